This design comes from an exercise in tuning for small area on the open sky130 flow, not from production work. RTL that was checked went through simulation tests only; none was proved equivalent to the original. The runs stand in the order in which they began. Some may have run side by side, so a run need not build on the results above it, and the first need not be the original design. Some runs may be left out. An edit can pass the tests and still lose a function that they never use. The RTL of runs 2, 4 and 5 was laid out without a check of its function. Power and IR drop assume default switching activity.

## design/flow/design.v

```verilog
module pctrl(
   input             clk,
   input             nRst,
   input       [7:0] address,
   input             rx,
   output reg  [2:0] opcode
);
   parameter      OUT_DATA1      = 3'h0,
                  OUT_DATA2      = 3'h1,
                  OUT_RES        = 3'h2,
                  OUT_RES_ADD    = 3'h3,
                  LOAD_RES       = 3'h4,
                  MUL            = 3'h5,
                  MUL_ADD        = 3'h6,
                  NO_OP          = 3'h7;
   parameter      IDLE           = 3'h0,
                  FETCH          = 3'h1,
                  DECODE         = 3'h2,
                  EXECUTE        = 3'h3,
                  WAIT           = 3'h4;
   reg      [3:0]    state;
   reg      [7:0]    shifter;
   reg      [6:0]    count;
   always @(posedge clk or negedge nRst) begin
      if (!nRst) begin
         opcode   <= NO_OP; 
         state    <= IDLE;
         shifter  <= 0;
         count    <= 0;
       end else begin
         count <= count - 1'b1;
         case(state) 
            IDLE:       if(!rx) begin
                           count       <= 8;
                           state       <= FETCH;
                        end
            FETCH:      begin
                           shifter     <= {rx,shifter[7:1]}; 
                           if(count == 0)
                              if(shifter == address) begin
                                 count <= 7'd6;
                                 state <= DECODE;
                              end else begin 
                                 count <= 7'd50;
                                 state <= WAIT;
                              end
                        end
            DECODE:     begin
                           shifter     <= {rx,shifter[7:1]}; 
                           if(count == 0) begin
                              opcode   <= shifter[3:1];      
                              state    <= EXECUTE;
                              case(shifter[3:1])
                                 OUT_RES,
                                 OUT_RES_ADD:   count    <= 7'd127;
                                 default:       count    <= 7'd31;
                              endcase
                           end
                        end
            EXECUTE:    begin
                           if(opcode == MUL)       opcode <= NO_OP;
                           if(opcode == MUL_ADD)   opcode <= NO_OP;
                           if(count == 0) begin 
                              state <= IDLE;
                              opcode <= NO_OP;
                           end
                        end
            WAIT:       begin
                           count <= count - 1'b1;
                           if(count == 1) begin
                              state <= IDLE;
                              shifter <= 0;
                           end 
                        end
            default:    state <= IDLE;
          endcase
       end
   end
endmodule
module pdata(
   input             clk,
   input             nRst,
   input             rx,
   input    [2:0]    opcode,
   output            tx
);
   parameter      SIZE        = 32;
   parameter      OUT_DATA1   = 3'h0,
                  OUT_DATA2   = 3'h1,
                  OUT_RES     = 3'h2,
                  OUT_RES_ADD = 3'h3,
                  LOAD_RES    = 3'h4,
                  MUL         = 3'h5,
                  MUL_ADD     = 3'h6,
                  NO_OP       = 3'h7;
   reg   [SIZE-1:0]        data_1;
   reg   [SIZE-1:0]        data_2;
   reg   [(4*SIZE)-1:0]    acc;
   assign   tx = 
      (opcode == OUT_DATA1  )    ? data_1[0]:
      (opcode == OUT_DATA2  )    ? data_2[0]:
      (opcode == OUT_RES    )    ? acc[0]:
      (opcode == OUT_RES_ADD)    ? acc[0]:
                                 1'b0; 
   always @(posedge clk or negedge nRst) begin
      if (!nRst) begin
         data_1         <= 0;
         data_2         <= 0;  
         acc            <= 0;
      end else begin
         case(opcode)
            OUT_DATA1:  data_1      <= {rx,data_1[SIZE-1:1]};
            OUT_DATA2:  data_2      <= {rx,data_2[SIZE-1:1]};
            OUT_RES,
            OUT_RES_ADD:    acc     <= {1'b0,acc[(4*SIZE)-1:1]};  
            MUL:        acc         <= data_1*data_2;
            MUL_ADD:    acc         <= acc + (data_1*data_2);
         endcase
      end
   end
endmodule
module percept(
   input             clk,
   input             nRst,
   input [7:0]       address,
   input             rx,
   output            tx
);
   wire  [2:0] opcode;
   pctrl pctrl(
      .clk           (clk        ),
      .nRst          (nRst       ),
      .address       (address    ),
      .rx            (rx         ),
      .opcode        (opcode     )
   );
   pdata pdata(
      .clk           (clk        ),
      .nRst          (nRst       ),
      .rx            (rx         ),
      .opcode        (opcode     ),
      .tx            (tx         )
   );
endmodule
module bank(
   input             clk,
   input             nRst,
   input             rx,
   output            tx
);
   wire   [7:0] address [3:0];
   wire   [3:0] tx_i;
   genvar i;
   generate
      for (i=0; i <= 3; i=i+1)  begin: bank
         percept percept_inst (  
            .clk           (clk        ),
            .nRst          (nRst       ),
            .address       (address[i] ),
            .rx            (rx         ),
            .tx            (tx_i[i]    )
         );  
      end  
   endgenerate
   assign tx = |tx_i;
   assign address[0] = 0;
   assign address[1] = 1;
   assign address[2] = 2;
   assign address[3] = 4;
endmodule
```

## design/flow/constraint.sdc

```tcl
create_clock -name core_clock -period 14.0 [get_ports {clk}]
set_input_delay 2.8000 -clock core_clock [delete_from_list [all_inputs] [get_ports {clk}]]
set_output_delay 2.8000 -clock core_clock [all_outputs]
set_load 0.01 [all_outputs]
```

## design/flow/run.sh

```bash
#!/bin/bash
# synth_recipe.tcl (not shown) runs the flow's synth.tcl, then flattens the netlist and writes it again
# the make line also repeats each setting of config.mk as NAME=value (left out here)
make -C /OpenROAD-flow-scripts/flow DESIGN_CONFIG=/design/flow/config.mk WORK_HOME=/design/flow/orfs CLKGATE_MAP_FILE= SYNTH_SCRIPT=/design/flow/synth_recipe.tcl finish
```

## design/flow/config.mk

```make
export PLATFORM = sky130hd
export DESIGN_NAME = bank
export DESIGN_NICKNAME = bank
export VERILOG_FILES = /design/flow/design.v
export SDC_FILE = /design/flow/constraint.sdc
export NUM_CORES = 4
export LEC_CHECK = 0
export CAP_MARGIN = 20
export CORE_MARGIN = 2
export CORE_UTILIZATION = 40
export PLACE_DENSITY = 0.6
export SLEW_MARGIN = 20
```

==> results of run 1 <==
==> Yosys cell counts (67+ instances only) <==
library cell,n
sky130_fd_sc_hd__fa_1,3588
sky130_fd_sc_hd__inv_1,3534
sky130_fd_sc_hd__nand2_1,2864
sky130_fd_sc_hd__and2_1,2329
sky130_fd_sc_hd__clkbuf_1,1368
sky130_fd_sc_hd__ha_1,1356
sky130_fd_sc_hd__a21oi_1,908
sky130_fd_sc_hd__dfrtp_1,840
sky130_fd_sc_hd__nor2_1,730
sky130_fd_sc_hd__o21ai_0,609
sky130_fd_sc_hd__a21o_1,354
sky130_fd_sc_hd__nand3_1,319
sky130_fd_sc_hd__xnor2_1,303
sky130_fd_sc_hd__mux2_2,268
sky130_fd_sc_hd__nand4_1,243
sky130_fd_sc_hd__nor3_1,241
sky130_fd_sc_hd__o22ai_1,218
sky130_fd_sc_hd__xor2_1,218
sky130_fd_sc_hd__and3_1,159
sky130_fd_sc_hd__o211ai_1,146
sky130_fd_sc_hd__a211oi_1,138
sky130_fd_sc_hd__a31oi_1,118
sky130_fd_sc_hd__mux2i_1,103
sky130_fd_sc_hd__o21bai_1,101
sky130_fd_sc_hd__nor4_1,90
sky130_fd_sc_hd__nand2b_1,77
sky130_fd_sc_hd__o21a_1,75
sky130_fd_sc_hd__a221oi_1,74
sky130_fd_sc_hd__o221ai_1,72
sky130_fd_sc_hd__or3_1,72
sky130_fd_sc_hd__a22oi_1,70
sky130_fd_sc_hd__o31ai_1,67
==> through the flow <==
step | instance area (um2) | setup slack (ns) | cells | utilization, %
floorplan | 196000 | 3.96 | 22400 | -
global placement | 202000 | 0.936 | 27800 | 41.3
detailed placement | 202000 | 1.11 | 27800 | 41.3
CTS | 207000 | 1.04 | 28100 | 42.2
global route | 207000 | 0.522 | 28100 | 42.2
finish | 207000 | 1.26 | 28100 | 42.2
==> logic make-up after synthesis <==
group | after synthesis | synth area share (%)
simple gates | 7357 | 18.6
buf+inv | 4949 | 9.48
fa+ha+maj | 4949 | 45.3
compound gates | 3414 | 11.3
flops | 852 | 10.9
xor+xnor | 521 | 2.33
mux | 371 | 2.06
==> final cells by class <==
cell class                 count  area share (%)
clock buffer                 182            1.90
timing repair buffer         348            1.30
multi-input combinational  16600            75.7
antenna                        3         0.00363
sequential                   852            10.4
tap                         6475            3.92
clock inverter                63           0.351
inverter                    3542            6.43
==> critical path, delay by kind of cell (launching register included) <==
family                   cells  cell delay [ns]
AO/OA/AOI/OAI                9             2.68
XOR/XNOR                     1             0.18
adder cells (fa/ha/maj)     10             4.92
buffers and inverters        5             0.79
flip-flops                   1             0.70
AND/OR/NAND/NOR             11             3.28
==> per-layer routing <==
layer	vias to the layer above	GRT usage, %
li1	69600	-
met1	80000	32.2
met2	4563	38.5
met3	764	2.24
met4	2	5.26
met5	-	0
==> power by group through the flow <==
| stage | clock network (mW) | logic, mW | registers [mW] |
|---|---|---|---|
| after floorplan | 0 | 2.79 | 3.10 |
| after global placement | 0 | 3.97 | 3.59 |
| after detailed placement | 0 | 4.01 | 3.60 |
| after CTS | 3.82 | 4.04 | 3.56 |
| after global routing | 3.90 | 4.41 | 3.64 |
| final | 3.72 | 4.06 | 3.58 |
==> sequential cells by signal (all words and copies together), names as in the netlist <==
| name | count |
|---|---|
| bank.percept_inst.pdata.data_1 | 128 |
| bank.percept_inst.pctrl.state | 12 |
| bank.percept_inst.pdata.acc | 512 |
| bank.percept_inst.pdata.data_2 | 128 |
| bank.percept_inst.pctrl.count | 28 |
| bank.percept_inst.pctrl.opcode | 12 |
| bank.percept_inst.pctrl.shifter | 32 |
==> path summary, 6_finish.rpt <==
check                                                             end  cells past startpoint                                  start  slack (ns)
worst max register to register     bank[1].percept_inst.pdata.acc[95]                     36  bank[1].percept_inst.pdata.data_2[24]        1.26
worst min-delay path            bank[2].percept_inst.pctrl.shifter[0]                      2  bank[2].percept_inst.pctrl.shifter[0]        0.49
max in group asynchronous       bank[1].percept_inst.pdata.data_2[20]                      4                                   nRst        9.15
worst max-delay path               bank[1].percept_inst.pdata.acc[95]                     36  bank[1].percept_inst.pdata.data_2[24]        1.26
worst min register to register  bank[2].percept_inst.pctrl.shifter[0]                      2  bank[2].percept_inst.pctrl.shifter[0]        0.49
min in group asynchronous           bank[3].percept_inst.pdata.acc[5]                      1                                   nRst        1.97
==> summary.txt, run 1 <==
Run status
The run finished with no timing, DRC or antenna violations.

STA
The final hold violation count is 0. For the final routed database, the setup TNS stands at 0 ns. The max-slew violation total from the final report is 0. The slew at the pin with the worst max-slew slack is approximately 1.2 ns. Setup violations remaining at the end of the flow were counted as 0. Setup repair after global routing left no endpoint under its margin. The achievable frequency is 0.0785 GHz.

The worst path in the final design needs a cycle of 12.74 ns, including I/O delays and setup. Final hold analysis gives a worst-case slack of 0.489 ns. The period utilization is 91.0%. The worst pin sits at a relative slew slack of between 20% and 30%.

The clock skew is approximately 0.066 ns.

Cells and area
Summing all multi-input logic gate instances after layout gives 156000 um2. In the final layout, flip-flops and latches occupy ~21000 um2. Compared with the post-synthesis result, the final layout area differs by 5.28%. In the layout the commonest cells are sky130_fd_sc_hd__fa_1, sky130_fd_sc_hd__inv_1, sky130_fd_sc_hd__nand2_1. The share of final-layout standard cells stronger than drive strength 1 is between 4 and 5%.

The number of nets at the end of the flow is approximately 26000. The library cell used most frequently in the layout, excluding fill and tap cells, is sky130_fd_sc_hd__fa_1. The filler cell count in the final layout is 48700.

Setup path
The kind of launch point of the worst setup path is a flip-flop. The worst setup path is captured at a flip-flop. The required arrival time at the worst endpoint is 14.74 ns. The critical path arrival is 13.48 ns. The highest cell delay on the worst timing path is 0.74 ns. The critical path is of the reg -> reg type. The critical path's most frequent cell is sky130_fd_sc_hd__fa_1.

Along the worst path, the maximum fanout reaches 22. Among all stages on the critical path, the largest delay is contributed by sky130_fd_sc_hd__nor3_1.

Synthesis
Among all flip-flop cells after synthesis, the most frequent one is sky130_fd_sc_hd__dfrtp_1. Of all cell types, the one taking the most synthesized area is sky130_fd_sc_hd__fa_1. For this run, asynchronously set or reset flops after synthesis account for 100%. Counting every instance in the synthesized netlist gives around 22000. Of the synthesized area, sequential elements account for 10.9%. Yosys mapped a number of flops with a built-in enable equal to 0. The register bit total from synthesis is 852.

For this run, the number of Yosys warnings is 3. The cell area after synthesis is 196000 um2. In the post-synthesis netlist, the biggest area contributors are sky130_fd_sc_hd__fa_1, sky130_fd_sc_hd__dfrtp_1, sky130_fd_sc_hd__ha_1. The average instance in the mapped netlist occupies about 8.8 um2. In this run the biggest area consumer among cell types represents 36.6% of the synthesized area. The net count after synthesis is 27400. Counting distinct cell types in the post-synthesis netlist gives approximately 100.

Floorplanning
The core region is 489000 um2. The cell row count is 257. The number of top-level design ports is 4. The full die area is slightly below 500000 um2. The initial utilization of the core area, before any placement, comes to approximately two fifths. In this run the horizontal extent of the chip is 704 um. The die height is 704 um.

Placed design
The final estimated routing congestion in global placement is approximately 0.91. The placed wire-length estimate after detailed placement is 430000 um. In this run the tool buffered the top-level ports with 3 buffer cells.

Power and ir drop
Combinational logic burns between 30% and 40% of the power. The power spent charging and discharging nets is 5.09 mW. The design internal power is around 6.3 mW. Total power for the finished layout comes to around 11 mW. Summed over all cells, the static leakage comes to 102 nW. The sequential fraction of design power is between 30% and 40%. VDD sags by at most 97.7 uV. Dividing total power by cell area gives a power density of 54.9 nW/um2. The fraction of power spent switching nets is 44.8%.

Per report_power, the clock group accounts for 32.7% of the total.

GRT
Across every metal layer, demand over resource in global routing totals 23.0%. The number of global-route vias before repair is between 150k and 200k. For this run the aggregate overflow at the end of global routing stands at 0. The first global-routing pass estimated a little over 900000 um of wire. The number of antenna violations at the first check in global routing is 4.

The largest net degree at the start of global routing is 139.

Routing
The vias per cell is 5.52. The routed design uses 31600 um of met3 wire. The routed wire length per instance is 20.2 um. Across all layers, the routed design uses about 150k vias.

The routed wire length is 567000 um. The post-detailed-route DRC marker count is 0. The highest metal layer carrying signal wires in the routed design is met5.

The total length of routed met2 wires is 271000 um. The detailed router put a total of 251000 um of wire on met1. The detailed router's first-iteration violation count is 10800. The first detailed-routing pass ran for 7 iterations. In this run the remaining antenna-violating nets after routing total 0.

CTS
In this run the post-CTS setup repair buffer count came out at 0. The clock sink count is 852. After clock tree synthesis, the clock-pin slew on the worst setup and hold paths is 0.06 ns. Buffers inserted to repair hold after CTS numbered 0. The post-cts repair resize count is 0. In this run, CTS created clock tree buffers numbering 137. At the later pin of the worst-skew pair, clock insertion delay measures 0.89 ns.

CTS placed an instance of sky130_fd_sc_hd__clkbuf_16 at the clock tree root. The buffer depth of the longest clock path is 4. The TritonCTS clock tree is yes. In this run the number of H-tree levels came out at 4.

Worst hold path
The tightest min-delay check is of the reg -> reg type.

Job
The number of max-cap violations is 0.
==> run 2: changes to the inputs <==
==> design/flow/design.v (replaced) <==
module pctrl #(
   parameter [7:0]   ADDR = 8'd0
)(
   input             clk,
   input             nRst,
   input             rx,
   output reg        busy,
   output reg  [7:0] cnt,
   output reg        mine,
   output reg  [2:0] op
);
   wire last = mine ? (op[2:1] == 2'b01 ? (cnt == 8'd144) : (cnt == 8'd48))
                    : (cnt == 8'd59);
   always @(posedge clk or negedge nRst) begin
      if (!nRst)
         busy <= 1'b0;
      else if (!busy)
         busy <= !rx;
      else if (last)
         busy <= 1'b0;
   end
   always @(posedge clk) begin
      if (!busy) begin
         cnt   <= 8'd1;
         mine  <= 1'b1;
      end else begin
         cnt   <= cnt + 1'b1;
         if (cnt[7:4] == 4'd0 && cnt[3:0] != 4'd0 && cnt[3:0] <= 4'd8)
            if (rx != ADDR[cnt[2:0] - 3'd1]) mine <= 1'b0;
         if (cnt == 8'd9)  op[0] <= rx;
         if (cnt == 8'd10) op[1] <= rx;
         if (cnt == 8'd11) op[2] <= rx;
      end
   end
endmodule
module pdata(
   input             clk,
   input             nRst,
   input             rx,
   input             busy,
   input      [7:0]  cnt,
   input             mine,
   input      [2:0]  op,
   output            tx
);
   reg   [31:0]   d1;
   reg   [31:0]   d2;
   reg   [31:0]   l;
   reg   [31:0]   m;
   reg   [63:0]   up;
   reg            c;
   reg            z1, z2, za;
   reg            mul;
   reg   [5:0]    phi;
   wire  exec     = busy & mine & (cnt >= 8'd17);
   wire  out_d1   = exec & (op == 3'd0);
   wire  out_d2   = exec & (op == 3'd1);
   wire  out_res  = exec & (op[2:1] == 2'b01);
   wire  res_lo   = out_res & (cnt <= 8'd80);
   wire  start    = busy & mine & (cnt == 8'd12) & (op == 3'd5 || op == 3'd6);
   wire  clr      = start & (~op[1] | za);
   wire  s1       = mul | res_lo;
   wire  s2       = phi[5] & ~mul & ~out_res;
   wire  h        = ~s1 & ~s2 & ~clr;
   wire        b     = mul & d2[0] & ~z1 & ~z2;
   wire [32:0] ax    = {m[0], l};
   wire [32:0] ay    = {c, d1 & {32{b}}};
   wire [33:0] cy;
   wire [32:0] res;
   assign cy[0] = 1'b0;
   genvar i;
   generate
      for (i = 0; i < 33; i = i + 1) begin : fa
         assign res[i]  = ax[i] ^ ay[i] ^ cy[i];
         assign cy[i+1] = (ax[i] & ay[i]) | (cy[i] & (ax[i] ^ ay[i]));
      end
   endgenerate
   wire [33:0] sum   = {cy[33], res};
   wire [63:0] ring  = {m, l};
   wire [63:0] ring2 = {ring[1:0], ring[63:2]};
   wire        u_sh  = (out_res & ~res_lo & (cnt[1:0] == 2'd0)) | s2;
   wire        u_h   = ~u_sh & ~clr;
   wire [4:0]  uinc  = {1'b0, up[3:0]} + {4'd0, c};
   wire [3:0]  utop  = s2 ? uinc[3:0] : 4'd0;
   wire [1:0]  usel  = cnt[1:0] - 2'd1;
   wire        tap   = res_lo ? l[0] : up[usel];
   assign tx = (out_d1 & ~z1 & d1[0]) | (out_d2 & ~z2 & d2[0]) |
               (out_res & ~za & tap);
   always @(posedge clk) begin
      if (out_d1)       d1 <= {rx, d1[31:1]};
      if (out_d2)       d2 <= {rx, d2[31:1]};
      else if (mul)     d2 <= {d2[0], d2[31:1]};
      l  <= ({32{h}}  & l)
          | ({32{s1}} & res[32:1])
          | ({32{s2}} & ring2[31:0]);
      m  <= ({32{h}}  & m)
          | ({32{s1}} & {mul & res[0], m[31:1]})
          | ({32{s2}} & ring2[63:32]);
      up <= ({64{u_h}}  & up)
          | ({64{u_sh}} & {utop, up[63:4]});
      c  <= mul ? sum[33] : (s2 & uinc[4]);
   end
   always @(posedge clk or negedge nRst) begin
      if (!nRst) begin
         z1    <= 1'b1;
         z2    <= 1'b1;
         za    <= 1'b1;
         mul   <= 1'b0;
         phi   <= 6'd0;
      end else begin
         if (out_d1 && cnt == 8'd48) z1 <= 1'b0;
         if (out_d2 && cnt == 8'd48) z2 <= 1'b0;
         if (start)                  za <= 1'b0;
         if (start)
            mul <= 1'b1;
         else if (phi == 6'd31)
            mul <= 1'b0;
         if (s1)      phi <= phi + 6'd1;
         else if (s2) phi <= phi + 6'd2;
      end
   end
endmodule
module percept #(
   parameter [7:0]   ADDR = 8'd0
)(
   input             clk,
   input             nRst,
   input             rx,
   output            tx
);
   wire        busy;
   wire [7:0]  cnt;
   wire        mine;
   wire [2:0]  op;
   pctrl #(.ADDR(ADDR)) pctrl (
      .clk     (clk),
      .nRst    (nRst),
      .rx      (rx),
      .busy    (busy),
      .cnt     (cnt),
      .mine    (mine),
      .op      (op)
   );
   pdata pdata (
      .clk     (clk),
      .nRst    (nRst),
      .rx      (rx),
      .busy    (busy),
      .cnt     (cnt),
      .mine    (mine),
      .op      (op),
      .tx      (tx)
   );
endmodule
module bank(
   input             clk,
   input             nRst,
   input             rx,
   output            tx
);
   wire   [3:0] tx_i;
   percept #(.ADDR(8'd0)) p0 (.clk(clk), .nRst(nRst), .rx(rx), .tx(tx_i[0]));
   percept #(.ADDR(8'd1)) p1 (.clk(clk), .nRst(nRst), .rx(rx), .tx(tx_i[1]));
   percept #(.ADDR(8'd2)) p2 (.clk(clk), .nRst(nRst), .rx(rx), .tx(tx_i[2]));
   percept #(.ADDR(8'd4)) p3 (.clk(clk), .nRst(nRst), .rx(rx), .tx(tx_i[3]));
   assign tx = |tx_i;
endmodule
==> summary.txt, run 2 <==
Floorplanning
The horizontal extent of the die is 299 um (-58%). The full die area is 89600 um2 (-82%). The die height is 299 um (-58%). The core footprint was 86600 um2 (-82%).

The number of top-level design ports is 4 (unchanged). The cell row count is 108 (-58%). The starting utilization of the core area came to 40.3% (+0.16 points).

Synthesis
The count of unique library cells instantiated by Yosys is 69 (-34%). The share of the synthesized area in the top cell type is 31.7% (-4.9 points). The share of async-settable or async-resettable flops after synthesis is 5.09% (-95 points).

For this run, the leading register cell type out of synthesis is sky130_fd_sc_hd__dfxtp_1. The average size of a mapped cell is 10.8 um2 (+23%). The instance count of the mapped netlist came to 3228 (-86%). The cell area after synthesis is 34900 um2 (-82%). The register bit total from synthesis is 864 (+1.4%). The number of flops mapped to enable cells by yosys is 268 (+268). The net count after synthesis was 3400 (-88%).

Of all cell types, the one taking the most synthesized area is sky130_fd_sc_hd__dfxtp_1. The number of warnings printed during yosys synthesis is 5 (+2). After synthesis, the cell types taking the most area are sky130_fd_sc_hd__dfxtp_1, sky130_fd_sc_hd__edfxtp_1, sky130_fd_sc_hd__fa_1. The portion of the post-synthesis area used by sequential elements was 58.0% (+47 points). The most repeated cell in the gate-level netlist after synthesis is sky130_fd_sc_hd__nand2_1. The commonest cells after synthesis are sky130_fd_sc_hd__nand2_1, sky130_fd_sc_hd__dfxtp_1, sky130_fd_sc_hd__inv_1, sky130_fd_sc_hd__edfxtp_1, sky130_fd_sc_hd__o21ai_0.

Routing
The remaining antenna violation count came to 0 (unchanged). The vias per cell was 5.06 (-8.3%). The routed wire length is 59400 um (-90%). The routed wire length per instance is 13.5 um (-33%). The detailed router's first-iteration violation count was 2322 (-78%). The iteration count of the initial detailed-routing pass is 14 (+7). The post-detailed-route DRC marker count is 0 (unchanged). The via total after detailed routing is 22300 (-86%).

Cells and area
The filler cell count in the final layout is 7982 (-84%). The most common library cell in the layout ignoring fill and taps is sky130_fd_sc_hd__nand2_1. The register cell area after layout is 20200 um2 (-5.5%). The share of final-layout standard cells stronger than drive strength 1 is 10.3% (+5.6 points). The number of antenna repair diodes came to 0 (-3). The total non-filler cell area in the finished layout is 39400 um2 (-81%). The number of nets at the end of the flow is 3336 (-87%). In the layout the commonest cells are sky130_fd_sc_hd__nand2_1, sky130_fd_sc_hd__dfxtp_1, sky130_fd_sc_hd__inv_1. Compared with the post-synthesis result, the final layout area differs by 12.8%. The final cell count without fillers is 4396 (-84%). The area taken by multi-input logic gates is 13200 um2 (-92%).

Setup path
For this design, the slowest cell found on the critical path is sky130_fd_sc_hd__fa_1. The peak fanout along the critical path is 2 (-91%). The launch point of the worst reg-to-reg path is p2.pdata.z1.

The kind of launch point of the worst setup path is a flip-flop. The worst reg-to-reg setup slack is 0.62 ns (-0.64 ns). The end of the worst register-to-register path is p2.pdata.l[31]. The critical path is of the reg -> reg type.

STA classifies the critical path endpoint as a flip-flop. The required arrival time at the worst endpoint is 14.51 ns (-0.23 ns). The timing endpoint of the critical path is p2.pdata.l[31]. The highest cell delay on the worst timing path was 0.43 ns (-0.31 ns).

The critical path arrival is 13.90 ns (+0.42 ns). The most critical setup path has its startpoint at p2.pdata.z1. Among the stages of the critical path, the cell type that occurs most often is sky130_fd_sc_hd__fa_2. The cell depth of the worst flop-to-flop path came to 41 (+14%).

GRT
The overall track demand over capacity in global routing is 13.3% (-9.6 points). The remaining global-route overflow was 0 (unchanged). The largest net degree at the start of global routing was 122 (-12%). The number of global-route vias before repair is 21000 (-87%). The number of antenna violations at the first check in global routing is 0 (-4). The wire length of the first global-routing pass is 103000 um (-89%).

CTS
The CTS buffer count came to 91 (-34%). The number of buffers inserted by post-CTS setup repair is 0 (unchanged). The clock sink count is 864 (+1.4%). The number of hold-repair buffers added at the cts stage came to 0 (unchanged). In this run the clock root is driven by a sky130_fd_sc_hd__clkbuf_16. The clock-pin slew reported for the worst setup and hold paths after clock tree synthesis is 0.06 ns (about the same). The H-tree depth is 3 (-1).

The clock latency at the later pin of the worst-skew pair is 0.64 ns (-0.25 ns). The buffer depth of the longest clock path is 3 (-1). TritonCTS built the clock tree.

Placed design
The number of port buffers is 3 (unchanged). The standard cell area after detailed placement is 36100 um2 (-82%). The total placed cells including tap cells is 4224 (-85%).

The placed wire-length estimate after detailed placement is 34200 um (-92%). The final estimated routing congestion in global placement came to 0.755 (-17%).

Run status
The flow ran to the end and the layout has no timing, DRC or antenna violations.

Power and ir drop
The overall power is 5.19 mW (-54%). The sequential fraction of design power is 51.2% (+20 points). The fraction of power spent switching nets is 22.1% (-23 points). The relative contribution of combinational cells to total power is 3.1% (-33 points). The power density normalized to cell area is 132 nW/um2 (+140%). The fraction of power consumed by the clock network is 45.7% (+13 points).

The largest vdd supply drop was 92.1 uV (-5.7%). The leakage component of the power is 14.2 nW (-86%). The design internal power is 4.05 mW (-35%). The power spent charging and discharging nets came to 1.15 mW (-77%).

STA
The slew at the pin with the worst max-slew slack is 0.948 ns (-0.218 ns). The final setup violation count is 0 (unchanged). The max-slew violation total from the final report came to 0 (unchanged). The final hold violation count was 0 (unchanged). The period utilization is 95.6% (+4.6 points). The shortest period the worst path allows is 13.38 ns (+0.639 ns). The worst-case hold slack was 0.395 ns (-0.0940 ns).

The headroom to the max-slew limit is 36.8% (+15 points). The clock skew is 0.0540 ns (-0.0118 ns). The achievable frequency is 0.0747 GHz (-4.8%). Setup repair after global routing left no endpoint under its margin.

Worst hold path
The worst min-delay path category is reg -> reg.

Job
The number of max-cap violations came to 0 (unchanged).
[run 2: changes by cell type after synthesis, sizes merged, moves of 1203 or more]
cell / before / now
fa: 3588 / 128
inv: 3534 / 290
and2: 2331 / 64
nand2: 2864 / 656
ha: 1356 / 41
clkbuf: 1369 / 166
[run 2: area by class of cell]
| class | instances | area share [%] |
|---|---|---|
| Inverter | 290 | 2.77 |
| Tap cell | 1155 | 3.67 |
| Multi-Input combinational cell | 1864 | 33.4 |
| Sequential cell | 864 | 51.4 |
| Clock inverter | 47 | 1.05 |
| Timing Repair Buffer | 53 | 1.10 |
| Clock buffer | 123 | 6.61 |
[run 2: metrics by stage]
step | setup WS, ns | util (%) | setup TNS, ns
4_1_cts | 0.0272 | 45.3 | 0
6_report | 0.618 | 45.4 | 0
5_1_grt | 0.00305 | 45.4 | 0
3_3_place_gp | -0.263 | 41.7 | -0.604
3_5_place_dp | -0.493 | 41.7 | -1.27
2_1_floorplan | -0.0327 | - | -0.0327
[run 2: repair_timing]
item,4_1_cts,5_1_grt
setup endpoints to repair,5,7
gates cloned,0,0
resized for setup,32,35
pin swaps,0,6
[run 2: cells by family (layout without fill, tap and decap cells)]
family | after synthesis | in the layout | synth area share, %
simple gates | 1007 | 1007 | 12.6
compound gates | 637 | 637 | 13.7
mux | 11 | 11 | 0.477
flops | 864 | 864 | 58.0
xor+xnor | 40 | 40 | 1.00
fa+ha+maj | 169 | 169 | 8.82
buf+inv | 500 | 513 | 5.50
[run 2: per-layer routing]
metal,up-vias,global-route usage [%],wire [um]
met5,-,0,0
met4,0,4.17,1490
met2,322,19.5,25200
li1,11100,-,-
met1,10700,20.1,30500
met3,94,2.32,2210
[run 2: worst min path at each step]
stage / startpoint / end / cells after the start
finish: p0.pdata.d2[27] / p0.pdata.d2[26] / 0
detailed placement: p1.pdata.d2[28] / p1.pdata.d2[27] / 0
global route: p0.pdata.d2[27] / p0.pdata.d2[26] / 0
CTS: p0.pdata.d2[27] / p0.pdata.d2[26] / 0
floorplan: p0.pdata.d2[1] / p0.pdata.d2[0] / 0
global placement: p3.pdata.d2[8] / p3.pdata.d2[7] / 0
[run 2: critical path, delay by kind of cell, from the launching register on]
family | cells | cell delay, ns
AOI/OAI and AO/OA | 1 | 0.28
DFF | 1 | 0.38
and+or+nand+nor | 2 | 0.45
adders and majority gates | 33 | 11.80
buffers and inverters | 5 | 0.34
[run 2: power groups by stage]
| stage | Sequential (mW) | Combinational [mW] | Clock [mW] |
|---|---|---|---|
| global route | 2.66 | 0.183 | 2.56 |
| detailed placement | 2.71 | 0.160 | 0 |
| floorplan | 2.69 | 0.133 | 0 |
| CTS | 2.66 | 0.161 | 2.46 |
| global placement | 2.71 | 0.158 | 0 |
| finish | 2.66 | 0.159 | 2.38 |
==> run 3: changes to the inputs <==
==> design/flow/design.v (replaced) <==
module pctrl #(
   parameter [7:0]   ADDR = 8'd0
)(
   input             clk,
   input             nRst,
   input             rx,
   output reg        busy,
   output reg  [7:0] cnt,
   output reg        mine,
   output reg  [2:0] op
);
   wire last = mine ? (op[2:1] == 2'b01 ? (cnt == 8'd159) : (cnt == 8'd63))
                    : (cnt == 8'd74);
   always @(posedge clk or negedge nRst) begin
      if (!nRst)
         busy <= 1'b0;
      else if (!busy)
         busy <= !rx;
      else if (last)
         busy <= 1'b0;
   end
   always @(posedge clk) begin
      if (!busy) begin
         cnt   <= 8'd16;
         mine  <= 1'b1;
      end else begin
         cnt   <= cnt + 1'b1;
         if (cnt[7:3] == 5'b00010 && rx != ADDR[cnt[2:0]]) mine <= 1'b0;
         if (cnt == 8'd24) op[0] <= rx;
         if (cnt == 8'd25) op[1] <= rx;
         if (cnt == 8'd26) op[2] <= rx;
      end
   end
endmodule
module pdata(
   input             clk,
   input             nRst,
   input             rx,
   input             busy,
   input      [7:0]  cnt,
   input             mine,
   input      [2:0]  op,
   output            tx
);
   reg   [31:0]   d1;
   reg   [31:0]   d2;
   reg   [31:0]   l;
   reg   [31:0]   m;
   reg   [63:0]   up;
   reg            c;
   reg            pc;
   reg            z1, z2, za;
   wire  act      = busy & mine;
   wire  exec     = act & (cnt[7:5] != 3'd0);
   wire  mulop    = op[2] & (op[1] ^ op[0]);
   wire  out_d1   = exec & (op == 3'd0);
   wire  out_d2   = exec & (op == 3'd1);
   wire  out_res  = exec & (op[2:1] == 2'b01);
   wire  res_lo   = out_res & (cnt[7:5] == 3'd1 || cnt[7:5] == 3'd2);
   wire  res_hi   = out_res & ~res_lo;
   wire  step     = act & mulop & (cnt[7:5] == 3'd1);
   wire  start    = act & mulop & (cnt == 8'd31);
   wire  clr      = start & (~op[1] | za);
   wire  swap     = ~busy & mine & mulop & (cnt == 8'd64);
   wire  s1       = step | res_lo;
   wire  h        = ~s1 & ~swap & ~clr;
   reg         b;
   always @(posedge clk)
      b <= act & mulop & (cnt >= 8'd31) & (cnt <= 8'd62) & ~z1 & ~z2 &
           ((cnt == 8'd31) ? d2[0] : d2[1]);
   wire [32:0] ax    = {m[0], l};
   wire [32:0] ay    = {c, d1 & {32{b}}};
   wire [33:0] cy;
   wire [32:0] res;
   assign cy[0] = 1'b0;
   genvar i;
   generate
      for (i = 0; i < 33; i = i + 1) begin : fa
         assign res[i]  = ax[i] ^ ay[i] ^ cy[i];
         assign cy[i+1] = (ax[i] & ay[i]) | (cy[i] & (ax[i] ^ ay[i]));
      end
   endgenerate
   wire        zap   = za | ~op[1];
   wire [1:0]  uin   = up[1:0] & {2{~zap}};
   wire        u0    = uin[0] ^ pc;
   wire        uc0   = uin[0] & pc;
   wire        u1    = uin[1] ^ uc0;
   wire        uc1   = uin[1] & uc0;
   wire        u_sh  = step | (res_hi & cnt[0]);
   wire        tapu  = up[cnt[0]];
   wire        tap   = res_lo ? l[0] : (tapu ^ pc);
   assign tx = (out_d1 & ~z1 & d1[0]) | (out_d2 & ~z2 & d2[0]) |
               (out_res & ~za & tap);
   always @(posedge clk) begin
      if (out_d1)       d1 <= {rx, d1[31:1]};
      if (out_d2)       d2 <= {rx, d2[31:1]};
      else if (step)    d2 <= {d2[0], d2[31:1]};
      l  <= ({32{h}}    & l)
          | ({32{s1}}   & res[32:1])
          | ({32{swap}} & m);
      m  <= ({32{h}}    & m)
          | ({32{s1}}   & {step & res[0], m[31:1]})
          | ({32{swap}} & l);
      if (u_sh)
         up <= {(step ? {u1, u0} : 2'b00), up[63:2]};
      c  <= step & cy[33];
      if (clr || (res_hi && cnt == 8'd159))
         pc <= 1'b0;
      else if (step)
         pc <= (cnt == 8'd63) ? cy[33] : uc1;
      else if (res_hi)
         pc <= pc & tapu;
   end
   always @(posedge clk or negedge nRst) begin
      if (!nRst) begin
         z1    <= 1'b1;
         z2    <= 1'b1;
         za    <= 1'b1;
      end else begin
         if (out_d1 && cnt == 8'd63) z1 <= 1'b0;
         if (out_d2 && cnt == 8'd63) z2 <= 1'b0;
         if (step   && cnt == 8'd63) za <= 1'b0;
      end
   end
endmodule
module percept #(
   parameter [7:0]   ADDR = 8'd0
)(
   input             clk,
   input             nRst,
   input             rx,
   output            tx
);
   wire        busy;
   wire [7:0]  cnt;
   wire        mine;
   wire [2:0]  op;
   pctrl #(.ADDR(ADDR)) pctrl (
      .clk     (clk),
      .nRst    (nRst),
      .rx      (rx),
      .busy    (busy),
      .cnt     (cnt),
      .mine    (mine),
      .op      (op)
   );
   pdata pdata (
      .clk     (clk),
      .nRst    (nRst),
      .rx      (rx),
      .busy    (busy),
      .cnt     (cnt),
      .mine    (mine),
      .op      (op),
      .tx      (tx)
   );
endmodule
module bank(
   input             clk,
   input             nRst,
   input             rx,
   output            tx
);
   wire   [3:0] tx_i;
   percept #(.ADDR(8'd0)) p0 (.clk(clk), .nRst(nRst), .rx(rx), .tx(tx_i[0]));
   percept #(.ADDR(8'd1)) p1 (.clk(clk), .nRst(nRst), .rx(rx), .tx(tx_i[1]));
   percept #(.ADDR(8'd2)) p2 (.clk(clk), .nRst(nRst), .rx(rx), .tx(tx_i[2]));
   percept #(.ADDR(8'd4)) p3 (.clk(clk), .nRst(nRst), .rx(rx), .tx(tx_i[3]));
   assign tx = |tx_i;
endmodule
--- a/design/flow/config.mk
+++ b/design/flow/config.mk
@@ -7,6 +7,10 @@
 export LEC_CHECK = 0
 export CAP_MARGIN = 20
 export CORE_MARGIN = 2
-export CORE_UTILIZATION = 40
-export PLACE_DENSITY = 0.6
+export CORE_UTILIZATION = 65
+export CTS_BUF_LIST = sky130_fd_sc_hd__clkbuf_8 sky130_fd_sc_hd__clkbuf_16
+export CTS_CLUSTER_DIAMETER = 80
+export CTS_CLUSTER_SIZE = 30
+export PLACE_DENSITY = 0.75
+export SETUP_SLACK_MARGIN = 0.1
 export SLEW_MARGIN = 20
==> summary.txt, run 3 <==
STA
Setup repair after global routing could not meet its margin everywhere. The headroom to the max-slew limit is 38.3% (+1.5 points). The least setup slack across all paths after layout is 0.613 ns (-0.00474 ns).

The final hold violation count came to 0 (unchanged). The shortest period the worst path allows is 13.39 ns (+0.00474 ns). The max-slew violation total from the final report came to 0 (unchanged).

The period utilization is 95.6% (about the same). The slew at the pin with the worst max-slew slack came to 0.923 ns (-0.0257 ns). The clock skew is 0.0182 ns (-0.0358 ns).

The final setup violation count came to 0 (unchanged). The worst-case hold slack is 0.416 ns (+0.0215 ns). The achievable frequency is 0.0747 GHz (about the same).

Setup path
The worst reg-to-reg setup slack is 0.61 ns (about the same). The endpoint identified for the worst register-to-register timing path is p2.pdata.l[31]. The required arrival time at the worst endpoint was 14.51 ns (about the same). The kind of end point of the critical path is a flip-flop. In this design, the critical path's most frequently occurring cell is sky130_fd_sc_hd__fa_1. The path type of the worst setup path is reg -> reg. The timing endpoint of the critical path is p2.pdata.l[31]. The launch point of the worst reg-to-reg path is p2.pdata.d1[0].

The cell depth of the worst flop-to-flop path was 39 (-4.9%). The peak fanout along the critical path is 2 (unchanged). The largest individual stage delay along the critical path comes from the cell sky130_fd_sc_hd__fa_1. The worst setup path is launched from a flip-flop. The highest cell delay on the worst timing path is 0.53 ns (+0.10 ns). The critical path arrival is 13.90 ns (about the same). The launch point of the worst path is p2.pdata.d1[0].

Run status
The flow ran to the end and the layout has no timing, DRC or antenna violations.

CTS
The H-tree depth is 2 (-1). The clock latency at the later pin of the worst-skew pair is 0.61 ns (-0.03 ns). The root buffer cell chosen for the clock tree is sky130_fd_sc_hd__clkbuf_16. The clock-pin slew reported for the worst setup and hold paths after clock tree synthesis is 0.10 ns (+0.04 ns). The buffer depth of the longest clock path is 3 (unchanged).

The clock sink count is 844 (-2.3%). The number of hold-repair buffers added at the cts stage is 0 (unchanged). The TritonCTS clock tree is yes.

The CTS buffer count is 37 (-59%).

Synthesis
The xor/xnor cell area share of the yosys netlist came to 0.656% (-0.35 points). The fraction of the mapped netlist area in simple logic gates was 11.3% (-1.2 points). The number of warnings printed during yosys synthesis is 5 (unchanged). The share of async-settable or async-resettable flops after synthesis is 1.90% (-3.2 points). The most repeated cell in the gate-level netlist after synthesis is sky130_fd_sc_hd__edfxtp_1. The average size of a mapped cell is 13.6 um2 (+26%). The post-synthesis share of cell area spent on full adders, half adders and majority gates came to 9.17% (+0.35 points). The net count after synthesis is 2633 (-23%). The cell area after synthesis is 33400 um2 (-4.2%).

The count of unique library cells instantiated by Yosys is 69 (unchanged). The portion of the post-synthesis area used by sequential elements was 66.6% (+8.6 points). The instance count of the mapped netlist is 2462 (-24%). Sorting the synthesized cells by area gives the leading types as sky130_fd_sc_hd__edfxtp_1, sky130_fd_sc_hd__dfxtp_1, sky130_fd_sc_hd__fa_1.

By count the netlist is led by sky130_fd_sc_hd__edfxtp_1, sky130_fd_sc_hd__dfxtp_1, sky130_fd_sc_hd__nand2_1, sky130_fd_sc_hd__inv_1, sky130_fd_sc_hd__fa_1. The number of flops mapped to enable cells by yosys is 524 (+96%). The register bit total from synthesis came to 844 (-2.3%). The complex-gate fraction of the synthesized area was 8.64% (-5.0 points). The share of the synthesized area in the top cell type came to 47.1% (+15 points). The main combinational cell family by area after synthesis is simple AND/OR/NAND/NOR gates. The fraction of synthesized area in multiplexers was 0.259% (-0.22 points).

The largest total area in the synthesized netlist belongs to sky130_fd_sc_hd__edfxtp_1. The leading register cell type out of synthesis is sky130_fd_sc_hd__edfxtp_1.

Floorplanning
The die height came to 231 um (-23%). The cell row count is 83 (-23%). The horizontal extent of the die was 231 um (-23%). The full die area was 53200 um2 (-41%).

The starting utilization of the core area is 65.4% (+25 points). The core footprint is 51100 um2 (-41%). The number of top-level design ports was 4 (unchanged).

Cells and area
Leaving out fill and tap cells, the most frequent cell in the layout is sky130_fd_sc_hd__edfxtp_1. The register cell area after layout is 22200 um2 (+10%). The share of final-layout standard cells stronger than drive strength 1 is 8.36% (-1.9 points). The filler cell count in the final layout is 3434 (-57%). The number of nets at the end of the flow is 2593 (-22%). The number of antenna repair diodes is 0 (unchanged). The share of the core filled with cells in the final layout is 69.6% (+24 points). The area taken by multi-input logic gates is 10300 um2 (-22%).

The layout overhead on the synthesized area is 6.49%. In the layout the commonest cells are sky130_fd_sc_hd__edfxtp_1, sky130_fd_sc_hd__dfxtp_1, sky130_fd_sc_hd__nand2_1. The total non-filler cell area in the finished layout came to 35600 um2 (-9.6%).

Worst hold path
The min-delay analysis places its worst path in the category reg -> reg.

Routing
The detailed router's first-iteration violation count is 1769 (-24%). The vias per cell was 5.89 (+16%). The remaining antenna violation count is 0 (unchanged).

The routed wire length per instance came to 17.3 um (+28%). The iteration count of the initial detailed-routing pass is 5 (-9). The routed wire length is 54100 um (-9.0%). The post-detailed-route DRC marker count is 0 (unchanged). The via total after detailed routing was 18500 (-17%).

Placed design
The number of port buffers is 3 (unchanged). The placed wire-length estimate after detailed placement was 32500 um (-5.0%). The placement-stage worst setup slack was -0.342 ns (+0.151 ns). The final estimated routing congestion in global placement is 0.853 (+13%). The standard cell area after detailed placement is 34200 um2 (-5.3%).

GRT
The wire length of the first global-routing pass is 90300 um (-13%). The number of global-route vias before repair is 17900 (-15%). The largest net degree at the start of global routing is 96 (-21%).

The remaining global-route overflow is 0 (unchanged). The number of antenna violations at the first check in global routing was 0 (unchanged). The overall track demand over capacity in global routing is 20.6% (+7.3 points).

Power and ir drop
The largest vdd supply drop is 115 uV (+25%). The leakage component of the power is 12.0 nW (-16%). The power density normalized to cell area is 130 nW/um2 (-1.6%).

Job
The number of max-cap violations was 0 (unchanged).
## run 3: layout make-up
type                       count  share of cell area (%)
tap                          680                    2.39
clock buffer                  39                    2.71
sequential                   844                    62.5
timing repair buffer          50                    1.12
clock inverter                29                   0.598
multi-input combinational   1328                    28.9
inverter                     161                    1.70
## run 3: layer usage
| layer | vias up | wire [um] | track usage [%] |
|---|---|---|---|
| li1 | 8749 | - | - |
| met1 | 9250 | 25900 | 31.7 |
| met2 | 391 | 25200 | 31.8 |
| met3 | 60 | 1990 | 2.16 |
| met4 | 0 | 966 | 5.83 |
| met5 | - | 0 | 0 |
## run 3: what timing repair did
action,CTS,global route
resized for setup,27,36
setup endpoints to repair,12,13
buffers inserted,1,2
endpoints found under the hold margin,0,0
gates cloned,1,0
pin swaps,1,2
## run 3: worst min-delay path by stage
stage	cells past startpoint	to	slack (ns)	startpoint
2_1_floorplan	0	p0.pdata.d2[10]	0.40	p0.pdata.d2[11]
3_3_place_gp	0	p2.pdata.up[0]	0.40	p2.pdata.up[2]
3_5_place_dp	0	p1.pdata.up[23]	0.40	p1.pdata.up[25]
4_1_cts	0	p3.pdata.up[3]	0.42	p3.pdata.up[5]
5_1_grt	0	p3.pdata.up[3]	0.41	p3.pdata.up[5]
6_report	0	p3.pdata.up[3]	0.42	p3.pdata.up[5]
## run 3: logic make-up after synthesis
logic type | count (synthesis)
DFF | 844
and+or+nand+nor | 773
xor gates and xnor gates | 25
buffers and inverters | 290
AOI/OAI and AO/OA | 354
muxes | 8
adders and majority gates | 168
## run 3: where the power goes
| part | internal (mW) | total (mW) | switching (mW) |
|---|---|---|---|
| clock | 0.530 | 1.29 | 0.764 |
| combinational | 0.186 | 0.426 | 0.240 |
| sequential | 2.76 | 2.90 | 0.134 |
| total | 3.48 | 4.62 | 1.14 |
## run 3: worst max-delay path: cells and delay by family, from the launching register on
family	cells	cell delay [ns]
fa+ha+maj	33	12.25
flops	1	0.38
buf+inv	3	0.19
simple gates	2	0.19
compound gates	1	0.28
## run 3: per-stage QoR
| stage | TNS, ns | total power, mW | std cells |
|---|---|---|---|
| 3_3_place_gp | -0.153 | 3.34 | 3057 |
| 3_5_place_dp | -1.23 | 3.37 | 3059 |
| 6_report | 0 | 4.62 | 3131 |
| 5_1_grt | 0 | 4.82 | 3131 |
| 2_1_floorplan | 0 | 3.25 | 2462 |
| 4_1_cts | 0 | 4.66 | 3129 |
==> run 4: changes to the inputs <==
--- a/design/flow/design.v
+++ b/design/flow/design.v
@@ -61,9 +61,9 @@
    wire  step     = act & mulop & (cnt[7:5] == 3'd1);
    wire  start    = act & mulop & (cnt == 8'd31);
    wire  clr      = start & (~op[1] | za);
-   wire  swap     = ~busy & mine & mulop & (cnt == 8'd64);
-   wire  s1       = step | res_lo;
-   wire  h        = ~s1 & ~swap & ~clr;
+   wire  last     = step & (cnt == 8'd63);
+   wire  s1       = (step & ~last) | res_lo;
+   wire  h        = ~s1 & ~last & ~clr;
    reg         b;
    always @(posedge clk)
       b <= act & mulop & (cnt >= 8'd31) & (cnt <= 8'd62) & ~z1 & ~z2 &
@@ -97,17 +97,17 @@
       else if (step)    d2 <= {d2[0], d2[31:1]};
       l  <= ({32{h}}    & l)
           | ({32{s1}}   & res[32:1])
-          | ({32{swap}} & m);
+          | ({32{last}} & {res[0], m[31:1]});
       m  <= ({32{h}}    & m)
           | ({32{s1}}   & {step & res[0], m[31:1]})
-          | ({32{swap}} & l);
+          | ({32{last}} & res[32:1]);
       if (u_sh)
          up <= {(step ? {u1, u0} : 2'b00), up[63:2]};
       c  <= step & cy[33];
       if (clr || (res_hi && cnt == 8'd159))
          pc <= 1'b0;
       else if (step)
-         pc <= (cnt == 8'd63) ? cy[33] : uc1;
+         pc <= last ? cy[33] : uc1;
       else if (res_hi)
          pc <= pc & tapu;
    end
@@ -119,7 +119,7 @@
       end else begin
          if (out_d1 && cnt == 8'd63) z1 <= 1'b0;
          if (out_d2 && cnt == 8'd63) z2 <= 1'b0;
-         if (step   && cnt == 8'd63) za <= 1'b0;
+         if (last)                   za <= 1'b0;
       end
    end
 endmodule
==> design/flow/config.mk (replaced) <==
export PLATFORM = sky130hd
export DESIGN_NAME = bank
export DESIGN_NICKNAME = bank
export VERILOG_FILES = /design/flow/design.v
export SDC_FILE = /design/flow/constraint.sdc
export NUM_CORES = 4
export LEC_CHECK = 0
export CAP_MARGIN = 20
export CORE_MARGIN = 2
export CORE_UTILIZATION = 70
export CTS_BUF_LIST = sky130_fd_sc_hd__clkbuf_16
export CTS_CLUSTER_DIAMETER = 50
export CTS_CLUSTER_SIZE = 40
export PLACE_DENSITY = 0.8
export SETUP_SLACK_MARGIN = 0.05
export SLEW_MARGIN = 20
==> summary.txt, run 4 <==
Synthesis
In the post-synthesis netlist, the biggest area contributors are sky130_fd_sc_hd__edfxtp_1, sky130_fd_sc_hd__dfxtp_1, sky130_fd_sc_hd__fa_1. The share of async-settable or async-resettable flops after synthesis is 1.90% (unchanged). The portion of the post-synthesis area used by sequential elements is 67.3% (+0.69 points). Yosys instantiated no cell more often than sky130_fd_sc_hd__edfxtp_1. sky130_fd_sc_hd__edfxtp_1 takes more of the synthesized area than any other cell. The number of flops mapped to enable cells by yosys came to 524 (unchanged). The instance count of the mapped netlist is 2324 (-5.6%). The commonest cells after synthesis are sky130_fd_sc_hd__edfxtp_1, sky130_fd_sc_hd__dfxtp_1, sky130_fd_sc_hd__nor2_1, sky130_fd_sc_hd__a221o_1, sky130_fd_sc_hd__nand2_1. The count of unique library cells instantiated by Yosys was 72 (+4.3%). The net count after synthesis was 2495 (-5.2%). The average size of a mapped cell is 14.2 um2 (+4.9%). The cell area after synthesis came to 33100 um2 (-1.0%).

The share of the synthesized area in the top cell type is 47.6% (+0.49 points). The number of warnings printed during yosys synthesis is 5 (unchanged). The leading register cell type out of synthesis is sky130_fd_sc_hd__edfxtp_1. The register bit total from synthesis was 844 (unchanged).

Placed design
The standard cell area after detailed placement was 33800 um2 (-1.3%). The final estimated routing congestion in global placement came to 0.839 (-1.6%). The total placed cells including tap cells came to 2868 (-6.2%). The placed wire-length estimate after detailed placement came to 32600 um (about the same). The placement-stage worst setup slack came to -0.514 ns (-0.173 ns). The number of port buffers is 3 (unchanged).

Routing
The total length of routed met2 wires came to 26400 um (+4.8%). The vias per cell is 6.13 (+4.0%). The total met3 wirelength after detailed routing is 2770 um (+39%).

The via total after detailed routing is 18200 (-1.3%). The top layer reached by signal wires is met4. The wire length on met1 is 25600 um (-1.1%). The iteration count of the initial detailed-routing pass was 7 (+2). The remaining antenna violation count came to 0 (unchanged).

The routed wire length per instance is 18.8 um (+8.8%). The post-detailed-route DRC marker count was 0 (unchanged). The detailed router's first-iteration violation count is 1611 (-8.9%). The routed wire length is 55900 um (+3.3%).

Floorplanning
The full die area is 49000 um2 (-8.0%). The number of top-level design ports is 4 (unchanged). The starting utilization of the core area is 71.0% (+5.6 points). The horizontal extent of the die was 221 um (-4.1%). The core footprint was 46600 um2 (-8.9%). The cell row count is 79 (-4.8%).

The die height is 221 um (-4.1%).

STA
The clock skew is 0.0486 ns (+0.0303 ns). The period utilization came to 96.5% (+0.88 points). The shortest period the worst path allows was 13.51 ns (+0.123 ns).

The slew at the pin with the worst max-slew slack is 1.11 ns (+0.187 ns). The achievable frequency is 0.0740 GHz (-0.91%). The final hold violation count is 0 (unchanged).

The least setup slack across all paths after layout is 0.491 ns (-0.123 ns). The setup TNS after final layout was 0 ns (unchanged). The max-slew violation total from the final report was 0 (unchanged). The final setup violation count is 0 (unchanged). The headroom to the max-slew limit was 26.0% (-12 points).

Worst hold path
The worst hold path begins at p1.pdata.d2[22]. The worst min-delay path category is reg -> reg.

GRT
The number of antenna violations at the first check in global routing is 0 (unchanged). The overall track demand over capacity in global routing was 22.9% (+2.3 points). The wire length of the first global-routing pass came to 92600 um (+2.6%).

The number of global-route vias before repair was 18300 (+1.8%). The largest net degree at the start of global routing came to 65 (-32%). The remaining global-route overflow is 0 (unchanged).

Cells and area
The total non-filler cell area in the finished layout is 36100 um2 (+1.4%). The share of final-layout standard cells stronger than drive strength 1 came to 12.4% (+4.1 points). Relative to the synthesized area, the layout overhead comes to 9.15%.

The final cell count without fillers came to 2973 (-5.0%). The most common library cell in the layout ignoring fill and taps is sky130_fd_sc_hd__edfxtp_1. The share of the core filled with cells in the final layout came to 77.5% (+7.9 points). The number of antenna repair diodes is 0 (unchanged). Leaving out fill and tap cells, the most frequent cells in the layout are sky130_fd_sc_hd__edfxtp_1, sky130_fd_sc_hd__dfxtp_1, sky130_fd_sc_hd__nor2_1. The number of nets at the end of the flow was 2491 (-3.9%).

CTS
The TritonCTS clock tree is yes. Clock tree synthesis selected as its root buffer the cell sky130_fd_sc_hd__clkbuf_16. The clock sink count was 844 (unchanged). The number of hold-repair buffers added at the cts stage was 0 (unchanged). The clock latency at the later pin of the worst-skew pair is 0.65 ns (+0.04 ns).

The clock-pin slew reported for the worst setup and hold paths after clock tree synthesis is 0.12 ns (+0.02 ns). The buffer depth of the longest clock path is 3 (unchanged). The H-tree depth was 2 (unchanged). The CTS buffer count is 55 (+49%).

Setup path
The kind of launch point of the worst setup path is a flip-flop. The critical path arrival is 14.02 ns (+0.12 ns). The worst setup path is captured at a flip-flop. The highest cell delay on the worst timing path is 0.44 ns (-0.09 ns).

The peak fanout along the critical path is 2 (unchanged). By instance count, the cell type seen most on the critical path is sky130_fd_sc_hd__fa_2. The number of buffer and inverter instances along the worst setup path was 3 (unchanged). The required arrival time at the worst endpoint came to 14.51 ns (about the same).

The slowest stage of the critical path is the sky130_fd_sc_hd__fa_1 cell. The path type of the worst setup path is reg -> reg. Tracing the worst setup path back leads to its startpoint at p0.pdata.d1[0]. The critical path's top delay family is adder cells. The launch point of the worst reg-to-reg path is p0.pdata.d1[0].

Job
The number of max-cap violations is 0 (unchanged).

Power and ir drop
The power density normalized to cell area was 153 nW/um2 (+18%). The sequential fraction of design power was 55.3% (-7.5 points). The largest vdd supply drop was 142 uV (+24%).

The relative contribution of combinational cells to total power was 11.4% (+2.2 points). The fraction of power consumed by the clock network came to 33.3% (+5.3 points). The power spent charging and discharging nets was 1.53 mW (+35%). The design internal power is 4.00 mW (+15%). The leakage component of the power was 11.8 nW (-1.9%).

The fraction of power spent switching nets came to 27.7% (+3.1 points).

Run status
The run finished with no timing, DRC or antenna violations.
run 4: changes by cell type after synthesis, moves of 20 or more:
cell	change
sky130_fd_sc_hd__a22oi_1	-77
sky130_fd_sc_hd__nand2b_1	-37
sky130_fd_sc_hd__a221o_1	+96
sky130_fd_sc_hd__nand2_1	-76
sky130_fd_sc_hd__nor3_1	-34
sky130_fd_sc_hd__buf_2	+20
sky130_fd_sc_hd__nor2_1	+130
sky130_fd_sc_hd__nand3_1	-80
sky130_fd_sc_hd__clkbuf_1	-47
sky130_fd_sc_hd__o211ai_1	-34
run 4: area by class of cell:
cell class	count	area (um2)
Clock inverter	43	633
Sequential cell	844	22200
Fill cell	2591	10500
Multi-Input combinational cell	1199	9910
Inverter	168	631
Clock buffer	60	1500
Timing Repair Buffer	52	400
Tap cell	607	759
run 4: routing by layer:
layer  global-route usage [%]  up-vias
met5                        0        -
met4                     6.73        0
met3                     3.28       82
met2                     36.0      537
met1                     34.1     9197
li1                         -     8403
run 4: cell families after synthesis:
family	after synthesis	synth area share, %
flops	844	67.3
simple gates	647	9.24
compound gates	345	9.42
buf+inv	281	3.69
fa+ha+maj	168	9.27
xor+xnor	26	0.689
mux	13	0.420
run 4: final timing paths:
kind / slack [ns] / end / depth (start not counted)
worst max-delay path: 0.49 / p0.pdata.pc / 40
worst max register to register: 0.49 / p0.pdata.pc / 40
min in group asynchronous: 2.12 / p2.pctrl.busy / 1
worst min register to register: 0.39 / p1.pdata.d2[21] / 0
worst min-delay path: 0.39 / p1.pdata.d2[21] / 0
max in group asynchronous: 11.46 / p0.pdata.z1 / 1
run 4: metrics by stage:
| stage | power (mW) | hold WS [ns] |
|---|---|---|
| 2_1_floorplan | 3.56 | 0.400 |
| 3_3_place_gp | 3.67 | 0.401 |
| 3_5_place_dp | 3.72 | 0.405 |
| 4_1_cts | 5.56 | 0.398 |
| 6_report | 5.54 | 0.392 |
| 5_1_grt | 5.76 | 0.401 |
run 4: repair_timing:
| item | 4_1_cts | 5_1_grt |
|---|---|---|
| endpoints found under the setup margin | 27 | 21 |
| pin swaps | 1 | 2 |
| gates resized for setup | 39 | 27 |
| buffers inserted | 1 | 0 |
run 4: power by group through the flow:
stage | Combinational [mW] | Clock (mW) | Sequential, mW
final | 0.633 | 1.84 | 3.06
after global routing | 0.704 | 1.97 | 3.09
after CTS | 0.628 | 1.88 | 3.06
after detailed placement | 0.613 | 0 | 3.10
after global placement | 0.577 | 0 | 3.09
after floorplan | 0.540 | 0 | 3.02
==> run 5: changes to the inputs <==
--- a/design/flow/config.mk
+++ b/design/flow/config.mk
@@ -9,8 +9,8 @@
 export CORE_MARGIN = 2
 export CORE_UTILIZATION = 70
 export CTS_BUF_LIST = sky130_fd_sc_hd__clkbuf_16
-export CTS_CLUSTER_DIAMETER = 50
-export CTS_CLUSTER_SIZE = 40
+export CTS_CLUSTER_DIAMETER = 80
+export CTS_CLUSTER_SIZE = 30
 export PLACE_DENSITY = 0.8
 export SETUP_SLACK_MARGIN = 0.05
 export SLEW_MARGIN = 20
==> summary.txt, run 5 <==
GRT
The wire length of the first global-routing pass is 88900 um (-4.0%). The largest net degree at the start of global routing was 65 (unchanged). The number of antenna violations at the first check in global routing is 0 (unchanged). The overall track demand over capacity in global routing was 21.9% (-1.0 points). The remaining global-route overflow is 0 (unchanged). The number of global-route vias before repair was 17700 (-3.1%).

Synthesis
The post-synthesis share of cell area spent on full adders, half adders and majority gates was 9.27% (unchanged). The most repeated cell in the gate-level netlist after synthesis is sky130_fd_sc_hd__edfxtp_1. The xor/xnor cell area share of the yosys netlist was 0.689% (unchanged). Ranked by instance count, the synthesized netlist is headed by sky130_fd_sc_hd__edfxtp_1, sky130_fd_sc_hd__dfxtp_1, sky130_fd_sc_hd__nor2_1, sky130_fd_sc_hd__a221o_1, sky130_fd_sc_hd__nand2_1. The average size of a mapped cell is 14.2 um2 (unchanged). The biggest area consumer among synthesized cells is sky130_fd_sc_hd__edfxtp_1. The main combinational cell family by area after synthesis is compound AO/OA/AOI/OAI gates.

The cell area after synthesis is 33100 um2 (unchanged). The portion of the post-synthesis area used by sequential elements is 67.3% (unchanged). The number of flops mapped to enable cells by yosys is 524 (unchanged). The fraction of synthesized area in multiplexers is 0.420% (unchanged). The register bit total from synthesis came to 844 (unchanged). Yosys attributes the largest share of cell area to sky130_fd_sc_hd__edfxtp_1, sky130_fd_sc_hd__dfxtp_1, sky130_fd_sc_hd__fa_1. The most used flip-flop cell after synthesis is sky130_fd_sc_hd__edfxtp_1. The fraction of the mapped netlist area in simple logic gates is 9.24% (unchanged). The count of unique library cells instantiated by Yosys is 72 (unchanged).

The complex-gate fraction of the synthesized area is 9.42% (unchanged). The net count after synthesis is 2495 (unchanged). The number of warnings printed during yosys synthesis is 5 (unchanged). The share of the synthesized area in the top cell type is 47.6% (unchanged). The share of async-settable or async-resettable flops after synthesis is 1.90% (unchanged).

The instance count of the mapped netlist is 2324 (unchanged).

STA
The slew at the pin with the worst max-slew slack is 1.11 ns (-0.00341 ns). The period utilization was 96.5% (about the same). The final setup violation count is 0 (unchanged). The setup TNS after final layout is 0 ns (unchanged).

The shortest period the worst path allows is 13.51 ns (+0.00443 ns). The final hold violation count is 0 (unchanged). The achievable frequency is 0.0740 GHz (about the same). The max-slew violation total from the final report is 0 (unchanged). The clock skew is 0.0250 ns (-0.0236 ns). The worst-case hold slack is 0.414 ns (+0.0223 ns). The headroom to the max-slew limit was 26.3% (+0.23 points).

Setup repair after global routing could not meet its margin everywhere.

Floorplanning
The die height came to 221 um (unchanged). The horizontal extent of the die was 221 um (unchanged). The full die area is 49000 um2 (unchanged). The starting utilization of the core area was 71.0% (unchanged).

The core footprint was 46600 um2 (unchanged). The number of top-level design ports is 4 (unchanged). The cell row count is 79 (unchanged).

Setup path
The kind of launch point of the worst setup path is a flip-flop. In this run the critical register-to-register path is launched from p1.pdata.d1[0]. The highest cell delay on the worst timing path is 0.55 ns (+0.11 ns).

In this run the critical register-to-register path is captured at p1.pdata.l[31]. The path type of the worst setup path is reg -> reg. The required arrival time at the worst endpoint is 14.49 ns (-0.02 ns).

By instance count, the cell type seen most on the critical path is sky130_fd_sc_hd__fa_2. The launch point of the worst path is p1.pdata.d1[0]. The peak fanout along the critical path was 2 (unchanged). The critical path arrival is 14.00 ns (-0.02 ns).

The cell depth of the worst flop-to-flop path is 39 (-2.5%). The critical path's top delay family is adder cells. The slowest stage of the critical path belongs to the cell sky130_fd_sc_hd__fa_1. The worst reg-to-reg setup slack is 0.49 ns (about the same). The count of cell instances traversed by the critical path was 39 (-2.5%). STA classifies the critical path endpoint as a flip-flop.

The number of buffer and inverter instances along the worst setup path is 3 (unchanged).

Cells and area
The layout overhead on the synthesized area is 6.02%. The register cell area after layout came to 22200 um2 (unchanged). Leaving out fill and tap cells, the most frequent cells in the layout are sky130_fd_sc_hd__edfxtp_1, sky130_fd_sc_hd__dfxtp_1, sky130_fd_sc_hd__nor2_1. The number of antenna repair diodes is 0 (unchanged). The area taken by multi-input logic gates is 9910 um2 (about the same). The filler cell count in the final layout is 2733 (+5.5%). The most common library cell in the layout ignoring fill and taps is sky130_fd_sc_hd__edfxtp_1. The number of nets at the end of the flow was 2472 (-0.76%).

The share of final-layout standard cells stronger than drive strength 1 is 10.3% (-2.1 points).

Worst hold path
The hold-critical path endpoint is p3.pdata.d2[9]. The worst min-delay path category is reg -> reg. The hold path depth was 0 (unchanged). The worst hold path begins at p3.pdata.d2[10].

Power and ir drop
The relative contribution of combinational cells to total power is 12.7% (+1.3 points). The overall power came to 4.92 mW (-11%). The power density normalized to cell area came to 140 nW/um2 (-8.6%). The design internal power came to 3.65 mW (-8.8%). The fraction of power consumed by the clock network is 25.1% (-8.2 points). The fraction of power spent switching nets was 25.8% (-1.9 points). The leakage component of the power is 11.3 nW (-3.8%).

The power spent charging and discharging nets is 1.27 mW (-17%). The sequential fraction of design power is 62.2% (+6.9 points). The largest vdd supply drop is 148 uV (+4.5%).

CTS
The clock-pin slew reported for the worst setup and hold paths after clock tree synthesis is 0.11 ns (about the same). TritonCTS built the clock tree. The clock latency at the later pin of the worst-skew pair is 0.61 ns (-0.04 ns).

The CTS buffer count came to 35 (-36%). The H-tree depth was 2 (unchanged). The clock tree root buffer cell is sky130_fd_sc_hd__clkbuf_16. The buffer depth of the longest clock path is 3 (unchanged). The clock sink count is 844 (unchanged).

Routing
The routed wire length is 53700 um (-4.0%). The remaining antenna violation count is 0 (unchanged). The post-detailed-route DRC marker count is 0 (unchanged). The iteration count of the initial detailed-routing pass came to 6 (-1).

The detailed router's first-iteration violation count came to 1646 (+2.2%). The via total after detailed routing was 17900 (-1.5%). The routed wire length per instance was 18.3 um (-2.7%). The vias per cell is 6.12 (-0.21%).

Placed design
The final estimated routing congestion in global placement is 0.839 (unchanged). The placed wire-length estimate after detailed placement is 32600 um (unchanged). The number of port buffers is 3 (unchanged).

Job
The number of max-cap violations is 0 (unchanged).

Run status
The run finished with no timing, DRC or antenna violations.
[run 5: how the worst max path moves through the flow]
stage,endpoint
2_1_floorplan,p1.pdata.l[31]
3_3_place_gp,p0.pdata.pc
3_5_place_dp,p0.pdata.pc
4_1_cts,p0.pdata.pc
5_1_grt,p2.pdata.pc
6_report,p1.pdata.l[31]
[run 5: cell families after synthesis]
family / after synthesis
AND/OR/NAND/NOR: 647
buffers and inverters: 281
flip-flops: 844
XOR/XNOR: 26
multiplexers: 13
adder cells (fa/ha/maj): 168
AO/OA/AOI/OAI: 345
[run 5: routing by layer]
metal  wire [um]  GRT usage [%]
met5           0              0
met4        1030           6.15
met3        2390           2.66
met2       25000           33.9
met1       25300           33.5
[run 5: what timing repair did]
item / CTS / global route
hold buffers: 0 / 0
pin swaps: 1 / 2
setup buffers: 1 / 1
resized for setup: 39 / 26
endpoints found under the hold margin: 0 / 0
endpoints found under the setup margin: 27 / 20
[run 5: area by class of cell]
type	instances	share of cell area, %
Sequential cell	844	63.5
Multi-Input combinational cell	1199	28.3
Clock buffer	37	2.64
Tap cell	607	2.17
Inverter	168	1.80
Timing Repair Buffer	53	1.16
Clock inverter	27	0.493
[run 5: stage by stage]
stage          cells  instance area, um2  util (%)  setup slack, ns
6_report        2935               35000      75.3            0.486
5_1_grt         2935               35000      75.3          0.00922
4_1_cts         2933               35000      75.1           0.0818
3_5_place_dp    2868               33800      72.5           -0.514
3_3_place_gp    2868               33700      72.5           -0.249
2_1_floorplan   2324               33100         -           0.0627
[run 5: worst register-to-register path, delay by kind of cell, from the launching register on]
kind	cells	cell delay (ns)
simple gates	2	0.19
compound gates	1	0.26
fa+ha+maj	33	12.42
buf+inv	3	0.19
flops	1	0.37
[run 5: power groups by stage]
stage / registers, mW / clock network (mW) / logic, mW
final: 3.06 / 1.23 / 0.626
after global routing: 3.09 / 1.34 / 0.698
after CTS: 3.05 / 1.26 / 0.622
after detailed placement: 3.10 / 0 / 0.613
after global placement: 3.09 / 0 / 0.577
after floorplan: 3.02 / 0 / 0.540
==> run 6: changes to the inputs <==
--- a/design/flow/design.v
+++ b/design/flow/design.v
@@ -9,8 +9,10 @@
    output reg        mine,
    output reg  [2:0] op
 );
-   wire last = mine ? (op[2:1] == 2'b01 ? (cnt == 8'd159) : (cnt == 8'd63))
-                    : (cnt == 8'd74);
+   wire end_res = cnt[7] & (cnt[5:0] == 6'd63);
+   wire end_op  = cnt[6] & (cnt[4:0] == 5'd31);
+   wire end_mis = cnt[6] & cnt[5] & (cnt[3:0] == 4'b1010);
+   wire last    = mine ? (op[2:1] == 2'b01 ? end_res : end_op) : end_mis;
    always @(posedge clk or negedge nRst) begin
       if (!nRst)
          busy <= 1'b0;
@@ -21,14 +23,14 @@
    end
    always @(posedge clk) begin
       if (!busy) begin
-         cnt   <= 8'd16;
+         cnt   <= 8'd48;
          mine  <= 1'b1;
       end else begin
          cnt   <= cnt + 1'b1;
-         if (cnt[7:3] == 5'b00010 && rx != ADDR[cnt[2:0]]) mine <= 1'b0;
-         if (cnt == 8'd24) op[0] <= rx;
-         if (cnt == 8'd25) op[1] <= rx;
-         if (cnt == 8'd26) op[2] <= rx;
+         if (cnt[7:3] == 5'b00110 && rx != ADDR[cnt[2:0]]) mine <= 1'b0;
+         if (cnt == 8'd56) op[0] <= rx;
+         if (cnt == 8'd57) op[1] <= rx;
+         if (cnt == 8'd58) op[2] <= rx;
       end
    end
 endmodule
@@ -51,23 +53,22 @@
    reg            pc;
    reg            z1, z2, za;
    wire  act      = busy & mine;
-   wire  exec     = act & (cnt[7:5] != 3'd0);
+   wire  exec     = act & (cnt[7] | cnt[6]);
    wire  mulop    = op[2] & (op[1] ^ op[0]);
    wire  out_d1   = exec & (op == 3'd0);
    wire  out_d2   = exec & (op == 3'd1);
    wire  out_res  = exec & (op[2:1] == 2'b01);
-   wire  res_lo   = out_res & (cnt[7:5] == 3'd1 || cnt[7:5] == 3'd2);
-   wire  res_hi   = out_res & ~res_lo;
-   wire  step     = act & mulop & (cnt[7:5] == 3'd1);
-   wire  start    = act & mulop & (cnt == 8'd31);
+   wire  res_lo   = out_res & ~cnt[7];
+   wire  res_hi   = out_res & cnt[7];
+   wire  step     = act & mulop & ~cnt[7] & cnt[6] & ~cnt[5];
+   wire  start    = act & mulop & ~cnt[7] & ~cnt[6] & (cnt[3:0] == 4'hf);
    wire  clr      = start & (~op[1] | za);
-   wire  last     = step & (cnt == 8'd63);
+   wire  last     = step & (cnt[4:0] == 5'd31);
    wire  s1       = (step & ~last) | res_lo;
    wire  h        = ~s1 & ~last & ~clr;
    reg         b;
    always @(posedge clk)
-      b <= act & mulop & (cnt >= 8'd31) & (cnt <= 8'd62) & ~z1 & ~z2 &
-           ((cnt == 8'd31) ? d2[0] : d2[1]);
+      b <= ~z1 & ~z2 & (start ? d2[0] : (step & ~last & d2[1]));
    wire [32:0] ax    = {m[0], l};
    wire [32:0] ay    = {c, d1 & {32{b}}};
    wire [33:0] cy;
@@ -104,7 +105,7 @@
       if (u_sh)
          up <= {(step ? {u1, u0} : 2'b00), up[63:2]};
       c  <= step & cy[33];
-      if (clr || (res_hi && cnt == 8'd159))
+      if (clr || (res_hi && cnt[5:0] == 6'd63))
          pc <= 1'b0;
       else if (step)
          pc <= last ? cy[33] : uc1;
@@ -117,8 +118,8 @@
          z2    <= 1'b1;
          za    <= 1'b1;
       end else begin
-         if (out_d1 && cnt == 8'd63) z1 <= 1'b0;
-         if (out_d2 && cnt == 8'd63) z2 <= 1'b0;
+         if (out_d1 && cnt[4:0] == 5'd31) z1 <= 1'b0;
+         if (out_d2 && cnt[4:0] == 5'd31) z2 <= 1'b0;
          if (last)                   za <= 1'b0;
       end
    end
==> summary.txt, run 6 <==
Run status
The flow ran to the end and the layout has no timing, DRC or antenna violations.

Placed design
The final estimated routing congestion in global placement is 0.834 (-0.57%). The standard cell area after detailed placement is 33600 um2 (-0.49%). The placed wire-length estimate after detailed placement is 32800 um (+0.78%). The number of port buffers was 3 (unchanged).

Routing
The post-detailed-route DRC marker count is 0 (unchanged). The routed wire length is 54200 um (+1.0%). The remaining antenna violation count is 0 (unchanged). The routed wire length per instance came to 18.6 um (+1.9%). The via total after detailed routing is 17700 (-1.1%). The iteration count of the initial detailed-routing pass is 8 (+2).

The vias per cell is 6.10 (-0.29%). The detailed router's first-iteration violation count is 1409 (-14%).

CTS
The clock-pin slew reported for the worst setup and hold paths after clock tree synthesis was 0.12 ns (about the same). The clock sink count is 844 (unchanged). The H-tree depth is 2 (unchanged).

The buffer depth of the longest clock path was 3 (unchanged). The number of hold-repair buffers added at the cts stage is 0 (unchanged). The clock latency at the later pin of the worst-skew pair is 0.60 ns (about the same). The TritonCTS clock tree is yes. The root buffer cell chosen for the clock tree is sky130_fd_sc_hd__clkbuf_16. The CTS buffer count was 35 (unchanged).

GRT
The wire length of the first global-routing pass is 88900 um (unchanged). The overall track demand over capacity in global routing came to 22.8% (+0.94 points). The remaining global-route overflow is 0 (unchanged). The number of global-route vias before repair was 17600 (-0.61%). The number of antenna violations at the first check in global routing is 0 (unchanged). The largest net degree at the start of global routing is 65 (unchanged).

Synthesis
By area the synthesized netlist is led by sky130_fd_sc_hd__edfxtp_1, sky130_fd_sc_hd__dfxtp_1, sky130_fd_sc_hd__fa_1. By count the netlist is led by sky130_fd_sc_hd__edfxtp_1, sky130_fd_sc_hd__dfxtp_1, sky130_fd_sc_hd__nand2_1, sky130_fd_sc_hd__inv_1, sky130_fd_sc_hd__nor2_1. The share of the synthesized area in the top cell type came to 48.1% (+0.46 points). The fraction of the mapped netlist area in simple logic gates is 9.00% (-0.24 points). The xor/xnor cell area share of the yosys netlist is 0.589% (-0.10 points).

The register bit total from synthesis is 844 (unchanged). The leading register cell type out of synthesis is sky130_fd_sc_hd__edfxtp_1. The fraction of synthesized area in multiplexers is 0.462% (+0.042 points). The complex-gate fraction of the synthesized area is 8.99% (-0.43 points).

The portion of the post-synthesis area used by sequential elements was 67.9% (+0.65 points). The count of unique library cells instantiated by Yosys was 66 (-8.3%). The cell area after synthesis is 32700 um2 (-0.95%). The post-synthesis share of cell area spent on full adders, half adders and majority gates is 9.51% (+0.24 points). The biggest area consumer among synthesized cells is sky130_fd_sc_hd__edfxtp_1.

The instance count of the mapped netlist came to 2297 (-1.2%). The number of flops mapped to enable cells by yosys is 524 (unchanged). The average size of a mapped cell is 14.3 um2 (+0.21%). The share of async-settable or async-resettable flops after synthesis is 1.90% (unchanged).

The net count after synthesis is 2472 (-0.92%). The most repeated cell in the gate-level netlist after synthesis is sky130_fd_sc_hd__edfxtp_1. The number of warnings printed during yosys synthesis was 5 (unchanged). After synthesis, the largest family of logic cells by area is adder cells.

STA
The setup TNS after final layout is 0 ns (unchanged). The period utilization is 96.1% (-0.46 points). The clock skew was 0.0224 ns (-0.00259 ns). The final setup violation count came to 0 (unchanged). The worst-case hold slack was 0.421 ns (+0.00645 ns). The shortest period the worst path allows is 13.45 ns (-0.0637 ns). Setup repair after global routing left no endpoint under its margin. The max-slew violation total from the final report was 0 (unchanged).

The achievable frequency was 0.0743 GHz (+0.47%). The slew at the pin with the worst max-slew slack is 1.16 ns (+0.0570 ns). The final hold violation count came to 0 (unchanged).

The headroom to the max-slew limit is 22.5% (-3.8 points).

Setup path
The worst setup path is of the reg -> reg kind. The peak fanout along the critical path is 2 (unchanged). The slowest stage of the critical path is the sky130_fd_sc_hd__fa_1 cell. The worst reg-to-reg setup slack came to 0.55 ns (+0.06 ns).

The critical path arrival is 13.95 ns (-0.05 ns). In this design, the critical path's most frequently occurring cell is sky130_fd_sc_hd__fa_2. STA classifies the critical path startpoint as a flip-flop. The highest cell delay on the worst timing path is 0.42 ns (-0.13 ns). The required arrival time at the worst endpoint was 14.50 ns (about the same).

STA classifies the critical path endpoint as a flip-flop.

Power and ir drop
The leakage component of the power was 12.5 nW (+10%). The overall power is 4.27 mW (-13%). The power density normalized to cell area is 122 nW/um2 (-13%).

The largest vdd supply drop is 132 uV (-11%).

Floorplanning
The core footprint is 46400 um2 (-0.42%). The horizontal extent of the die is 220 um (-0.47%). The cell row count is 79 (unchanged).

The starting utilization of the core area is 70.6% (-0.38 points). The die height is 220 um (-0.47%). The number of top-level design ports is 4 (unchanged). The full die area is 48500 um2 (-0.94%).

Cells and area
The share of final-layout standard cells stronger than drive strength 1 is 10.6% (+0.29 points). The total non-filler cell area in the finished layout was 34900 um2 (-0.44%). The number of nets at the end of the flow is 2451 (-0.85%). In the layout the commonest cells are sky130_fd_sc_hd__edfxtp_1, sky130_fd_sc_hd__dfxtp_1, sky130_fd_sc_hd__nand2_1. The number of antenna repair diodes came to 0 (unchanged).

The most common library cell in the layout ignoring fill and taps is sky130_fd_sc_hd__edfxtp_1. Compared with the post-synthesis result, the final layout area differs by 6.57%.

Job
The number of max-cap violations came to 0 (unchanged).

Worst hold path
The min-delay analysis places its worst path in the category reg -> reg.
run 6: routing by layer:
metal | global-route usage (%) | share of wire, %
met1 | 32.7 | 45
met2 | 37.8 | 49
met3 | 3.24 | 4.3
met4 | 5.23 | 1.6
met5 | 0 | 0
run 6: path summary, 6_finish.rpt:
path,startpoint,endpoint,depth (start not counted)
worst min register to register,p1.pdata.up[20],p1.pdata.up[18],0
worst max-delay path,p1.pdata.d1[0],p1.pdata.pc,40
min in group asynchronous,nRst,p0.pctrl.busy,1
worst max register to register,p1.pdata.d1[0],p1.pdata.pc,40
worst min-delay path,p1.pdata.up[20],p1.pdata.up[18],0
max in group asynchronous,nRst,p1.pctrl.busy,1
run 6: per-stage QoR:
stage          setup WS [ns]  instances  utilization (%)
6_report               0.550       2910             75.3
4_1_cts               0.0538       2906             75.0
3_3_place_gp          -0.244       2841             72.4
5_1_grt               0.0542       2910             75.3
3_5_place_dp          -0.486       2842             72.4
2_1_floorplan         0.0525       2297                -
run 6: report_power, final:
part	total (mW)	switching, mW	internal (mW)
Sequential	2.75	0.0688	2.69
Clock	1.25	0.731	0.523
Combinational	0.263	0.142	0.120
run 6: worst max-delay path: cells and delay by family (launching register included):
family	cells	cell delay (ns)
mux	1	0.14
simple gates	3	0.44
flops	1	0.36
fa+ha+maj	33	12.19
buf+inv	3	0.21
run 6: timing repair:
action                                  CTS  global route
setup buffers                             0             3
resized for setup                        35            29
pin swaps                                 2             8
endpoints found under the setup margin   22            18
run 6: kinds of logic after synthesis:
| kind of cell | Yosys count |
|---|---|
| DFF | 844 |
| AOI/OAI and AO/OA | 328 |
| buffers and inverters | 289 |
| adders and majority gates | 172 |
| muxes | 14 |
| and+or+nand+nor | 628 |
| xor gates and xnor gates | 22 |
run 6: area by class of cell:
type,count,area (um2)
fill,2740,11500
timing repair buffer,51,405
clock inverter,28,200
inverter,180,676
sequential,844,22200
multi-input combinational,1164,9710
tap,607,759
clock buffer,36,901
==> run 7: changes to the inputs <==
--- a/design/flow/config.mk
+++ b/design/flow/config.mk
@@ -11,6 +11,7 @@
 export CTS_BUF_LIST = sky130_fd_sc_hd__clkbuf_16
 export CTS_CLUSTER_DIAMETER = 80
 export CTS_CLUSTER_SIZE = 30
+export GPL_TIMING_DRIVEN = 0
 export PLACE_DENSITY = 0.8
 export SETUP_SLACK_MARGIN = 0.05
 export SLEW_MARGIN = 20
==> summary.txt, run 7 <==
Run status
The run finished with no timing, DRC or antenna violations.

Floorplanning
The horizontal extent of the die is 220 um (unchanged). The die height was 220 um (unchanged). The cell row count is 79 (unchanged). The starting utilization of the core area is 70.6% (unchanged). The full die area is 48500 um2 (unchanged). The core footprint came to 46400 um2 (unchanged). The number of top-level design ports was 4 (unchanged).

CTS
The clock latency at the later pin of the worst-skew pair is 0.60 ns (about the same). The clock tree root buffer cell is sky130_fd_sc_hd__clkbuf_16. The TritonCTS clock tree is yes. The H-tree depth is 2 (unchanged). The buffer depth of the longest clock path was 3 (unchanged).

The clock-pin slew reported for the worst setup and hold paths after clock tree synthesis was 0.11 ns (about the same). The clock sink count is 844 (unchanged). The CTS buffer count is 36 (+2.9%).

Routing
The detailed router's first-iteration violation count is 1484 (+5.3%). The routed wire length is 58000 um (+7.0%). The post-detailed-route DRC marker count is 0 (unchanged). The vias per cell was 6.14 (+0.77%).

The remaining antenna violation count is 0 (unchanged). The routed wire length per instance was 19.4 um (+4.3%). The via total after detailed routing is 18300 (+3.4%).

The iteration count of the initial detailed-routing pass is 6 (-2).

Placed design
The placed wire-length estimate after detailed placement was 36700 um (+12%). The final estimated routing congestion in global placement is 0.847 (+1.5%). The total placed cells including tap cells is 2919 (+2.7%). The number of port buffers was 3 (unchanged).

Setup path
The highest cell delay on the worst timing path is 0.56 ns (+0.14 ns). The peak fanout along the critical path is 5 (+3). The worst register-to-register path begins at p3.pdata.b.

In this run the critical register-to-register path is captured at p3.pdata.m[31]. The critical path's most frequent cell is sky130_fd_sc_hd__fa_2. The worst setup path is captured at a flip-flop. STA classifies the critical path startpoint as a flip-flop. The largest individual stage delay along the critical path comes from the cell sky130_fd_sc_hd__fa_1. The worst reg-to-reg setup slack is 0.43 ns (-0.12 ns). The cell depth of the worst flop-to-flop path is 40 (unchanged). The critical path is of the reg -> reg type. The critical path arrival is 14.07 ns (+0.12 ns). The required arrival time at the worst endpoint is 14.49 ns (about the same).

Worst hold path
The tightest min-delay check is of the reg -> reg type. The worst hold path terminates at p0.pdata.d2[1]. The hold path depth came to 0 (unchanged). The startpoint identified for the worst hold timing path is p0.pdata.d2[2].

Power and ir drop
The power density normalized to cell area is 122 nW/um2 (-0.59%). The overall power is 4.29 mW (+0.44%). The leakage component of the power is 12.6 nW (+0.93%). The largest vdd supply drop is 168 uV (+27%).

GRT
The wire length of the first global-routing pass came to 94300 um (+6.0%). The remaining global-route overflow came to 0 (unchanged). The largest net degree at the start of global routing is 65 (unchanged).

The number of antenna violations at the first check in global routing is 1 (+1). The number of global-route vias before repair is 18600 (+6.0%). The overall track demand over capacity in global routing came to 24.3% (+1.5 points).

Synthesis
The number of warnings printed during yosys synthesis was 5 (unchanged). The portion of the post-synthesis area used by sequential elements is 67.9% (unchanged). By count the netlist is led by sky130_fd_sc_hd__edfxtp_1, sky130_fd_sc_hd__dfxtp_1, sky130_fd_sc_hd__nand2_1, sky130_fd_sc_hd__inv_1, sky130_fd_sc_hd__nor2_1.

Of all cell types, the one taking the most synthesized area is sky130_fd_sc_hd__edfxtp_1. Yosys attributes the largest share of cell area to sky130_fd_sc_hd__edfxtp_1, sky130_fd_sc_hd__dfxtp_1, sky130_fd_sc_hd__fa_1. The most repeated cell in the gate-level netlist after synthesis is sky130_fd_sc_hd__edfxtp_1.

The leading register cell type out of synthesis is sky130_fd_sc_hd__edfxtp_1. The count of unique library cells instantiated by Yosys is 66 (unchanged). The number of flops mapped to enable cells by yosys is 524 (unchanged).

The cell area after synthesis is 32700 um2 (unchanged). The instance count of the mapped netlist came to 2297 (unchanged). The share of the synthesized area in the top cell type is 48.1% (unchanged). The register bit total from synthesis is 844 (unchanged). The average size of a mapped cell came to 14.3 um2 (unchanged). The share of async-settable or async-resettable flops after synthesis was 1.90% (unchanged). The net count after synthesis is 2472 (unchanged).

Cells and area
The final cell count without fillers is 2986 (+2.6%). The layout overhead on the synthesized area is 7.67%. The share of final-layout standard cells stronger than drive strength 1 is 10.4% (-0.17 points). The filler cell count in the final layout is 2750 (+0.36%). The number of nets at the end of the flow is 2527 (+3.1%). Leaving out fill and tap cells, the most frequent cells in the layout are sky130_fd_sc_hd__edfxtp_1, sky130_fd_sc_hd__dfxtp_1, sky130_fd_sc_hd__nand2_1.

The most common library cell in the layout ignoring fill and taps is sky130_fd_sc_hd__edfxtp_1.

STA
The max-slew violation total from the final report came to 0 (unchanged). The clock skew is 0.0257 ns (+0.00330 ns). The period utilization is 97.0% (+0.88 points). The final hold violation count is 0 (unchanged). The worst-case hold slack is 0.405 ns (-0.0156 ns). The final setup violation count was 0 (unchanged). Setup repair after global routing could not meet its margin everywhere. The headroom to the max-slew limit is 27.9% (+5.4 points). The shortest period the worst path allows is 13.57 ns (+0.123 ns). The slew at the pin with the worst max-slew slack was 1.08 ns (-0.0840 ns). The achievable frequency is 0.0737 GHz (-0.91%).

Job
The number of max-cap violations came to 0 (unchanged).
run 7: cells by family (layout without fill, tap and decap cells):
group                      after synthesis  after routing  synth area share, %
other                                    0              1                    0
and+or+nand+nor                        628            628                 9.00
buffers and inverters                  289            370                 3.53
AOI/OAI and AO/OA                      328            328                 8.99
xor gates and xnor gates                22             22                0.589
adders and majority gates              172            172                 9.51
DFF                                    844            844                 67.9
muxes                                   14             14                0.462
run 7: what timing repair did:
action | CTS | global route
pin swaps | 3 | 9
endpoints found under the setup margin | 32 | 16
gates resized for setup | 56 | 26
buffers inserted | 1 | 1
hold buffers | 0 | 0
gates cloned | 0 | 0
run 7: power by group:
group,switching [mW],internal (mW)
Sequential,0.0578,2.68
Combinational,0.153,0.121
Clock,0.743,0.529
Total,0.954,3.33
run 7: area by class of cell:
cell class	count	area (um2)	share of cell area [%]
plain buffers	109	512	1.45
clock buffers	38	951	2.70
well taps	607	759	2.15
diodes	1	2.50	0.00710
flip-flops and latches	844	22200	63.1
inverters	180	676	1.92
repair buffers	17	238	0.674
multi-input cells	1164	9680	27.5
clock inverters	26	183	0.518
run 7: how the worst max path moves through the flow:
stage / cells past startpoint / slack (ns) / to / start
3_5_place_dp: 40 / -0.69 / p3.pdata.m[31] / p3.pdata.b
5_1_grt: 40 / 0.02 / p0.pdata.pc / p0.pdata.d1[0]
3_3_place_gp: 40 / -0.59 / p2.pdata.pc / p2.pdata.b
2_1_floorplan: 40 / 0.05 / p1.pdata.pc / p1.pdata.b
6_report: 40 / 0.43 / p3.pdata.m[31] / p3.pdata.b
4_1_cts: 40 / 0.06 / p3.pdata.m[31] / p3.pdata.b
run 7: routing by layer:
metal	wire length (um)	vias up	share of wire [%]	GRT usage [%]
met5	0	-	0	0
met4	1160	0	2.0	6.85
met3	2910	86	5.0	3.22
met2	28200	565	49	40.4
met1	25700	9304	44	34.3
li1	-	8392	-	-
run 7: worst max-delay path, delay by kind of cell (launching register included):
family | cells | cell delay [ns]
compound gates | 2 | 0.36
fa+ha+maj | 33 | 12.28
buf+inv | 4 | 0.30
flops | 1 | 0.39
simple gates | 1 | 0.13
run 7: metrics by stage:
| stage | setup WS [ns] | utilization, % | setup TNS (ns) | area, um2 |
|---|---|---|---|---|
| floorplan | 0.0525 | - | 0 | 32800 |
| global placement | -0.595 | 72.5 | -6.52 | 33600 |
| detailed placement | -0.688 | 73.1 | -9.37 | 33900 |
| CTS | 0.0581 | 75.9 | 0 | 35200 |
| global route | 0.0191 | 76.0 | 0 | 35300 |
| finish | 0.427 | 76.0 | 0 | 35300 |
==> run 8: changes to the inputs <==
==> design/flow/config.mk (replaced) <==
export PLATFORM = sky130hd
export DESIGN_NAME = bank
export DESIGN_NICKNAME = bank
export VERILOG_FILES = /design/flow/design.v
export SDC_FILE = /design/flow/constraint.sdc
export NUM_CORES = 4
export LEC_CHECK = 0
export CAP_MARGIN = 20
export CORE_MARGIN = 2
export CORE_UTILIZATION = 75
export CTS_BUF_LIST = sky130_fd_sc_hd__clkbuf_16
export CTS_CLUSTER_DIAMETER = 70
export CTS_CLUSTER_SIZE = 32
export PLACE_DENSITY = 0.88
export SETUP_SLACK_MARGIN = 0.05
export SLEW_MARGIN = 20
==> summary.txt, run 8 <==
Run status
The flow ran to the end and the layout has no timing, DRC or antenna violations.

Floorplanning
The starting utilization of the core area was 76.0% (+5.4 points). The full die area is 45300 um2 (-6.5%). The core footprint came to 43100 um2 (-7.1%).

The number of top-level design ports was 4 (unchanged). The die height is 213 um (-3.3%). The cell row count came to 76 (-3.8%).

The horizontal extent of the die is 213 um (-3.3%).

Placed design
The placed wire-length estimate after detailed placement is 35200 um (-4.1%). The total placed cells including tap cells is 2818 (-3.5%). The final estimated routing congestion in global placement came to 0.866 (+2.2%). The number of port buffers was 3 (unchanged).

Routing
The routed wire length is 59700 um (+3.0%). The iteration count of the initial detailed-routing pass was 6 (unchanged). The remaining antenna violation count came to 0 (unchanged). The total met3 wirelength after detailed routing is 3530 um (+21%). The total length of routed met2 wires is 30000 um (+6.3%). The detailed router's first-iteration violation count is 1857 (+25%). The via total after detailed routing is 18400 (+0.14%). The wire length on met1 came to 24400 um (-4.9%).

The vias per cell is 6.37 (+3.6%). The routed wire length per instance is 20.7 um (+6.6%). The top layer reached by signal wires is met4. The post-detailed-route DRC marker count is 0 (unchanged).

Synthesis
The count of unique library cells instantiated by Yosys was 66 (unchanged). The cell area after synthesis is 32700 um2 (unchanged). The average size of a mapped cell is 14.3 um2 (unchanged). The number of warnings printed during yosys synthesis is 5 (unchanged). By count the netlist is led by sky130_fd_sc_hd__edfxtp_1, sky130_fd_sc_hd__dfxtp_1, sky130_fd_sc_hd__nand2_1, sky130_fd_sc_hd__inv_1, sky130_fd_sc_hd__nor2_1.

The leading register cell type out of synthesis is sky130_fd_sc_hd__edfxtp_1. The portion of the post-synthesis area used by sequential elements is 67.9% (unchanged). The share of async-settable or async-resettable flops after synthesis was 1.90% (unchanged). The share of the synthesized area in the top cell type came to 48.1% (unchanged).

The instance count of the mapped netlist is 2297 (unchanged). Of all cell types, the one taking the most synthesized area is sky130_fd_sc_hd__edfxtp_1. Yosys instantiated no cell more often than sky130_fd_sc_hd__edfxtp_1.

In the post-synthesis netlist, the biggest area contributors are sky130_fd_sc_hd__edfxtp_1, sky130_fd_sc_hd__dfxtp_1, sky130_fd_sc_hd__fa_1. The net count after synthesis is 2472 (unchanged). The register bit total from synthesis is 844 (unchanged). The number of flops mapped to enable cells by yosys is 524 (unchanged).

Setup path
The launch point of the worst reg-to-reg path is p2.pdata.d1[0]. The kind of launch point of the worst setup path is a flip-flop. The cell at the slowest stage of the critical path is sky130_fd_sc_hd__fa_1. The cell depth of the worst flop-to-flop path is 41 (+2.5%). The critical path's most frequent cell is sky130_fd_sc_hd__fa_2. The end of the worst register-to-register path is p2.pdata.pc. The peak fanout along the critical path is 2 (-3).

The worst reg-to-reg setup slack came to 0.42 ns (about the same). The highest cell delay on the worst timing path is 0.44 ns (-0.12 ns). The critical path arrival is 14.09 ns (+0.02 ns).

STA classifies the critical path endpoint as a flip-flop. The path type of the worst setup path is reg -> reg. The required arrival time at the worst endpoint came to 14.51 ns (+0.02 ns).

GRT
The number of antenna violations at the first check in global routing is 0 (-1). The number of global-route vias before repair was 18500 (-0.82%). The wire length of the first global-routing pass was 95500 um (+1.4%). The overall track demand over capacity in global routing is 26.9% (+2.5 points). The remaining global-route overflow is 0 (unchanged).

The largest net degree at the start of global routing is 65 (unchanged).

Cells and area
The number of nets at the end of the flow is 2449 (-3.1%). The final cell count without fillers was 2885 (-3.4%). The share of final-layout standard cells stronger than drive strength 1 is 11.2% (+0.74 points). The area taken by multi-input logic gates was 9740 um2 (+0.62%). The number of antenna repair diodes is 0 (-1). Leaving out fill and tap cells, the most frequent cells in the layout are sky130_fd_sc_hd__edfxtp_1, sky130_fd_sc_hd__dfxtp_1, sky130_fd_sc_hd__nand2_1. The most common library cell in the layout ignoring fill and taps is sky130_fd_sc_hd__edfxtp_1. The filler cell count in the final layout came to 2092 (-24%). The register cell area after layout is 22200 um2 (about the same). Relative to the synthesized area, the layout overhead comes to 6.72%.

Worst hold path
The worst min-delay path startpoint is p3.pdata.up[31]. The hold path depth is 0 (unchanged). The hold-critical path endpoint is p3.pdata.up[29]. The tightest min-delay check is of the reg -> reg type.

CTS
The CTS buffer count is 37 (+2.8%). The clock-pin slew reported for the worst setup and hold paths after clock tree synthesis is 0.12 ns (about the same). The clock tree root buffer cell is sky130_fd_sc_hd__clkbuf_16. The clock sink count came to 844 (unchanged). The H-tree depth is 2 (unchanged). TritonCTS built the clock tree. The clock latency at the later pin of the worst-skew pair is 0.60 ns (about the same).

The buffer depth of the longest clock path is 3 (unchanged).

Power and ir drop
The overall power was 4.33 mW (+1.0%). The leakage component of the power came to 12.5 nW (-0.96%). The power density normalized to cell area is 124 nW/um2 (+1.9%). The largest vdd supply drop is 119 uV (-29%).

STA
The final setup violation count is 0 (unchanged). Setup repair after global routing could not meet its margin everywhere. The final hold violation count came to 0 (unchanged). The max-slew violation total from the final report is 0 (unchanged). The achievable frequency is 0.0737 GHz (about the same). The slew at the pin with the worst max-slew slack was 0.872 ns (-0.207 ns).

The clock skew was 0.0243 ns (-0.00144 ns). The shortest period the worst path allows is 13.58 ns (+0.00241 ns). The period utilization is 97.0% (about the same). The headroom to the max-slew limit is 41.8% (+14 points).

Job
The number of max-cap violations was 0 (unchanged).
==> run 8: cell counts after synthesis <==
No cell type changed its count.
==> run 8: layer usage <==
layer | up-vias | track usage, %
li1 | 8245 | -
met3 | 152 | 3.19
met2 | 795 | 45.5
met1 | 9180 | 36.9
met4 | 0 | 9.16
met5 | - | 0
==> run 8: power breakdown <==
part / switching [mW] / total, mW / internal, mW
logic: 0.156 / 0.278 / 0.123
registers: 0.0709 / 2.76 / 2.69
clock network: 0.776 / 1.30 / 0.522
==> run 8: area by class of cell <==
| cell class | count | area share, % |
|---|---|---|
| Clock buffer | 37 | 2.65 |
| Clock inverter | 28 | 0.738 |
| Inverter | 180 | 1.93 |
| Multi-Input combinational cell | 1164 | 27.9 |
| Sequential cell | 844 | 63.6 |
| Tap cell | 585 | 2.09 |
| Timing Repair Buffer | 47 | 1.06 |
==> run 8: per-stage QoR <==
stage / area, um2 / hold slack (ns) / TNS [ns] / worst slack, ns / util [%]
after global placement: 33500 / 0.402 / -1.25 / -0.242 / 77.8
after global routing: 34900 / 0.410 / 0 / 0.0136 / 81.1
after floorplan: 32800 / 0.400 / 0 / 0.0525 / -
after CTS: 34800 / 0.411 / 0 / 0.0505 / 80.9
final: 34900 / 0.412 / 0 / 0.424 / 81.1
after detailed placement: 33500 / 0.405 / -4.76 / -0.540 / 77.9
==> run 8: repair_timing <==
action | 4_1_cts | 5_1_grt
gates resized for setup | 44 | 27
setup buffers | 1 | 1
endpoints found under the setup margin | 28 | 14
hold buffers | 0 | 0
pin swaps | 5 | 8
==> run 8: kinds of logic (layout without fill, tap and decap cells) <==
| kind of cell | after synthesis | count (layout) | share of synthesized area, % |
|---|---|---|---|
| flip-flops | 844 | 844 | 67.9 |
| AND/OR/NAND/NOR | 628 | 628 | 9.00 |
| AO/OA/AOI/OAI | 328 | 328 | 8.99 |
| buffers and inverters | 289 | 292 | 3.53 |
| adder cells (fa/ha/maj) | 172 | 172 | 9.51 |
| XOR/XNOR | 22 | 22 | 0.589 |
| multiplexers | 14 | 14 | 0.462 |
==> run 8: critical path: cells and delay by family, from the launching register on <==
| family | cells | cell delay, ns |
|---|---|---|
| fa+ha+maj | 33 | 12.20 |
| compound gates | 3 | 0.51 |
| flops | 1 | 0.37 |
| simple gates | 2 | 0.21 |
| buf+inv | 3 | 0.21 |
==> run 8: worst max path at each step <==
stage / end / startpoint / slack, ns / cells after the start
final: p2.pdata.pc / p2.pdata.d1[0] / 0.42 / 41
after global routing: p3.pdata.m[31] / p3.pdata.d1[0] / 0.01 / 40
after CTS: p2.pdata.pc / p2.pdata.d1[0] / 0.05 / 41
after detailed placement: p0.pdata.pc / p0.pdata.d1[0] / -0.54 / 40
after global placement: p1.pdata.pc / p1.pdata.d1[0] / -0.24 / 40
after floorplan: p1.pdata.pc / p1.pdata.b / 0.05 / 40
==> run 9: changes to the inputs <==
==> design/flow/config.mk (replaced) <==
export PLATFORM = sky130hd
export DESIGN_NAME = bank
export DESIGN_NICKNAME = bank
export VERILOG_FILES = /design/flow/design.v
export SDC_FILE = /design/flow/constraint.sdc
export NUM_CORES = 4
export LEC_CHECK = 0
export CAP_MARGIN = 5
export CORE_MARGIN = 2
export CORE_UTILIZATION = 70
export CTS_BUF_LIST = sky130_fd_sc_hd__clkbuf_16
export CTS_CLUSTER_DIAMETER = 80
export CTS_CLUSTER_SIZE = 30
export PLACE_DENSITY = 0.8
export SETUP_SLACK_MARGIN = 0.05
export SLEW_MARGIN = 5
==> summary.txt, run 9 <==
Run status
The flow ran to the end and the layout has no timing, DRC or antenna violations.

CTS
The clock-pin slew reported for the worst setup and hold paths after clock tree synthesis is 0.10 ns (-0.02 ns). The clock latency at the later pin of the worst-skew pair is 0.61 ns (about the same). The buffer depth of the longest clock path was 3 (unchanged). CTS placed an instance of sky130_fd_sc_hd__clkbuf_16 at the clock tree root. The number of hold-repair buffers added at the cts stage is 0 (unchanged). The TritonCTS clock tree is yes.

The clock sink count is 844 (unchanged). The H-tree depth is 2 (unchanged). The CTS buffer count is 36 (-2.7%).

Synthesis
Ranked by total cell area, the synthesized netlist is headed by sky130_fd_sc_hd__edfxtp_1, sky130_fd_sc_hd__dfxtp_1, sky130_fd_sc_hd__fa_1. The biggest area consumer among synthesized cells is sky130_fd_sc_hd__edfxtp_1. By count the netlist is led by sky130_fd_sc_hd__edfxtp_1, sky130_fd_sc_hd__dfxtp_1, sky130_fd_sc_hd__nand2_1, sky130_fd_sc_hd__inv_1, sky130_fd_sc_hd__nor2_1. The number of flops mapped to enable cells by yosys was 524 (unchanged). The complex-gate fraction of the synthesized area was 8.99% (unchanged).

The xor/xnor cell area share of the yosys netlist came to 0.589% (unchanged). The share of the synthesized area in the top cell type is 48.1% (unchanged). The post-synthesis share of cell area spent on full adders, half adders and majority gates is 9.51% (unchanged). The number of warnings printed during yosys synthesis was 5 (unchanged). The net count after synthesis is 2472 (unchanged). The cell area after synthesis was 32700 um2 (unchanged). The instance count of the mapped netlist was 2297 (unchanged).

The average size of a mapped cell came to 14.3 um2 (unchanged). The fraction of the mapped netlist area in simple logic gates was 9.00% (unchanged). sky130_fd_sc_hd__edfxtp_1 is the most common cell in the netlist.

The count of unique library cells instantiated by Yosys came to 66 (unchanged). By area, the combinational part of the netlist is dominated by adder cells. The portion of the post-synthesis area used by sequential elements is 67.9% (unchanged). The share of async-settable or async-resettable flops after synthesis is 1.90% (unchanged). The fraction of synthesized area in multiplexers is 0.462% (unchanged). The most used flip-flop cell after synthesis is sky130_fd_sc_hd__edfxtp_1. The register bit total from synthesis came to 844 (unchanged).

Floorplanning
The core footprint is 46400 um2 (+7.6%). The number of top-level design ports is 4 (unchanged). The cell row count is 79 (+3.9%). The horizontal extent of the die is 220 um (+3.4%).

The die height is 220 um (+3.4%). The full die area is 48500 um2 (+7.0%). The starting utilization of the core area was 70.6% (-5.4 points).

Routing
The routed wire length per instance came to 18.6 um (-10%). The vias per cell is 6.14 (-3.5%). The routed wire length is 54200 um (-9.2%).

The iteration count of the initial detailed-routing pass is 5 (-1). The remaining antenna violation count is 0 (unchanged). The detailed router's first-iteration violation count is 1416 (-24%).

The post-detailed-route DRC marker count is 0 (unchanged). The via total after detailed routing was 17900 (-2.6%).

Cells and area
The area taken by multi-input logic gates was 9710 um2 (-0.33%). The share of the core filled with cells in the final layout is 75.3% (-5.8 points). The register cell area after layout came to 22200 um2 (unchanged). The layout overhead on the synthesized area came to 6.70% (about the same). The top cell types in the final layout, fill and taps aside, are sky130_fd_sc_hd__edfxtp_1, sky130_fd_sc_hd__dfxtp_1, sky130_fd_sc_hd__nand2_1. The total non-filler cell area in the finished layout is 34900 um2 (about the same). The library cell used most frequently in the layout, excluding fill and tap cells, is sky130_fd_sc_hd__edfxtp_1.

The number of antenna repair diodes is 0 (unchanged). The share of final-layout standard cells stronger than drive strength 1 is 10.5% (-0.67 points). The filler cell count in the final layout is 2719 (+30%). The final cell count without fillers was 2912 (+0.94%). The number of nets at the end of the flow came to 2452 (+0.12%).

Setup path
The kind of cell with the highest combined delay along the critical path is adder cells. The required arrival time at the worst endpoint is 14.50 ns (about the same). The worst reg-to-reg setup slack is 0.51 ns (+0.09 ns). The number of buffer and inverter instances along the worst setup path is 4 (+1). The most numerous cell type found on the critical path is sky130_fd_sc_hd__fa_2. The kind of launch point of the worst setup path is a flip-flop. The cell depth of the worst flop-to-flop path is 40 (-2.4%). The peak fanout along the critical path is 2 (unchanged). The critical path arrival is 13.99 ns (-0.10 ns). The end of the worst register-to-register path is p3.pdata.m[31]. The launch point of the worst reg-to-reg path is p3.pdata.d1[0]. The count of cell instances traversed by the critical path is 40 (-2.4%). The highest cell delay on the worst timing path is 0.56 ns (+0.12 ns). STA classifies the critical path endpoint as a flip-flop. In this run the worst setup path terminates at p3.pdata.m[31]. Tracing the worst setup path back leads to its startpoint at p3.pdata.d1[0].

The worst setup path is of the reg -> reg kind. The cell at the slowest stage of the critical path is sky130_fd_sc_hd__fa_1.

Placed design
The total placed cells including tap cells is 2841 (+0.82%). The number of port buffers is 3 (unchanged). The standard cell area after detailed placement is 33600 um2 (about the same). The final estimated routing congestion in global placement was 0.834 (-3.6%). The placed wire-length estimate after detailed placement was 32500 um (-7.6%).

GRT
The remaining global-route overflow is 0 (unchanged). The number of global-route vias before repair is 17700 (-4.0%). The largest net degree at the start of global routing was 65 (unchanged). The wire length of the first global-routing pass is 88900 um (-6.9%). The number of antenna violations at the first check in global routing is 2 (+2). The overall track demand over capacity in global routing is 22.8% (-4.1 points).

Job
The number of max-cap violations is 0 (unchanged).

STA
The final setup violation count was 0 (unchanged). The clock skew was 0.0284 ns (+0.00412 ns). The max-slew violation total from the final report is 0 (unchanged). The headroom to the max-slew limit came to 12.4% (-29 points). Setup repair after global routing left no endpoint under its margin. The shortest period the worst path allows was 13.49 ns (-0.0860 ns).

The period utilization is 96.4% (-0.61 points). The slew at the pin with the worst max-slew slack is 1.31 ns (+0.441 ns). The achievable frequency is 0.0741 GHz (+0.64%). The final hold violation count is 0 (unchanged).

Power and ir drop
The largest vdd supply drop was 187 uV (+57%). The power density normalized to cell area is 123 nW/um2 (-0.80%). The leakage component of the power is 12.5 nW (+0.20%).

Worst hold path
The worst min-delay path category is reg -> reg.
-- run 9: changes by cell type in the layout (fill, tap and decap cells not counted), sizes merged --
cell           change
buf                +3
inv                -3
bufinv             +2
clkbuf             +1
clkdlybuf4s50      +1
clkinvlp           +1
-- run 9: layout make-up --
type	count	area share (%)
flip-flops and latches	844	63.7
well taps	607	2.17
repair buffers	51	1.14
clock inverters	28	0.577
multi-input cells	1164	27.8
clock buffers	38	2.72
inverters	180	1.93
-- run 9: timing repair --
action,in CTS,in global routing
gates resized for setup,36,28
endpoints found under the setup margin,23,19
buffers inserted,1,3
pin swaps,1,8
-- run 9: per-stage QoR --
| stage | power (mW) | hold WS (ns) | setup TNS (ns) | setup slack [ns] |
|---|---|---|---|---|
| 4_1_cts | 4.32 | 0.413 | 0 | 0.0132 |
| 2_1_floorplan | 2.99 | 0.400 | 0 | 0.0525 |
| 5_1_grt | 4.45 | 0.421 | 0 | 0.000972 |
| 3_3_place_gp | 3.04 | 0.402 | -1.30 | -0.244 |
| 6_report | 4.30 | 0.415 | 0 | 0.510 |
| 3_5_place_dp | 3.07 | 0.405 | -3.64 | -0.482 |
-- run 9: worst min-delay path by stage --
| stage | start | endpoint | slack (ns) | cells after the start |
|---|---|---|---|---|
| finish | p0.pdata.up[24] | p0.pdata.up[22] | 0.41 | 0 |
| global route | p2.pdata.up[48] | p2.pdata.up[46] | 0.42 | 0 |
| CTS | p0.pdata.up[24] | p0.pdata.up[22] | 0.41 | 0 |
| detailed placement | p0.pdata.up[24] | p0.pdata.up[22] | 0.40 | 0 |
| global placement | p0.pdata.d2[15] | p0.pdata.d2[14] | 0.40 | 0 |
| floorplan | p0.pdata.d2[11] | p0.pdata.d2[10] | 0.40 | 0 |
-- run 9: per-layer routing --
metal / global-route usage, % / wire length, um / up-vias
met5: 0 / 17 / -
met4: 6.09 / 1130 / 4
met3: 3.37 / 2490 / 89
met2: 38.0 / 26200 / 481
met1: 32.0 / 24400 / 9076
li1: - / - / 8236
-- run 9: power breakdown --
part / total [mW] / internal, mW / switching, mW / leakage, nW
Clock: 1.28 / 0.546 / 0.731 / 0.617
Sequential: 2.76 / 2.69 / 0.0709 / 7.22
Combinational: 0.265 / 0.120 / 0.144 / 4.65
-- run 9: worst register-to-register path, delay by kind of cell, from the launching register on --
kind | cells | cell delay [ns]
AOI/OAI and AO/OA | 2 | 0.35
adders and majority gates | 33 | 12.27
buffers and inverters | 4 | 0.22
DFF | 1 | 0.40
and+or+nand+nor | 1 | 0.15
-- run 9: kinds of logic after synthesis --
| kind of cell | Yosys count |
|---|---|
| DFF | 844 |
| and+or+nand+nor | 628 |
| AOI/OAI and AO/OA | 328 |
| buffers and inverters | 289 |
| adders and majority gates | 172 |
| xor gates and xnor gates | 22 |
| muxes | 14 |
==> run 10: changes to the inputs <==
==> design/flow/flow/run.sh (new file) <==
#!/bin/bash
set -o pipefail
export CTS_ARGS="-sink_clustering_enable -repair_clock_nets -sink_clustering_size 18 -sink_clustering_max_diameter 80 -buf_list {sky130_fd_sc_hd__clkbuf_8 sky130_fd_sc_hd__clkbuf_16} -sink_clustering_buffer sky130_fd_sc_hd__clkbuf_8 -dont_use_dummy_load"
bash standard.sh > standard.log 2>&1
==> design/flow/standard.sh (new file) <==
#!/bin/bash
# synth_recipe.tcl (not shown) runs the flow's synth.tcl, then flattens the netlist and writes it again
# the make line also repeats each setting of config.mk as NAME=value (left out here)
make -C /OpenROAD-flow-scripts/flow DESIGN_CONFIG=/design/flow/config.mk WORK_HOME=/design/flow/orfs CLKGATE_MAP_FILE= SYNTH_SCRIPT=/design/flow/synth_recipe.tcl "${@:-finish}"
==> design/flow/config.mk (replaced) <==
export PLATFORM = sky130hd
export DESIGN_NAME = bank
export DESIGN_NICKNAME = bank
export VERILOG_FILES = /design/flow/design.v
export SDC_FILE = /design/flow/constraint.sdc
export NUM_CORES = 4
export LEC_CHECK = 0
export CAP_MARGIN = 20
export CORE_MARGIN = 2
export CORE_UTILIZATION = 70
export CTS_BUF_LIST = sky130_fd_sc_hd__clkbuf_16
export CTS_CLUSTER_DIAMETER = 80
export CTS_CLUSTER_SIZE = 18
export PLACE_DENSITY = 0.8
export SETUP_SLACK_MARGIN = 0.05
export SLEW_MARGIN = 20
removed: design/flow/run.sh
==> summary.txt, run 10 <==
Routing
The detailed router's first-iteration violation count is 1523 (+7.6%). The post-detailed-route DRC marker count is 0 (unchanged). The routed wire length is 53900 um (-0.63%). The vias per cell was 6.13 (-0.12%). The via total after detailed routing is 17800 (-0.60%).

The routed wire length per instance is 18.6 um (-0.15%). The iteration count of the initial detailed-routing pass came to 5 (unchanged). The remaining antenna violation count was 0 (unchanged).

STA
The headroom to the max-slew limit is 21.0% (+8.6 points). The worst-case hold slack came to 0.418 ns (+0.00286 ns). The achievable frequency came to 0.0743 GHz (+0.29%). The final setup violation count is 0 (unchanged).

The final hold violation count is 0 (unchanged). The slew at the pin with the worst max-slew slack is 1.19 ns (-0.128 ns). The period utilization is 96.1% (-0.28 points). Setup repair after global routing left no endpoint under its margin.

The max-slew violation total from the final report is 0 (unchanged). The clock skew is 0.0222 ns (-0.00620 ns). The setup TNS after final layout is 0 ns (unchanged). The shortest period the worst path allows is 13.45 ns (-0.0390 ns).

GRT
The number of global-route vias before repair is 17700 (-0.22%). The remaining global-route overflow is 0 (unchanged). The wire length of the first global-routing pass is 87700 um (-1.4%). The largest net degree at the start of global routing was 65 (unchanged). The number of antenna violations at the first check in global routing came to 1 (-1). The overall track demand over capacity in global routing is 22.5% (-0.33 points).

Synthesis
After synthesis, the cell types taking the most area are sky130_fd_sc_hd__edfxtp_1, sky130_fd_sc_hd__dfxtp_1, sky130_fd_sc_hd__fa_1. The count of unique library cells instantiated by Yosys is 66 (unchanged). The post-synthesis share of cell area spent on full adders, half adders and majority gates is 9.51% (unchanged). The average size of a mapped cell is 14.3 um2 (unchanged).

The fraction of the mapped netlist area in simple logic gates was 9.00% (unchanged). The xor/xnor cell area share of the yosys netlist came to 0.589% (unchanged). The complex-gate fraction of the synthesized area is 8.99% (unchanged). The cell area after synthesis is 32700 um2 (unchanged). The portion of the post-synthesis area used by sequential elements is 67.9% (unchanged). The instance count of the mapped netlist is 2297 (unchanged).

The most repeated cell in the gate-level netlist after synthesis is sky130_fd_sc_hd__edfxtp_1. The number of warnings printed during yosys synthesis was 5 (unchanged). The net count after synthesis is 2472 (unchanged). The number of flops mapped to enable cells by yosys came to 524 (unchanged).

The register bit total from synthesis is 844 (unchanged). The main combinational cell family by area after synthesis is adder cells. The commonest cells after synthesis are sky130_fd_sc_hd__edfxtp_1, sky130_fd_sc_hd__dfxtp_1, sky130_fd_sc_hd__nand2_1, sky130_fd_sc_hd__inv_1, sky130_fd_sc_hd__nor2_1.

The share of async-settable or async-resettable flops after synthesis is 1.90% (unchanged). The fraction of synthesized area in multiplexers was 0.462% (unchanged). The leading register cell type out of synthesis is sky130_fd_sc_hd__edfxtp_1. The share of the synthesized area in the top cell type is 48.1% (unchanged). Of all cell types, the one taking the most synthesized area is sky130_fd_sc_hd__edfxtp_1.

CTS
The CTS buffer count is 52 (+44%). The number of hold-repair buffers added at the cts stage is 0 (unchanged). The buffer depth of the longest clock path is 3 (unchanged). The tree is rooted in a sky130_fd_sc_hd__clkbuf_16. The clock sink count was 844 (unchanged). The TritonCTS clock tree is yes. The H-tree depth is 2 (unchanged). The clock-pin slew reported for the worst setup and hold paths after clock tree synthesis is 0.11 ns (about the same). The clock latency at the later pin of the worst-skew pair is 0.58 ns (-0.03 ns).

Setup path
The launch point of the worst reg-to-reg path is p1.pdata.d1[0]. The peak fanout along the critical path is 2 (unchanged). The critical path's most frequent cell is sky130_fd_sc_hd__fa_2. The slowest stage of the critical path belongs to the cell sky130_fd_sc_hd__fa_1. Tracing the worst setup path back leads to its startpoint at p1.pdata.d1[0]. The kind of end point of the critical path is a flip-flop. The highest cell delay on the worst timing path is 0.43 ns (-0.13 ns).

The worst setup path is launched from a flip-flop. The path type of the worst setup path is reg -> reg. The required arrival time at the worst endpoint is 14.48 ns (-0.02 ns).

The critical path arrival is 13.93 ns (-0.06 ns).

Power and ir drop
The overall power is 4.07 mW (-5.3%). The power density normalized to cell area came to 118 nW/um2 (-4.3%). The leakage component of the power is 12.3 nW (-1.8%). The largest vdd supply drop came to 107 uV (-43%).

Worst hold path
The worst min-delay path category is reg -> reg. The worst min-delay path startpoint is p2.pdata.up[14].

Floorplanning
The starting utilization of the core area is 70.6% (unchanged). The core footprint was 46400 um2 (unchanged). The die height is 220 um (unchanged).

The full die area is 48500 um2 (unchanged). The cell row count is 79 (unchanged). The number of top-level design ports is 4 (unchanged). The horizontal extent of the die came to 220 um (unchanged).

Placed design
The final estimated routing congestion in global placement is 0.834 (unchanged). The number of port buffers came to 3 (unchanged). The placed wire-length estimate after detailed placement is 32800 um (+0.89%).

Cells and area
In the layout the commonest cells are sky130_fd_sc_hd__edfxtp_1, sky130_fd_sc_hd__dfxtp_1, sky130_fd_sc_hd__nand2_1. The share of final-layout standard cells stronger than drive strength 1 was 10.8% (+0.33 points). The most common library cell in the layout ignoring fill and taps is sky130_fd_sc_hd__edfxtp_1. The filler cell count in the final layout is 2806 (+3.2%). The number of nets at the end of the flow is 2468 (+0.65%). The number of antenna repair diodes came to 0 (unchanged). The share of the core filled with cells in the final layout is 74.5% (-0.81 points). The layout overhead on the synthesized area is 5.55%.

Job
The number of max-cap violations came to 0 (unchanged).

Run status
The run finished with no timing, DRC or antenna violations.
## run 10: cell count changes in the layout (fill, tap and decap cells not counted), moves of 2 or more
cell	delta
sky130_fd_sc_hd__inv_1	-15
sky130_fd_sc_hd__clkbuf_8	+47
sky130_fd_sc_hd__a21o_1	-2
sky130_fd_sc_hd__a21o_2	+2
sky130_fd_sc_hd__clkbuf_16	-33
sky130_fd_sc_hd__inv_6	-2
sky130_fd_sc_hd__bufinv_16	-2
sky130_fd_sc_hd__clkinv_2	-3
sky130_fd_sc_hd__clkinv_4	-2
## run 10: metal layers
layer | up-vias | GRT usage, % | wire (um)
li1 | 8232 | - | -
met1 | 9073 | 32.2 | 24800
met2 | 404 | 36.5 | 25700
met3 | 68 | 3.73 | 2400
met4 | 2 | 5.82 | 908
met5 | - | 0 | 9
## run 10: cell families after synthesis
group	after synthesis
compound gates	328
xor+xnor	22
fa+ha+maj	172
buf+inv	289
flops	844
mux	14
simple gates	628
## run 10: cell type report
cell class                 instances  area, um2  area share, %
multi-input combinational       1164       9710           28.1
sequential                       844      22200           64.4
clock buffer                      52        772           2.23
tap                              607        759           2.20
timing repair buffer              51        398           1.15
inverter                         180        676           1.96
## run 10: worst max-delay path, delay by kind of cell, from the launching register on
family | cells | cell delay [ns]
multiplexers | 1 | 0.14
flip-flops | 1 | 0.36
adder cells (fa/ha/maj) | 33 | 12.19
buffers and inverters | 3 | 0.21
AND/OR/NAND/NOR | 3 | 0.44
## run 10: final timing paths
| kind | endpoint | slack [ns] | cells after the start |
|---|---|---|---|
| setup reg to reg | p1.pdata.pc | 0.55 | 40 |
| hold / removal | p2.pdata.up[12] | 0.42 | 0 |
| min in group asynchronous | p2.pctrl.busy | 2.78 | 1 |
| hold reg to reg | p2.pdata.up[12] | 0.42 | 0 |
| setup / recovery | p1.pdata.pc | 0.55 | 40 |
| max in group asynchronous | p3.pctrl.busy | 10.59 | 1 |
## run 10: what timing repair did
action	4_1_cts	5_1_grt
setup buffers	1	3
pin swaps	1	8
setup endpoints to repair	22	17
gates resized for setup	35	29
## run 10: per-stage QoR
stage	cells	cell area, um2	setup WS (ns)
after floorplan	2297	32800	0.0525
after global placement	2841	33600	-0.244
after detailed placement	2842	33600	-0.486
after CTS	2895	34500	0.00473
after global routing	2898	34600	0.0655
final	2898	34600	0.549
## run 10: report_power, final
part	internal (mW)	switching [mW]
Clock	0.370	0.685
Combinational	0.120	0.140
Sequential	2.68	0.0676
Total	3.18	0.893
==> run 11: changes to the inputs <==
--- a/design/flow/design.v
+++ b/design/flow/design.v
@@ -81,8 +81,7 @@
          assign cy[i+1] = (ax[i] & ay[i]) | (cy[i] & (ax[i] ^ ay[i]));
       end
    endgenerate
-   wire        zap   = za | ~op[1];
-   wire [1:0]  uin   = up[1:0] & {2{~zap}};
+   wire [1:0]  uin   = up[1:0];
    wire        u0    = uin[0] ^ pc;
    wire        uc0   = uin[0] & pc;
    wire        u1    = uin[1] ^ uc0;
@@ -102,8 +101,8 @@
       m  <= ({32{h}}    & m)
           | ({32{s1}}   & {step & res[0], m[31:1]})
           | ({32{last}} & res[32:1]);
-      if (u_sh)
-         up <= {(step ? {u1, u0} : 2'b00), up[63:2]};
+      up <= ({64{~u_sh & ~clr}} & up)
+          | ({64{u_sh}} & {(step ? {u1, u0} : 2'b00), up[63:2]});
       c  <= step & cy[33];
       if (clr || (res_hi && cnt[5:0] == 6'd63))
          pc <= 1'b0;
==> summary.txt, run 11 <==
Run status
The run finished with no timing, DRC or antenna violations.

Synthesis
The instance count of the mapped netlist is 2638 (+15%). Among all flip-flop cells after synthesis, the most frequent one is sky130_fd_sc_hd__dfxtp_1. The share of the synthesized area in the top cell type is 34.1% (-14 points). The cell area after synthesis was 32900 um2 (+0.44%). The most repeated cell in the gate-level netlist after synthesis is sky130_fd_sc_hd__dfxtp_1.

The number of flops mapped to enable cells by yosys came to 268 (-49%). The portion of the post-synthesis area used by sequential elements is 59.8% (-8.1 points). The register bit total from synthesis came to 844 (unchanged).

The count of unique library cells instantiated by Yosys is 78 (+18%). The share of async-settable or async-resettable flops after synthesis is 1.90% (unchanged). The net count after synthesis is 2813 (+14%). The average size of a mapped cell came to 12.5 um2 (-13%). In the synthesized netlist, the cells that appear most often are sky130_fd_sc_hd__dfxtp_1, sky130_fd_sc_hd__nand2_1, sky130_fd_sc_hd__edfxtp_1, sky130_fd_sc_hd__a22o_1, sky130_fd_sc_hd__inv_1. By area the synthesized netlist is led by sky130_fd_sc_hd__dfxtp_1, sky130_fd_sc_hd__edfxtp_1, sky130_fd_sc_hd__fa_1. The number of warnings printed during yosys synthesis is 5 (unchanged). The biggest area consumer among synthesized cells is sky130_fd_sc_hd__dfxtp_1.

Power and ir drop
The leakage component of the power was 13.3 nW (+8.5%). The largest vdd supply drop is 105 uV (-1.5%). The power density normalized to cell area came to 123 nW/um2 (+4.2%).

Setup path
The required arrival time at the worst endpoint is 14.47 ns (about the same). Counting stages on the worst path, the most repeated cell is sky130_fd_sc_hd__fa_2. The cell depth of the worst flop-to-flop path came to 39 (-2.5%). The number of buffer and inverter instances along the worst setup path is 3 (unchanged). The count of cell instances traversed by the critical path is 39 (-2.5%). The critical path's top delay family is adder cells. The highest cell delay on the worst timing path is 0.51 ns (+0.08 ns). The cell at the slowest stage of the critical path is sky130_fd_sc_hd__fa_1. STA classifies the critical path endpoint as a flip-flop. The kind of launch point of the worst setup path is a flip-flop. The peak fanout along the critical path is 2 (unchanged). The critical path arrival is 13.96 ns (+0.03 ns). The path type of the worst setup path is reg -> reg.

Routing
The routed wire length per instance came to 17.6 um (-5.6%). The iteration count of the initial detailed-routing pass came to 5 (unchanged). The detailed router's first-iteration violation count was 1618 (+6.2%). The remaining antenna violation count came to 0 (unchanged). The top layer reached by signal wires is met4. The wire length on met1 is 26700 um (+7.5%).

The post-detailed-route DRC marker count was 0 (unchanged). The total length of routed met2 wires was 25800 um (+0.14%). The total met3 wirelength after detailed routing is 2190 um (-8.7%). The vias per cell is 6.15 (+0.30%).

The via total after detailed routing is 19600 (+10%). The routed wire length was 55900 um (+3.7%).

STA
The max-slew violation total from the final report is 0 (unchanged). The worst-case hold slack was 0.421 ns (+0.00354 ns). The headroom to the max-slew limit is 29.9% (+8.9 points). The least setup slack across all paths after layout is 0.505 ns (-0.0445 ns).

The period utilization was 96.4% (+0.32 points). The setup TNS after final layout is 0 ns (unchanged). The final hold violation count came to 0 (unchanged).

The final setup violation count came to 0 (unchanged). The shortest period the worst path allows was 13.50 ns (+0.0445 ns). The clock skew is 0.0243 ns (+0.00207 ns). Setup repair after global routing left no endpoint under its margin.

The slew at the pin with the worst max-slew slack is 1.05 ns (-0.134 ns). The achievable frequency is 0.0741 GHz (-0.33%).

Placed design
The final estimated routing congestion in global placement is 0.858 (+2.9%). The number of port buffers is 3 (unchanged). The placement-stage worst setup slack is -0.525 ns (-0.0390 ns). The placed wire-length estimate after detailed placement is 34600 um (+5.4%).

Cells and area
The share of final-layout standard cells stronger than drive strength 1 is 9.97% (-0.85 points). The number of nets at the end of the flow came to 2754 (+12%). The most common library cell in the layout ignoring fill and taps is sky130_fd_sc_hd__dfxtp_1. The number of antenna repair diodes is 0 (unchanged). The layout overhead on the synthesized area is 4.49%.

In the layout the commonest cells are sky130_fd_sc_hd__dfxtp_1, sky130_fd_sc_hd__nand2_1, sky130_fd_sc_hd__edfxtp_1.

Floorplanning
The starting utilization of the core area is 70.8% (+0.16 points). The full die area was 48700 um2 (+0.44%). The horizontal extent of the die is 221 um (+0.22%). The number of top-level design ports is 4 (unchanged). The die height was 221 um (+0.22%).

The core footprint is 46500 um2 (+0.21%). The cell row count is 79 (unchanged).

GRT
The largest net degree at the start of global routing is 65 (unchanged). The number of global-route vias before repair came to 19300 (+9.2%). The number of antenna violations at the first check in global routing is 0 (-1). The remaining global-route overflow came to 0 (unchanged).

The wire length of the first global-routing pass is 94800 um (+8.1%). The overall track demand over capacity in global routing is 23.4% (+0.96 points).

CTS
The H-tree depth is 2 (unchanged). The clock-pin slew reported for the worst setup and hold paths after clock tree synthesis is 0.11 ns (about the same). The clock tree root buffer cell is sky130_fd_sc_hd__clkbuf_16. The buffer depth of the longest clock path is 3 (unchanged). The clock latency at the later pin of the worst-skew pair was 0.58 ns (about the same). The clock sink count came to 844 (unchanged). The CTS buffer count is 52 (unchanged). TritonCTS built the clock tree.

Worst hold path
The hold path depth was 0 (unchanged). The worst min-delay path category is reg -> reg.

Job
The number of max-cap violations is 0 (unchanged).
## run 11: cell count changes in the layout (fill, tap and decap cells not counted), sizes merged, moves of 7 or more
| cell | change |
|---|---|
| dfxtp | +256 |
| a221o | -57 |
| nand2b | +32 |
| nand3 | +7 |
| inv | +34 |
| nor2 | -53 |
| and3 | -10 |
| o221ai | +59 |
| nand4 | -8 |
| a22o | +257 |
| nand2 | +35 |
| and2 | -23 |
| edfxtp | -256 |
## run 11: per-stage QoR
step | total power [mW] | cells | instance area, um2 | utilization, %
2_1_floorplan | 3.09 | 2638 | 32900 | -
3_3_place_gp | 3.17 | 3128 | 33300 | 71.8
3_5_place_dp | 3.20 | 3128 | 33300 | 71.8
4_1_cts | 4.25 | 3180 | 34200 | 73.7
5_1_grt | 4.41 | 3184 | 34400 | 74.0
6_report | 4.21 | 3184 | 34400 | 74.0
## run 11: per-layer routing
| metal | vias to the layer above | track usage [%] |
|---|---|---|
| met5 | - | 0 |
| met4 | 0 | 6.16 |
| met3 | 89 | 3.70 |
| met2 | 372 | 36.7 |
| met1 | 9822 | 34.5 |
| li1 | 9310 | - |
## run 11: logic make-up (layout without fill, tap and decap cells)
| family | Yosys count | in the layout | synth area share [%] |
|---|---|---|---|
| xor+xnor | 22 | 22 | 0.586 |
| compound gates | 594 | 594 | 16.0 |
| flops | 844 | 844 | 59.8 |
| fa+ha+maj | 172 | 172 | 9.47 |
| buf+inv | 376 | 315 | 4.80 |
| mux | 12 | 12 | 0.400 |
| simple gates | 618 | 618 | 8.90 |
## run 11: area by class of cell
cell class                      count  area [um2]
Fill cell                        3023       12100
Timing Repair Buffer               49         388
Sequential cell                   844       19700
Tap cell                          607         759
Multi-Input combinational cell   1418       12000
Inverter                          214         803
Clock buffer                       52         772
## run 11: power by group
part / total (mW) / switching [mW] / internal [mW]
Clock: 1.06 / 0.690 / 0.370
Sequential: 2.74 / 0.104 / 2.64
Combinational: 0.414 / 0.224 / 0.190
## run 11: what timing repair did
item                                    CTS  global route
gates resized for setup                  40            33
endpoints found under the setup margin   26            20
pin swaps                                 0             1
buffers inserted                          0             3
gates cloned                              0             0
hold buffers                              0             0
## run 11: worst paths after layout
| check | to | slack, ns | startpoint |
|---|---|---|---|
| setup reg to reg | p0.pdata.m[31] | 0.50 | p0.pdata.d1[0] |
| hold / removal | p1.pdata.d2[27] | 0.42 | p1.pdata.d2[28] |
| min in group asynchronous | p1.pctrl.busy | 2.76 | nRst |
| max in group asynchronous | p2.pctrl.busy | 10.60 | nRst |
| setup / recovery | p0.pdata.m[31] | 0.50 | p0.pdata.d1[0] |
| hold reg to reg | p1.pdata.d2[27] | 0.42 | p1.pdata.d2[28] |

afterwards: timing with drivers on the ports:
How much do the figures lean on ideal ports? The routed layouts below were timed once more, with nothing changed but the port constraints. Step 1 sets driving cells, clkbuf_16 on the clock port and buf_2 on the other inputs (assumed; they add their load-dependent delay and slew). Step 2 adds t to the input delays and takes it off the output delays; t is the mean of the earliest and latest rising clock arrival at the registers after step 1. Input paths then give back, and output paths get back, about the clock's delay inside the block. a / b / c = ideal ports / drivers / drivers and shift; a / b = the first two.
run	t (ns)	setup WS [ns]	worst hold slack (ns)	clock arrival spread, ns
run 1	0.992	1.257 / 1.257 / 1.257	0.489 / 0.489 / 0.489	0.089 / 0.089
run 2	0.679	0.618 / 0.618 / 0.618	0.395 / 0.395 / 0.395	0.055 / 0.055
run 3	0.660	0.613 / 0.613 / 0.613	0.416 / 0.416 / 0.416	0.022 / 0.022
run 4	0.685	0.491 / 0.491 / 0.491	0.392 / 0.392 / 0.392	0.051 / 0.051
run 5	0.647	0.486 / 0.486 / 0.486	0.414 / 0.414 / 0.414	0.035 / 0.035
run 6	0.641	0.550 / 0.550 / 0.550	0.421 / 0.421 / 0.421	0.024 / 0.025
run 7	0.637	0.427 / 0.427 / 0.427	0.405 / 0.405 / 0.405	0.032 / 0.032
run 8	0.649	0.424 / 0.424 / 0.424	0.412 / 0.412 / 0.412	0.030 / 0.030
run 9	0.651	0.510 / 0.510 / 0.510	0.415 / 0.415 / 0.415	0.032 / 0.033
run 10	0.619	0.549 / 0.549 / 0.549	0.418 / 0.418 / 0.418	0.024 / 0.024
run 11	0.627	0.505 / 0.505 / 0.505	0.421 / 0.421 / 0.421	0.028 / 0.028
After both steps setup and hold are still met in every run listed.
